Context: an optimization exercise on an open-source flow, tuned for small area, a short achievable clock period and few clock cycles. The choices shown serve that exercise and are no tape-out recipe. At most, simulation tests tie the RTL to the original design; equivalence was not proved. Runs are listed by start time; runs that overlapped did not see each other's results, and the first one shown may already differ from the original design. The series may have gaps, and a smaller design here may also do less where the tests do not look. For run 2, only the layout was checked, not whether the RTL still works. Power and IR drop assume default switching activity.

### run.sh
#!/bin/bash
# synth_recipe.tcl (not shown) runs the flow's synth.tcl, then flattens the netlist and writes it again
# the make line also repeats each setting of config.mk as NAME=value (left out here)
make -C /OpenROAD-flow-scripts/flow DESIGN_CONFIG=/design/flow/config.mk WORK_HOME=/design/flow/orfs CLKGATE_MAP_FILE= SYNTH_SCRIPT=/design/flow/synth_recipe.tcl finish
### config.mk
export PLATFORM = sky130hd
export DESIGN_NAME = rvga_top
export DESIGN_NICKNAME = rvga_top
export VERILOG_FILES = /design/flow/design.v
export SDC_FILE = /design/flow/constraint.sdc
export NUM_CORES = 4
export LEC_CHECK = 0
export CAP_MARGIN = 20
export CORE_MARGIN = 2
export CORE_UTILIZATION = 40
export SLEW_MARGIN = 20
### constraint.sdc
create_clock -name core_clock -period 9.0 [get_ports {clk_i}]
set_input_delay 1.8000 -clock core_clock [delete_from_list [all_inputs] [get_ports {clk_i}]]
set_output_delay 1.8000 -clock core_clock [all_outputs]
set_load 0.01 [all_outputs]
### design.v
typedef logic [127:0] rvga_cacheline;
typedef logic [31:0] rvga_word;
typedef logic [15:0] rvga_short;
typedef logic [7:0] rvga_byte;
typedef logic [4:0] rvga_reg;
typedef logic unsigned [6:0] rvga_funct7;
typedef logic unsigned [2:0] rvga_funct3;
typedef logic unsigned [3:0] rvga_wmask;
typedef logic unsigned [6:0] rvga_opcode;
typedef enum logic[6:0] {
    e_rvga_opcode_err     = 7'b0000000
    , e_rvga_opcode_lui   = 7'b0110111
    , e_rvga_opcode_auipc = 7'b0010111
    , e_rvga_opcode_jal   = 7'b1101111
    , e_rvga_opcode_jalr  = 7'b1100111
    , e_rvga_opcode_br    = 7'b1100011
    , e_rvga_opcode_ld    = 7'b0000011
    , e_rvga_opcode_st    = 7'b0100011
    , e_rvga_opcode_imm   = 7'b0010011
    , e_rvga_opcode_reg   = 7'b0110011
    , e_rvga_opcode_fence = 7'b0001111
    , e_rvga_opcode_misc  = 7'b1110011
} rvga_opcode_e;
typedef logic[2:0] rvga_inst_type;
typedef enum logic[2:0] {
    e_rvga_inst_type_e = 3'b000
    , e_rvga_inst_type_r = 3'b001
    , e_rvga_inst_type_i = 3'b010
    , e_rvga_inst_type_s = 3'b011
    , e_rvga_inst_type_b = 3'b100
    , e_rvga_inst_type_u = 3'b101
    , e_rvga_inst_type_j = 3'b110
} rvga_inst_type_e;
typedef logic[2:0] rvga_artop;
typedef enum logic[2:0] {
    e_rvga_artop_addsub  = 3'b000
    , e_rvga_artop_sll   = 3'b001 
    , e_rvga_artop_slt   = 3'b010
    , e_rvga_artop_sltu  = 3'b011
    , e_rvga_artop_xor   = 3'b100
    , e_rvga_artop_srx   = 3'b101
    , e_rvga_artop_or    = 3'b110
    , e_rvga_artop_and   = 3'b111
} rvga_artop_e;
typedef logic[2:0] rvga_brop;
typedef enum logic[2:0] {
    e_rvga_brop_beq    = 3'b000
    , e_rvga_brop_bne  = 3'b001
    , e_rvga_brop_blt  = 3'b100
    , e_rvga_brop_bge  = 3'b101
    , e_rvga_brop_bltu = 3'b110
    , e_rvga_brop_bgeu = 3'b111
} rvga_brop_e;
typedef logic[2:0] rvga_ldop;
typedef enum logic[2:0] {
    e_rvga_ldop_lb    = 3'b000
    , e_rvga_ldop_lh  = 3'b001
    , e_rvga_ldop_lw  = 3'b010
    , e_rvga_ldop_lbu = 3'b100
    , e_rvga_ldop_lhu = 3'b101
} rvga_ldop_e;
typedef logic[2:0] rvga_strop;
typedef enum logic[2:0] {
    e_rvga_strop_sb   = 3'b000
    , e_rvga_strop_sh = 3'b001
    , e_rvga_strop_sw = 3'b010
} rvga_strop_e;
typedef struct packed {
  rvga_word pc;
  rvga_opcode opcode;
  rvga_inst_type inst_type;
  rvga_reg rs1;
  rvga_reg rs2;
  rvga_reg rd;
  rvga_funct3 funct3;
  rvga_funct7 funct7;
  logic v;
  logic br_v;
  logic rd_w_v;
  logic imm_v;
  logic dmem_r_v;
  logic dmem_w_v;
  logic addpc_v;
  logic jmp_v;
  logic shift_v;
} rvga_cword;
typedef struct packed {
  rvga_word imm_data;
  rvga_word rs1_data;
  rvga_word rs2_data;
  rvga_word alu_result;
  rvga_word ld_result;
} rvga_dword;
module dff #(parameter width_p = 1
             , parameter reset_val_p = 0)
  ( input logic clk_i
    , input logic rst_i
    , input logic[width_p-1:0] i
    , input logic w_v_i
    , output logic[width_p-1:0] o
    );
logic[width_p-1:0] data_r, data_n;
always_comb begin
  data_n = i;
  o = data_r;
end
always_ff @(posedge clk_i) begin
  if (rst_i) begin
    data_r <= reset_val_p;
  end else if(w_v_i) begin
    data_r <= data_n;
  end else begin
    data_r <= data_r;
  end
end
endmodule
module mux #(parameter els_p = 2
             , parameter width_p = 1
	     )
  ( input logic [$clog2(els_p)-1:0] sel_i
    , input logic [els_p-1:0][width_p-1:0] i
   , output logic [width_p-1:0] o
   );
  assign o = i[sel_i];
endmodule
module adder #(parameter width_p = 1)
  ( input logic[width_p-1:0] a_i
    , input logic[width_p-1:0] b_i
    , output logic[width_p-1:0] o
    );
always_comb begin
  o = a_i + b_i;
end 
endmodule
module regfile #(parameter width_p = 32
                 , parameter els_p = 32
                 , parameter zero_init_p = 0
		         )
  ( input logic clk_i
    , input logic rst_i
    , input logic rd_w_v_i
    , input logic[$clog2(els_p)-1:0] rd_i
    , input logic[width_p-1:0] rd_data_i
    , input logic[$clog2(els_p)-1:0] rs1_i
    , output logic[width_p-1:0] rs1_data_o
    , input logic[$clog2(els_p)-1:0] rs2_i
    , output logic[width_p-1:0] rs2_data_o
    );
logic[width_p-1:0] phys_r[els_p-1:0];
always_comb begin
  rs1_data_o = (rd_w_v_i && (rs1_i == rd_i) && (rd_i != 0)) ? rd_data_i : phys_r[rs1_i];
  rs2_data_o = (rd_w_v_i && (rs2_i == rd_i) && (rd_i != 0)) ? rd_data_i : phys_r[rs2_i];
end
always_ff @(posedge clk_i) begin
  if (rst_i) begin
    for (integer i = 0; i < els_p; i++) begin
      if(zero_init_p) begin
        phys_r[i] <= '0;
      end else begin
        phys_r[i] <= i;
      end
    end
  end else if (rd_w_v_i) begin
    phys_r[rd_i] <= (rd_i == 0) ? 0 : rd_data_i;
  end
end
endmodule
module inst_decoder
  ( input rvga_word pc_i
    , input logic ir_v_i
    , input rvga_word ir_i
    , output rvga_cword decoded_o
    );
rvga_inst_type inst_type;
always_comb begin
  decoded_o.pc = pc_i;
  decoded_o.opcode = ir_i[6:0];
  decoded_o.rs1 = ir_i[19:15];
  decoded_o.rs2 = ir_i[24:20];
  decoded_o.rd = ir_i[11:7];
  decoded_o.funct3 = ir_i[14:12];
  decoded_o.funct7 = ir_i[31:25];
  decoded_o.v = ir_v_i;
  decoded_o.br_v = '0;
  decoded_o.rd_w_v = '0;
  decoded_o.imm_v = '0;
  decoded_o.dmem_r_v = '0;
  decoded_o.dmem_w_v = '0;
  decoded_o.addpc_v = '0;
  decoded_o.jmp_v = '0;
  decoded_o.shift_v = '0;
  case (decoded_o.opcode) 
    e_rvga_opcode_auipc: begin
      decoded_o.inst_type = e_rvga_inst_type_u;
      decoded_o.imm_v = '1;
      decoded_o.addpc_v = '1;
      decoded_o.rd_w_v = '1;
    end
    e_rvga_opcode_lui: begin
      decoded_o.inst_type = e_rvga_inst_type_u;
      decoded_o.funct3 = e_rvga_artop_addsub;
      decoded_o.funct7 = '0;
      decoded_o.rs1 = '0;
      decoded_o.imm_v = '1;
      decoded_o.rd_w_v = '1;
    end
    e_rvga_opcode_jal: begin
      decoded_o.inst_type = e_rvga_inst_type_j;
      decoded_o.addpc_v = '1;
      decoded_o.imm_v = '1;
      decoded_o.jmp_v = '1;
      decoded_o.rd_w_v = '1;
    end   
    e_rvga_opcode_jalr: begin 
      decoded_o.inst_type = e_rvga_inst_type_i;
      decoded_o.funct3 = e_rvga_artop_addsub;
      decoded_o.funct7 = '0;
      decoded_o.imm_v = '1;
      decoded_o.jmp_v = '1;
      decoded_o.rd_w_v = '1;
    end 
    e_rvga_opcode_imm: begin
      decoded_o.inst_type = e_rvga_inst_type_i;
      decoded_o.imm_v = '1;
      decoded_o.rd_w_v = '1;
      if((decoded_o.funct3 == e_rvga_artop_sll) || (decoded_o.funct3 == e_rvga_artop_srx)) begin
        decoded_o.shift_v = '1;
      end else begin
        decoded_o.funct7 = '0;
      end
    end
    e_rvga_opcode_reg: begin
      decoded_o.inst_type = e_rvga_inst_type_r;
      decoded_o.rd_w_v = '1;
      if((decoded_o.funct3 == e_rvga_artop_sll) || (decoded_o.funct3 == e_rvga_artop_srx)) begin
        decoded_o.shift_v = '1;
      end
    end
    e_rvga_opcode_br: begin
      decoded_o.inst_type = e_rvga_inst_type_b;
      decoded_o.br_v = '1;
      decoded_o.addpc_v = '1;
      decoded_o.imm_v = '1;
    end
    e_rvga_opcode_ld: begin
      decoded_o.inst_type = e_rvga_inst_type_i;
      decoded_o.imm_v = '1;
      decoded_o.dmem_r_v = '1;
      decoded_o.rd_w_v = '1;
    end
    e_rvga_opcode_st: begin
      decoded_o.inst_type = e_rvga_inst_type_s;
      decoded_o.imm_v = '1;
      decoded_o.dmem_w_v = '1;
    end
    default: begin
      decoded_o.inst_type = e_rvga_inst_type_e;
    end
  endcase
end
endmodule
module imm_construct
  ( input rvga_inst_type inst_type_i
    , input logic[31:7] imm_raw_i
    , input logic shift_v_i
    , output rvga_word imm_o
    );
logic[6:0] inst_unused;
always_comb begin
  case(inst_type_i)
    e_rvga_inst_type_i: if(shift_v_i) begin
                            imm_o = {27'b0, imm_raw_i[24:20]};
                        end else begin
                            imm_o = {{20{imm_raw_i[31]}}, imm_raw_i[31:20]};
                        end
    e_rvga_inst_type_s: imm_o = {{20{imm_raw_i[31]}}, imm_raw_i[31:25], imm_raw_i[11:7]};
    e_rvga_inst_type_b: imm_o = {{20{imm_raw_i[31]}}, imm_raw_i[7], imm_raw_i[30:25], imm_raw_i[11:8], 1'b0};
    e_rvga_inst_type_u: imm_o = {imm_raw_i[31:12], {12{1'b0}}};
    e_rvga_inst_type_j: imm_o = {{12{imm_raw_i[31]}}, imm_raw_i[19:12], imm_raw_i[20], imm_raw_i[30:21], 1'b0};
    default: imm_o = 0;
  endcase
end
endmodule
module decode_stage
  (input logic clk_i
   , input logic rst_i
   , input logic stall_v_i
   , input logic bubble_v_i
   , input rvga_word pc_i
   , input logic inst_v_i
   , input rvga_word inst_i
   , output rvga_cword cword_o
   , output logic[31:7] imm_raw_o
   , output logic br_v_o
   );
rvga_cword decoded;
rvga_word ir_n, ir_r;
logic ir_v_r;
rvga_word rvga_nop;
dff #(.width_p(32)
      ,.reset_val_p(32'h13)
      )
  ir(.clk_i(clk_i)
       ,.rst_i(rst_i)
       ,.i(ir_n)
       ,.w_v_i(~stall_v_i)
       ,.o(ir_r)
       );
  dff #(.width_p((1)))
 inst_v(.clk_i(clk_i)
        ,.rst_i(rst_i)
        ,.i(inst_v_i)
        ,.w_v_i(~stall_v_i)
        ,.o(ir_v_r)
        );
 mux #(.els_p(2)
       ,.width_p(32)
       )
 irmux(.sel_i(bubble_v_i)
       ,.i({rvga_nop, inst_i})
       ,.o(ir_n)
       );
 inst_decoder #()
       decoder (.pc_i(pc_i)
                ,.ir_v_i(ir_v_r)
                ,.ir_i(ir_r)
                ,.decoded_o(decoded)
                );
always_comb begin
  rvga_nop = 32'b0000_0000_0000_0000_0000_0000_0001_0011;
  cword_o = decoded;
  imm_raw_o = ir_r[31:7];
  br_v_o = decoded.br_v | decoded.jmp_v;
end
endmodule
module idrf_latch
  (input logic clk_i
   , input logic rst_i
   , input logic stall_v_i
   , input rvga_cword cword_i
   , output rvga_cword cword_o
   );
rvga_cword cword_n, cword_r;
   dff #(.width_p(76))
  cword (.clk_i(clk_i)
        ,.rst_i(rst_i)
        ,.w_v_i(~stall_v_i)
        ,.i(cword_i)
        ,.o(cword_r)
        );
always_comb begin
  cword_n = cword_i;
  cword_o = cword_r;
end
endmodule
module rfetch_stage
  (input logic clk_i
   , input logic rst_i
   , input logic stall_v_i
   , input rvga_cword cword_i
   , input rvga_reg rd_i
   , input rvga_word rd_data_i 
   , input logic rd_w_v_i
   , input logic[31:7] imm_raw_i
   , output rvga_word imm_data_o
   , output rvga_word rs1_data_o
   , output rvga_word rs2_data_o
   , output logic br_v_o
   );
logic[31:7] imm_raw_n, imm_raw_r;
  regfile #(.width_p(32)
            ,.els_p(32)
            ,.zero_init_p('1)
            )
   regfile (.clk_i(clk_i)
            ,.rst_i(rst_i)
            ,.rd_w_v_i(rd_w_v_i)
            ,.rd_i(rd_i)
            ,.rd_data_i(rd_data_i)
            ,.rs1_i(cword_i.rs1)
            ,.rs1_data_o(rs1_data_o)
            ,.rs2_i(cword_i.rs2)
            ,.rs2_data_o(rs2_data_o)
            );
     dff #(.width_p(25))
  imm_raw (.clk_i(clk_i)
           ,.rst_i(rst_i)
           ,.w_v_i(~stall_v_i)
           ,.i(imm_raw_n)
           ,.o(imm_raw_r)
           );
imm_construct #()
  imm_construct(.inst_type_i(cword_i.inst_type)
                ,.imm_raw_i(imm_raw_r[31:7])
                ,.shift_v_i(cword_i.shift_v)
                ,.imm_o(imm_data_o)
                );
always_comb begin
  imm_raw_n = imm_raw_i;
  br_v_o = cword_i.br_v | cword_i.jmp_v;
end
endmodule
module rfex_latch
  (input logic clk_i
   , input logic rst_i
   , input logic stall_v_i
   , input rvga_cword cword_i
   , output rvga_cword cword_o
   );
rvga_cword cword_n, cword_r;
   dff #(.width_p(76))
  cword (.clk_i(clk_i)
        ,.rst_i(rst_i)
        ,.w_v_i(~stall_v_i)
        ,.i(cword_i)
        ,.o(cword_r)
        );
always_comb begin
  cword_n = cword_i;
  cword_o = cword_r;
end
endmodule
module rvga_alu 
  ( input rvga_word a_i
    , input rvga_word b_i
    , input rvga_funct3 op_i
    , input logic alt_i
    , input logic addr_calc_v_i
    , output rvga_word o
    );
always_comb begin
  if (addr_calc_v_i) begin
    o = (a_i + b_i);
  end else begin
    case (op_i) 
      e_rvga_artop_addsub: o = alt_i ? (a_i - b_i) : (a_i + b_i);
      e_rvga_artop_sll: o = a_i << b_i;  
      e_rvga_artop_slt: o = {{31{'0}}, ($signed(a_i) < $signed(b_i))};
      e_rvga_artop_sltu: o = {{31{'0}}, ($unsigned(a_i) < $unsigned(b_i))};
      e_rvga_artop_xor: o = a_i ^ b_i;
      e_rvga_artop_srx: o = alt_i ? $signed($signed(a_i) >>> $signed(b_i)) : (a_i >> b_i);
      e_rvga_artop_or: o = a_i | b_i;   
      e_rvga_artop_and: o = a_i & b_i;
    endcase
  end
end
endmodule
module rvga_bru 
  ( input rvga_word a_i
    , input rvga_word b_i
    , input rvga_funct3 op_i
    , output logic o
    );
always_comb begin
  case (op_i) 
    e_rvga_brop_beq : o = (a_i == b_i);
    e_rvga_brop_bne : o = (a_i != b_i);
    e_rvga_brop_blt : o = ($signed(a_i) <  $signed(b_i));
    e_rvga_brop_bge : o = ($signed(a_i) >= $signed(b_i));
    e_rvga_brop_bltu: o = ($unsigned(a_i) < $unsigned(b_i));
    e_rvga_brop_bgeu: o = ($unsigned(a_i) >= $unsigned(b_i));
    default         : o = '0;
  endcase
end
endmodule
module execute_stage
  (input logic clk_i
   , input logic rst_i
   , input logic stall_v_i
   , input rvga_cword cword_i
   , input rvga_word imm_data_i
   , input rvga_word rs1_data_i
   , input rvga_word rs2_data_i
   , input logic forward_memory_execute_rs1_v_i
   , input logic forward_memory_execute_rs2_v_i
   , input logic forward_writeback_execute_rs1_v_i
   , input logic forward_writeback_execute_rs2_v_i 
   , input rvga_word memory_rd_data_i
   , input rvga_word writeback_rd_data_i
   , output rvga_word alu_result_o
   , output logic bru_result_o
   , output rvga_word st_data_o
   , output logic br_v_o
   );
rvga_word rs1_mux_o, rs2_mux_o;
rvga_word alua_mux_o, alub_mux_o;
rvga_word imm_data_r, rs1_data_r, rs2_data_r;
    mux #(.els_p(4)
          ,.width_p(32)
          )
 rs1_mux (.sel_i({forward_memory_execute_rs1_v_i, forward_writeback_execute_rs1_v_i})
          ,.i({memory_rd_data_i, memory_rd_data_i, writeback_rd_data_i, rs1_data_r})
          ,.o(rs1_mux_o)
          );
    mux #(.els_p(4)
          ,.width_p(32)
          )
 rs2_mux (.sel_i({forward_memory_execute_rs2_v_i, forward_writeback_execute_rs2_v_i})
          ,.i({memory_rd_data_i, memory_rd_data_i, writeback_rd_data_i, rs2_data_r})
          ,.o(rs2_mux_o)
          );
mux #(.els_p(2)
      ,.width_p(32)
      )
amux (.sel_i(cword_i.addpc_v)
      ,.i({cword_i.pc, rs1_mux_o})
      ,.o({alua_mux_o})
      );
mux #(.els_p(4)
      ,.width_p(32)            
      )
bmux (.sel_i({cword_i.imm_v, cword_i.shift_v})
      ,.i({imm_data_r, imm_data_r, {27'b0, rs2_mux_o[4:0]}, rs2_mux_o})
      ,.o({alub_mux_o})
      );
rvga_alu #()
      alu (.a_i(alua_mux_o)
           ,.b_i(alub_mux_o)
           ,.op_i(cword_i.funct3)
           ,.alt_i(cword_i.funct7[5])
           ,.addr_calc_v_i(cword_i.addpc_v || cword_i.dmem_r_v || cword_i.dmem_w_v)
           ,.o(alu_result_o)
           );
 rvga_bru #()
       bru (.a_i(rs1_mux_o)
            ,.b_i(rs2_mux_o)
            ,.op_i(cword_i.funct3)
            ,.o(bru_result_o)
            );
     dff #(.width_p(32)) 
 rs1_data (.clk_i(clk_i)
           ,.rst_i(rst_i)
           ,.w_v_i(~stall_v_i)
           ,.i(rs1_data_i)
           ,.o(rs1_data_r)
           );
     dff #(.width_p(32)) 
 rs2_data (.clk_i(clk_i)
           ,.rst_i(rst_i)
           ,.w_v_i(~stall_v_i)
           ,.i(rs2_data_i)
           ,.o(rs2_data_r)
           );
     dff #(.width_p(32)) 
 imm_data (.clk_i(clk_i)
           ,.rst_i(rst_i)
           ,.w_v_i(~stall_v_i)
           ,.i(imm_data_i)
           ,.o(imm_data_r)
           );
always_comb begin
  br_v_o = cword_i.br_v | cword_i.jmp_v;
  st_data_o = rs2_mux_o;
end
endmodule
module exmem_latch
  (input logic clk_i
   , input logic rst_i
   , input logic stall_v_i
   , input rvga_cword cword_i
   , output rvga_cword cword_o
   );
rvga_cword cword_n, cword_r;
   dff #(.width_p(76))
  cword (.clk_i(clk_i)
        ,.rst_i(rst_i)
        ,.w_v_i(~stall_v_i)
        ,.i(cword_i)
        ,.o(cword_r)
        );
always_comb begin
  cword_n = cword_i;
  cword_o = cword_r;
end
endmodule
module memory_slicer
  ( input rvga_word ld_data_i
    , input rvga_word st_data_i
    , input rvga_funct3 op_i
    , output rvga_wmask wmask_o
    , output rvga_word  ld_result_o
    , output rvga_word  st_result_o
   );
always_comb begin
  case(op_i)
    e_rvga_ldop_lb : ld_result_o = {{24{ld_data_i[7]}}, ld_data_i[7:0]};
    e_rvga_ldop_lh : ld_result_o = {{16{ld_data_i[15]}},ld_data_i[15:0]};
    e_rvga_ldop_lw : ld_result_o = ld_data_i[31:0];
    e_rvga_ldop_lbu: ld_result_o = {{24{'0}}, ld_data_i[7:0]};
    e_rvga_ldop_lhu: ld_result_o = {{16{'0}}, ld_data_i[15:0]};
    default: ld_result_o = '0;
  endcase
  case(op_i)
    e_rvga_strop_sb : begin 
                        st_result_o = {{24{st_data_i[7]}}, st_data_i[7:0]};
                        wmask_o = 4'b0001;
                      end
    e_rvga_strop_sh : begin 
                        st_result_o = {{16{st_data_i[15]}}, st_data_i[15:0]};
                        wmask_o = 4'b0011;
                      end
    e_rvga_strop_sw : begin 
                        st_result_o = st_data_i[31:0];
                        wmask_o = 4'b1111;
                      end
    default:          begin 
                        st_result_o = '0;
                        wmask_o = '0;
                      end
  endcase
end
endmodule
module memory_stage
  (input logic clk_i
   , input logic rst_i
   , input logic stall_v_i
   , input rvga_cword cword_i
   , input rvga_word alu_result_i
   , input logic bru_result_i
   , input rvga_word st_data_i
   , output logic dmem_r_v_o
   , output logic dmem_w_v_o
   , output rvga_word dmem_addr_o
   , input rvga_word dmem_data_i
   , output rvga_word dmem_data_o   
   , output rvga_wmask dmem_wmask_o
   , output logic btaken_o
   , output rvga_word alu_or_ld_result_o   
   , output logic br_v_o  
   );
 rvga_word st_data_n, st_data_r;
 logic bru_result_n, bru_result_r;
 rvga_word alu_result_r;
 rvga_word ld_result;
    mux #(.els_p(2)
          ,.width_p(32)
          )
result_mux(.sel_i(cword_i.dmem_r_v)
          ,.i({ld_result, alu_result_r})
          ,.o(alu_or_ld_result_o)
          );    
  memory_slicer #()
           slicer(.ld_data_i(dmem_data_i)
                  ,.st_data_i(st_data_r)
                  ,.op_i(cword_i.funct3)
                  ,.wmask_o(dmem_wmask_o)
                  ,.ld_result_o(ld_result)
                  ,.st_result_o(dmem_data_o)
                  );
        dff #(.width_p(32))
  alu_result(.clk_i(clk_i)
              ,.rst_i(rst_i)
              ,.w_v_i(~stall_v_i)
              ,.i(alu_result_i)
              ,.o(alu_result_r)
              );
      dff #(.width_p(32))
    st_data(.clk_i(clk_i)
            ,.rst_i(rst_i)
            ,.w_v_i(~stall_v_i)
            ,.i(st_data_n)
            ,.o(st_data_r)
            );
      dff #(.width_p(1))
 bru_result(.clk_i(clk_i)
            ,.rst_i(rst_i)
            ,.w_v_i(~stall_v_i)
            ,.i(bru_result_n)
            ,.o(bru_result_r)
            );      
always_comb begin
  st_data_n = st_data_i;
  bru_result_n = bru_result_i;
  dmem_r_v_o = cword_i.dmem_r_v;
  dmem_w_v_o = cword_i.dmem_w_v;
  dmem_addr_o = alu_result_r;
  btaken_o = cword_i.jmp_v || (cword_i.br_v && bru_result_r);
  br_v_o = cword_i.jmp_v || cword_i.br_v;
end
endmodule
module memwb_latch
  (input logic clk_i
   , input logic rst_i
   , input logic stall_v_i
   , input rvga_cword cword_i
   , output rvga_cword cword_o
   , input rvga_word alu_or_ld_result_i
   , output rvga_word alu_or_ld_result_o
   , input logic btaken_i
   , output logic btaken_o
   );
rvga_cword cword_n, cword_r;
rvga_word alu_or_ld_result_n, alu_or_ld_result_r;
logic btaken_n, btaken_r;
   dff #(.width_p(76))
  cword (.clk_i(clk_i)
        ,.rst_i(rst_i)
        ,.w_v_i(~stall_v_i)
        ,.i(cword_i)
        ,.o(cword_r)
        );
             dff #(.width_p(32))
 alu_or_ld_result (.clk_i(clk_i)
                   ,.rst_i(rst_i)
                   ,.w_v_i(~stall_v_i)
                   ,.i(alu_or_ld_result_n)
                   ,.o(alu_or_ld_result_r)
                   );
   dff #(.width_p(1))
 btaken (.clk_i(clk_i)
         ,.rst_i(rst_i)
         ,.w_v_i(~stall_v_i)
         ,.i(btaken_n)
         ,.o(btaken_r)
         );
always_comb begin
  cword_n = cword_i;
  cword_o = cword_r;
  alu_or_ld_result_n = alu_or_ld_result_i;
  alu_or_ld_result_o = alu_or_ld_result_r;
  btaken_n = btaken_i;
  btaken_o = btaken_r;
end
endmodule
module writeback_stage  
  (input logic clk_i
   , input logic rst_i
   , input logic stall_v_i
   , input rvga_cword cword_i
   , input rvga_word alu_or_ld_result_i
   , input logic btaken_i
   , output logic br_v_o
   , output logic btaken_o
   , output rvga_word btgt_o
   , output rvga_reg rd_o
   , output rvga_word rd_data_o 
   , output logic rd_w_v_o
   );
logic rdmux_sel;
rvga_word pc_plus4, rvga_zero;
rvga_word rdmux_o;
  mux #(.els_p(2)
        ,.width_p(32)
        )
 rdmux (.sel_i(cword_i.jmp_v)
        ,.i({pc_plus4, alu_or_ld_result_i})
        ,.o(rdmux_o)
        );    
  adder #(.width_p(32))
  pc_inc (.a_i(cword_i.pc)
          ,.b_i(32'd4)
          ,.o(pc_plus4)
          );   
always_comb begin
  rd_o = cword_i.rd;
  rd_w_v_o = cword_i.rd_w_v;
  rd_data_o = rdmux_o;
  br_v_o = cword_i.jmp_v || cword_i.br_v;
  btaken_o = btaken_i;
  btgt_o = alu_or_ld_result_i;
end
endmodule
module ifetch_stage
  (input logic clk_i
   , input logic rst_i
   , output rvga_word imem_addr_o
   , input rvga_word imem_data_i
   , input logic stall_v_i
   , input logic bubble_v_i
   , output rvga_word pc_o
   , output logic inst_v_o
   , output rvga_word inst_o
   , input logic btaken_i
   , input rvga_word btgt_i
   );
rvga_word prev_pc_r, pc_r, pcmux_o;
rvga_word pc_plus4; 
dff #(.width_p(32)
      )
 pc(.clk_i(clk_i)
      ,.rst_i(rst_i)
      ,.i(pcmux_o)
      ,.w_v_i(~(stall_v_i || (bubble_v_i && ~btaken_i)))
      ,.o(pc_r)
      );
   dff #(.width_p(32)
         )
 prev_pc(.clk_i(clk_i)
         ,.rst_i(rst_i)
         ,.i(pc_r)
         ,.w_v_i(~(stall_v_i || (bubble_v_i && ~btaken_i)))
         ,.o(prev_pc_r)
         );
 mux #(.els_p(2)
       ,.width_p(32)
       )
 pcmux(.sel_i(btaken_i)
       ,.i({btgt_i, pc_plus4})
       ,.o(pcmux_o)
       );
adder #(.width_p(32)
        ) 
 pc_inc (.a_i(pc_r)
         ,.b_i(32'd4)
         ,.o(pc_plus4)
         );
always_comb begin
  imem_addr_o = pc_r;
  pc_o = prev_pc_r;
  inst_o = imem_data_i;
  inst_v_o = ~bubble_v_i;
end
endmodule
module hazard
  ( input logic imem_read_v_i
    , input logic imem_resp_v_i
    , input logic dmem_read_v_i
    , input logic dmem_resp_v_i
    , input logic decode_br_v_i
    , input logic rfetch_br_v_i
    , input logic execute_br_v_i
    , input logic memory_br_v_i
    , input logic writeback_br_v_i
    , output logic hazard_stall_v_o
    , output logic bubble_v_o
    );
always_comb begin
  hazard_stall_v_o = (imem_read_v_i && ~imem_resp_v_i) || (dmem_read_v_i && ~dmem_resp_v_i);
  bubble_v_o = decode_br_v_i || rfetch_br_v_i || execute_br_v_i || memory_br_v_i || writeback_br_v_i;
end
endmodule
module forwarding
  ( input logic memory_rd_w_v_i
    , input rvga_reg memory_rd_i
    , input logic writeback_rd_w_v_i
    , input rvga_reg writeback_rd_i
    , input rvga_reg execute_rs1_i
    , input rvga_reg execute_rs2_i
    , input logic execute_rs1_v_i
    , input logic execute_rs2_v_i
    , output logic forward_memory_execute_rs1_v_o
    , output logic forward_memory_execute_rs2_v_o
    , output logic forward_writeback_execute_rs1_v_o
    , output logic forward_writeback_execute_rs2_v_o
  );
always_comb begin
  forward_memory_execute_rs1_v_o = execute_rs1_v_i && (memory_rd_w_v_i && (memory_rd_i == execute_rs1_i) && (memory_rd_i != 0));
  forward_memory_execute_rs2_v_o = execute_rs2_v_i && (memory_rd_w_v_i && (memory_rd_i == execute_rs2_i) && (memory_rd_i != 0));
  forward_writeback_execute_rs1_v_o = execute_rs1_v_i && (writeback_rd_w_v_i && (writeback_rd_i == execute_rs1_i) && (writeback_rd_i != 0));
  forward_writeback_execute_rs2_v_o = execute_rs2_v_i && (writeback_rd_w_v_i && (writeback_rd_i == execute_rs2_i) && (writeback_rd_i != 0));
end
endmodule
module rvga_top #()
(
    input logic clk_i
    , input logic rst_i
    , output rvga_word imem_addr_o
    , input rvga_word imem_data_i
    , input logic imem_resp_v_i
	, output logic dmem_r_v_o
    , output logic dmem_w_v_o
    , output rvga_word dmem_addr_o
    , input rvga_word dmem_data_i
    , output rvga_word dmem_data_o
    , output rvga_wmask dmem_wmask_o
    , input logic dmem_resp_v_i
);
rvga_word pc;
rvga_word inst;
logic inst_v;
rvga_inst_type decode_inst_type;
logic[31:7] decode_imm_raw;
rvga_word rfetch_imm_data;
rvga_word rfetch_rs1_data;
rvga_word rfetch_rs2_data;
rvga_word execute_st_data;
logic hazard_stall_v;
logic bubble_v;
logic forward_writeback_execute_rs1_v, forward_writeback_execute_rs2_v, forward_memory_execute_rs1_v, forward_memory_execute_rs2_v;
rvga_cword decode_cword, idrf_cword, rfex_cword, exmem_cword, memwb_cword, debug_cword;
logic decode_br_v, rfetch_br_v, execute_br_v, memory_br_v, writeback_br_v;
rvga_word writeback_rd_data;
logic writeback_btaken;
rvga_word writeback_btgt;
rvga_reg writeback_rd;
rvga_word memory_alu_or_ld_result, memwb_alu_or_ld_result; 
logic writeback_rd_w_v;
rvga_word execute_alu_result;
logic execute_bru_result;
logic bru_result;
logic memory_btaken, memwb_btaken;
  ifetch_stage ifetch(.clk_i(clk_i)
                      ,.rst_i(rst_i)
                      ,.imem_addr_o(imem_addr_o)
                      ,.imem_data_i(imem_data_i)
                      ,.stall_v_i(hazard_stall_v)
                      ,.bubble_v_i(bubble_v)
                      ,.pc_o(pc)
                      ,.inst_v_o(inst_v)
                      ,.inst_o(inst)
                      ,.btaken_i(writeback_btaken)
                      ,.btgt_i(writeback_btgt)
                      );
  decode_stage decode(.clk_i(clk_i)
                      ,.rst_i(rst_i)
                      ,.stall_v_i(hazard_stall_v)
                      ,.bubble_v_i(bubble_v)
                      ,.pc_i(pc)
                      ,.inst_v_i(inst_v)
                      ,.inst_i(inst)
                      ,.cword_o(decode_cword)
                      ,.imm_raw_o(decode_imm_raw)
                      ,.br_v_o(decode_br_v)
                      );
  idrf_latch idrf(.clk_i(clk_i)
                  ,.rst_i(rst_i)
                  ,.stall_v_i(hazard_stall_v)
                  ,.cword_i(decode_cword)
                  ,.cword_o(idrf_cword)
                  );
  rfetch_stage rfetch(.clk_i(clk_i)
                      ,.rst_i(rst_i)
                      ,.stall_v_i(hazard_stall_v)
                      ,.cword_i(idrf_cword)
                      ,.rd_i(writeback_rd)
                      ,.rd_data_i(writeback_rd_data) 
                      ,.rd_w_v_i(writeback_rd_w_v)
                      ,.imm_raw_i(decode_imm_raw)
                      ,.imm_data_o(rfetch_imm_data)
                      ,.rs1_data_o(rfetch_rs1_data)
                      ,.rs2_data_o(rfetch_rs2_data)
                      ,.br_v_o(rfetch_br_v)
                      );
  rfex_latch rfex(.clk_i(clk_i)
                  ,.rst_i(rst_i)
                  ,.stall_v_i(hazard_stall_v)
                  ,.cword_i(idrf_cword)
                  ,.cword_o(rfex_cword)
                  );
  execute_stage execute(.clk_i(clk_i)
                        ,.rst_i(rst_i)
                        ,.stall_v_i(hazard_stall_v)
                        ,.cword_i(rfex_cword)
                        ,.imm_data_i(rfetch_imm_data)
                        ,.rs1_data_i(rfetch_rs1_data)
                        ,.rs2_data_i(rfetch_rs2_data)
                        ,.forward_memory_execute_rs1_v_i(forward_memory_execute_rs1_v)
                        ,.forward_memory_execute_rs2_v_i(forward_memory_execute_rs2_v)
                        ,.forward_writeback_execute_rs1_v_i(forward_writeback_execute_rs1_v)
                        ,.forward_writeback_execute_rs2_v_i(forward_writeback_execute_rs2_v)                          
                        ,.memory_rd_data_i(memory_alu_or_ld_result)           
                        ,.writeback_rd_data_i(writeback_rd_data)   
                        ,.alu_result_o(execute_alu_result)
                        ,.bru_result_o(execute_bru_result)  
                        ,.st_data_o(execute_st_data)
                        ,.br_v_o(execute_br_v)
                        );
  exmem_latch exmem(.clk_i(clk_i)
                    ,.rst_i(rst_i)
                    ,.stall_v_i(hazard_stall_v)
                    ,.cword_i(rfex_cword)
                    ,.cword_o(exmem_cword)
                    );
  memory_stage memory(.clk_i(clk_i)
                      ,.rst_i(rst_i)
                      ,.stall_v_i(hazard_stall_v)
                      ,.cword_i(exmem_cword)
                      ,.alu_result_i(execute_alu_result)
                      ,.bru_result_i(execute_bru_result)
                      ,.st_data_i(execute_st_data)
                      ,.dmem_r_v_o(dmem_r_v_o)
                      ,.dmem_w_v_o(dmem_w_v_o)
                      ,.dmem_addr_o(dmem_addr_o)
                      ,.dmem_data_i(dmem_data_i)
                      ,.dmem_data_o(dmem_data_o)
                      ,.dmem_wmask_o(dmem_wmask_o)
                      ,.btaken_o(memory_btaken)
                      ,.alu_or_ld_result_o(memory_alu_or_ld_result)
                      ,.br_v_o(memory_br_v)
                      );
  memwb_latch memwb(.clk_i(clk_i)
                    ,.rst_i(rst_i)
                    ,.stall_v_i(hazard_stall_v)
                    ,.cword_i(exmem_cword)
                    ,.cword_o(memwb_cword)
                    ,.alu_or_ld_result_i(memory_alu_or_ld_result)
                    ,.alu_or_ld_result_o(memwb_alu_or_ld_result)
                    ,.btaken_i(memory_btaken)
                    ,.btaken_o(memwb_btaken)
                    );
  writeback_stage writeback(.clk_i(clk_i)
                            ,.rst_i(rst_i)
                            ,.stall_v_i(hazard_stall_v)
                            ,.cword_i(memwb_cword)
                            ,.alu_or_ld_result_i(memwb_alu_or_ld_result)
                            ,.rd_o(writeback_rd)
                            ,.rd_data_o(writeback_rd_data)
                            ,.rd_w_v_o(writeback_rd_w_v)
                            ,.btaken_i(memwb_btaken)
                            ,.br_v_o(writeback_br_v)
                            ,.btaken_o(writeback_btaken)
                            ,.btgt_o(writeback_btgt)
                            );
  hazard hazard(.imem_read_v_i('1)
                ,.imem_resp_v_i(imem_resp_v_i)
                ,.dmem_read_v_i(dmem_r_v_o)
                ,.dmem_resp_v_i(dmem_resp_v_i)
                ,.decode_br_v_i(decode_br_v)
                ,.rfetch_br_v_i(rfetch_br_v)
                ,.execute_br_v_i(execute_br_v)
                ,.memory_br_v_i(memory_br_v)
                ,.writeback_br_v_i(writeback_br_v)
                ,.hazard_stall_v_o(hazard_stall_v)
                ,.bubble_v_o(bubble_v)
                ); 
  forwarding #()
    forward(.memory_rd_w_v_i(exmem_cword.rd_w_v)
            ,.memory_rd_i(exmem_cword.rd)
            ,.writeback_rd_w_v_i(memwb_cword.rd_w_v)
            ,.writeback_rd_i(memwb_cword.rd)
            ,.execute_rs1_i(rfex_cword.rs1)
            ,.execute_rs2_i(rfex_cword.rs2)
            ,.execute_rs1_v_i(~rfex_cword.addpc_v || rfex_cword.br_v)
            ,.execute_rs2_v_i(~rfex_cword.imm_v || rfex_cword.br_v || rfex_cword.dmem_w_v)
            ,.forward_memory_execute_rs1_v_o(forward_memory_execute_rs1_v)
            ,.forward_memory_execute_rs2_v_o(forward_memory_execute_rs2_v)
            ,.forward_writeback_execute_rs1_v_o(forward_writeback_execute_rs1_v)
            ,.forward_writeback_execute_rs2_v_o(forward_writeback_execute_rs2_v)
            );
endmodule
==> results.py, run 1 <==
metrics = {
    "status": {
        "status": "no timing/DRC/antenna violations",
    },
    "global_route": {
        "grt_max_degree": 201,
        "grt_pass1_wl_um": 503300,
        "grt_use_total_pct": 31.87,
        "grt.overflow.total": 0,
        "antenna_found_initial": 15,
        "first_global_vias": 67620,
    },
    "drt": {
        "dr_wl_met3_um": 37800,
        "vias": 70200,
        "first_pass_iters": 8,
        "route.detailed.drc": 0,
        "top_layer_used": "met5",
        "ant_nets": 0,
        "vias_per_cell": 6.450,
        "drtIter0Drc": 10280,
        "wl_per_cell_um": 32.81,
        "wl_met2_um": 162400,
        "route.layer.met1.wl_um": 133000,
        "routed_wl_um": 357100,
    },
    "synthesis": {
        "netlist_area_um2": 86360,
        "ys_seq_area_share_pct": 47.69,
        "synthAdderAreaFrac_pct": 1.930,
        "muxShareOfSynthArea_pct": 19.97,
        "synth_compound_area_share_pct": 11.49,
        "synth_flop_cell": "edfxtp_1",
        "synth_top_family_by_area": "multiplexers",
        "synthArstFlopShare_pct": 0,
        "synth_top_area_share_pct": 35.61,
        "synth_seq_cells": 1545,
        "yosys.area_share.xor_xnor_pct": 0.6592,
        "yosys.area.top_type": "edfxtp_1",
        "syn_area_per_cell_um2": 10.76,
        "ys_warn_count": 24,
        "yosys-top-cells-area": "edfxtp_1 (36%), mux4_2 (17%), dfxtp_1 (12%)",
        "yosys.area_share.simple_pct": 14.33,
        "ys_types": 108,
        "synth-edff-count": 1024,
        "synthesis.instances": 8024,
    },
    "hold_path": {
        "whs_endpoint": "memwb.cword.data_r[50]",
        "holdPathStages": 2,
        "hp-start": "exmem.cword.data_r[50]",
        "hp-class": "reg -> reg",
    },
    "cts": {
        "ctsResizeCount": 0,
        "clk_pin_slew_ns": 0.06,
        "cts_tree": "done",
        "cts_buffers": 170,
        "clk_path_buf_depth": 3,
        "cts_htree_levels": 4,
        "postCtsSetupBuffers": 0,
        "clk_latency_ns": 0.85,
        "cts_root_buffer": "clkbuf_16",
        "clock_sinks": 1545,
        "hold_buffers": 0,
    },
    "critical_path": {
        "cp.depth": 19,
        "reg2reg_slack_ns": 1.52,
        "r2r_start": "memwb.cword.data_r[19]",
        "startpoint_type": "register",
        "ff2ff_path_depth": 19,
        "slowest_delay_ns": 1.12,
        "worst_r2r_endpoint": "memory.alu_result.data_r[9]",
        "crit_buf_inv": 1,
        "path_cells": "xnor2_1 -> nand2_1 -> o31ai_1 -> a31oi_1 -> mux2i_1 -> inv_1 -> ha_1 -> a21oi_1 -> o21bai_1 -> a211oi_1 -> o21ai_0 -> a21oi_1 -> a31oi_1 -> xnor2_1 -> a311oi_1 -> o311a_1 -> o31ai_1 -> a221oi_1 -> nor3_1",
        "arrival_ns": 8.15,
        "crit_family": "compound AO/OA/AOI/OAI gates",
        "end_kind": "register",
        "slowest_stage": "o31ai_1",
        "setup.worst_path.class": "reg -> reg",
        "critPathRequiredTime_ns": 9.67,
        "cp_max_fo": 18,
    },
    "sta": {
        "fmax_mhz": 133.8,
        "setup_slack_ns": 1.523,
        "hold_viol_final": 0,
        "setup_viol": 0,
        "finalCritPeriodShare_pct": 83.07,
        "skew_ns": 0.06636,
        "rsz0062_at_grt": "false",
        "whs_ns": 0.4380,
        "worst_pin_slew_ns": 1.358,
        "slew-limit-headroom_pct": 8.847,
        "finalMaxSlewViolations": 0,
        "min_period_ns": 7.477,
        "fin_tns_setup_ns": 0,
    },
    "power_and_ir_drop": {
        "ir_worst_vdd_uv": 187.2,
        "leakage_nw": 31.71,
        "p_per_area_nw_per_um2": 181.6,
    },
    "placement": {
        "pre_cts_ws_ns": 1.252,
        "place_hpwl_um": 241200,
        "routabilityCongestion": 1.063,
        "port_buffers": 169,
    },
    "run": {
        "maxCapViolations": 0,
    },
    "finish": {
        "drive_gt1_share_pct": 16.64,
        "fillCellCount": 19820,
        "synthToLayoutAreaGrowth_pct": 12.08,
        "finalNetCount": 8101,
    },
    "floorplan": {
        "rows": 170,
        "die_w_um": 468.6,
        "die_area_um2": 219600,
        "ioPinCount": 170,
        "start_util_pct": 40.24,
        "core_area_um2": 214600,
        "dieHeight_um": 468.6,
    },
}
-- metrics by stage --
stage	area, µm²	utilization (%)	power (W)	instances
floorplan	86470	-	0.009474	8055
global placement	91010	42.41	0.01050	10560
detailed placement	91100	42.45	0.01051	10570
CTS	96710	45.06	0.01756	10880
global route	96780	45.09	0.01803	10880
finish	96790	45.10	0.01758	10880
-- per-layer routing --
metal	global-route usage (%)	up-vias
li1	-	29450
met1	40.79	35300
met2	49.50	4418
met3	7.521	1009
met4	18.32	20
met5	0	-
-- area by class of cell --
class	instances	area, µm²	area share (%)
antenna	5	12.51	0.01293
clock buffer	231	4659	4.814
clock inverter	80	949.7	0.9812
inverter	138	519.2	0.5365
multi-input combinational	5641	42230	43.63
sequential	1545	41220	42.59
tap	2838	3551	3.669
timing repair buffer	405	3645	3.766
-- worst max-delay path by stage --
stage,start,endpoint,slack [ns]
finish,memwb.cword.data_r[19],memory.alu_result.data_r[9],1.52
global route,memwb.cword.data_r[19],memory.alu_result.data_r[0],1.33
CTS,memwb.cword.data_r[19],memory.alu_result.data_r[0],1.86
detailed placement,dmem_data_i[3],memory.alu_result.data_r[0],1.25
global placement,dmem_data_i[3],memory.alu_result.data_r[27],1.26
floorplan,dmem_data_i[3],memory.alu_result.data_r[0],2.82
-- Yosys cell counts, types with 72 or more instances --
master and instances:
a21oi_1 584, a22oi_1 76, a31oi_1 76, buf_1 87
clkbuf_1 579, dfxtp_1 521, edfxtp_1 1024, ha_1 130
inv_1 129, mux2i_1 223, mux4_2 640, nand2_1 1025
nand2b_1 72, nor2_1 1418, nor3_1 90, o211ai_1 96
o21ai_0 203
-- cell families after synthesis --
logic type	after synthesis
mux	914
fa+ha+maj	132
buf+inv	869
compound gates	1541
simple gates	2957
flops	1545
other cells	1
xor+xnor	65
-- flip-flops by register name, summed over array words and instances (netlist names), named ones only --
name                           flops
rfetch.regfile.phys_r           1024
idrf.cword.data_r                 62
rfex.cword.data_r                 59
exmem.cword.data_r                45
memwb.cword.data_r                40
decode.ir.data_r                  32
execute.imm_data.data_r           32
execute.rs1_data.data_r           32
execute.rs2_data.data_r           32
ifetch.prev_pc.data_r             32
memory.alu_result.data_r          32
memory.st_data.data_r             32
memwb.alu_or_ld_result.data_r     32
ifetch.pc.data_r                  30
rfetch.imm_raw.data_r             15
memory.bru_result.data_r           1
memwb.btaken.data_r                1
-- worst reg2reg max path, stage by stage, from the launching register on --
cell      delay (ns)
dfxtp_1         0.45
xnor2_1         0.46
nand2_1         0.46
o31ai_1         1.13
a31oi_1         0.27
mux2i_1         0.49
inv_1           0.14
ha_1            0.46
a21oi_1         0.12
o21bai_1        0.48
a211oi_1        0.17
o21ai_0         0.29
a21oi_1         0.12
a31oi_1         0.22
xnor2_1         0.10
a311oi_1        1.08
o311a_1         0.39
o31ai_1         0.12
a221oi_1        0.27
nor3_1          0.10
-- power by group --
part	internal, W	switching [W]	total [W]
logic	0.000852	0.00162	0.00247
clock network	0.00406	0.00306	0.00712
registers	0.00778	0.000211	0.00799
total	0.0127	0.00489	0.0176
-- cells in the final DEF (no fill, tap or decap), types with 29 or more instances in the layout --
cell type and count:
mux2_2 48, o21ai_0 203, a21o_1 63, nand2b_1 41
a22oi_1 76, clkinv_1 29, ha_1 130, xnor2_1 48
dfxtp_1 507, a31oi_1 74, mux2i_1 223, o31ai_1 51
edfxtp_1 1024, o211ai_1 96, mux4_2 640, nand2_2 41
inv_1 129, nand3_1 64, clkbuf_1 49, nor3_1 89
clkdlybuf4s50_1 168, nand2_1 986, conb_1 32, buf_4 221
a211oi_1 63, clkbuf_16 175, nor2b_1 33, nor2_1 1413
and2_1 32, a21oi_1 582, nor4_1 41, nand4_1 46
Testbench counts, summed over its fixed seeds: cycles 262,573.
==> inputs of run 2 (changes only) <==
==> design.v (replaced) <==
typedef logic [127:0] rvga_cacheline;
typedef logic [31:0] rvga_word;
typedef logic [15:0] rvga_short;
typedef logic [7:0] rvga_byte;
typedef logic [4:0] rvga_reg;
typedef logic unsigned [6:0] rvga_funct7;
typedef logic unsigned [2:0] rvga_funct3;
typedef logic unsigned [3:0] rvga_wmask;
typedef logic unsigned [6:0] rvga_opcode;
typedef enum logic[6:0] {
    e_rvga_opcode_err     = 7'b0000000
    , e_rvga_opcode_lui   = 7'b0110111
    , e_rvga_opcode_auipc = 7'b0010111
    , e_rvga_opcode_jal   = 7'b1101111
    , e_rvga_opcode_jalr  = 7'b1100111
    , e_rvga_opcode_br    = 7'b1100011
    , e_rvga_opcode_ld    = 7'b0000011
    , e_rvga_opcode_st    = 7'b0100011
    , e_rvga_opcode_imm   = 7'b0010011
    , e_rvga_opcode_reg   = 7'b0110011
    , e_rvga_opcode_fence = 7'b0001111
    , e_rvga_opcode_misc  = 7'b1110011
} rvga_opcode_e;
typedef logic[2:0] rvga_inst_type;
typedef enum logic[2:0] {
    e_rvga_inst_type_e = 3'b000
    , e_rvga_inst_type_r = 3'b001
    , e_rvga_inst_type_i = 3'b010
    , e_rvga_inst_type_s = 3'b011
    , e_rvga_inst_type_b = 3'b100
    , e_rvga_inst_type_u = 3'b101
    , e_rvga_inst_type_j = 3'b110
} rvga_inst_type_e;
typedef logic[2:0] rvga_artop;
typedef enum logic[2:0] {
    e_rvga_artop_addsub  = 3'b000
    , e_rvga_artop_sll   = 3'b001 
    , e_rvga_artop_slt   = 3'b010
    , e_rvga_artop_sltu  = 3'b011
    , e_rvga_artop_xor   = 3'b100
    , e_rvga_artop_srx   = 3'b101
    , e_rvga_artop_or    = 3'b110
    , e_rvga_artop_and   = 3'b111
} rvga_artop_e;
typedef logic[2:0] rvga_brop;
typedef enum logic[2:0] {
    e_rvga_brop_beq    = 3'b000
    , e_rvga_brop_bne  = 3'b001
    , e_rvga_brop_blt  = 3'b100
    , e_rvga_brop_bge  = 3'b101
    , e_rvga_brop_bltu = 3'b110
    , e_rvga_brop_bgeu = 3'b111
} rvga_brop_e;
typedef logic[2:0] rvga_ldop;
typedef enum logic[2:0] {
    e_rvga_ldop_lb    = 3'b000
    , e_rvga_ldop_lh  = 3'b001
    , e_rvga_ldop_lw  = 3'b010
    , e_rvga_ldop_lbu = 3'b100
    , e_rvga_ldop_lhu = 3'b101
} rvga_ldop_e;
typedef logic[2:0] rvga_strop;
typedef enum logic[2:0] {
    e_rvga_strop_sb   = 3'b000
    , e_rvga_strop_sh = 3'b001
    , e_rvga_strop_sw = 3'b010
} rvga_strop_e;
typedef struct packed {
  rvga_word pc;
  rvga_opcode opcode;
  rvga_inst_type inst_type;
  rvga_reg rs1;
  rvga_reg rs2;
  rvga_reg rd;
  rvga_funct3 funct3;
  rvga_funct7 funct7;
  logic v;
  logic br_v;
  logic rd_w_v;
  logic imm_v;
  logic dmem_r_v;
  logic dmem_w_v;
  logic addpc_v;
  logic jmp_v;
  logic shift_v;
} rvga_cword;
typedef struct packed {
  rvga_word imm_data;
  rvga_word rs1_data;
  rvga_word rs2_data;
  rvga_word alu_result;
  rvga_word ld_result;
} rvga_dword;
module rvga_top #()
(
    input logic clk_i
    , input logic rst_i
    , output rvga_word imem_addr_o
    , input rvga_word imem_data_i
    , input logic imem_resp_v_i
    , output logic dmem_r_v_o
    , output logic dmem_w_v_o
    , output rvga_word dmem_addr_o
    , input rvga_word dmem_data_i
    , output rvga_word dmem_data_o
    , output rvga_wmask dmem_wmask_o
    , input logic dmem_resp_v_i
);
logic [31:2] pc_r;       
logic        e_v;        
rvga_word    e_a;        
rvga_word    e_b;        
rvga_word    e_imm;      
rvga_reg     e_rd;
logic [2:0]  e_f3;
logic        e_we;       
logic        e_ld, e_st, e_br, e_jal, e_jalr;
logic        e_uns;      
logic        e_sub;
logic        e_sra;
logic        r_add, r_lt, r_xor, r_or, r_and, r_sr, r_sl, r_pc4, r_tgt, r_lui, r_ld;
logic [31:0][31:0] rfv;   
logic [31:1]       rf_wen;
rvga_word          rf_wdata;
rvga_word          res;
logic              stall;
assign rfv[0] = '0;
for (genvar i = 1; i < 32; i++) begin : g_rf
  logic [31:0] q;
  always_ff @(posedge clk_i) begin
    if (rf_wen[i]) q <= rf_wdata;
  end
  assign rfv[i] = q;
end
always_comb begin
  for (int i = 1; i < 32; i++) begin
    rf_wen[i] = rst_i || (e_we && !stall && (e_rd == 5'(i)));
  end
  rf_wdata = rst_i ? '0 : res;
end
function automatic rvga_word rf_read(input logic [4:0] s, input logic [31:0][31:0] v);
  logic [15:0][31:0] l1;
  logic [7:0][31:0]  l2;
  logic [3:0][31:0]  l3;
  logic [1:0][31:0]  l4;
  for (int j = 0; j < 16; j++) l1[j] = s[0] ? v[2*j+1] : v[2*j];
  for (int j = 0; j < 8; j++)  l2[j] = s[1] ? l1[2*j+1] : l1[2*j];
  for (int j = 0; j < 4; j++)  l3[j] = s[2] ? l2[2*j+1] : l2[2*j];
  for (int j = 0; j < 2; j++)  l4[j] = s[3] ? l3[2*j+1] : l3[2*j];
  rf_read = s[4] ? l4[1] : l4[0];
endfunction
rvga_word ins;
logic [4:0] op;
logic f_lui, f_auipc, f_jal, f_jalr, f_br, f_ld, f_st, f_opi, f_op;
logic [4:0] f_rs1, f_rs2, f_rd;
logic [2:0] f3;
rvga_word imm_i, imm_s, imm_b, imm_u, imm_j, f_imm, f_bimm;
rvga_word rs1_rf, rs2_rf, rs1_v, rs2_v, f_b;
logic fwd1, fwd2, f_b_imm;
logic f_alu;
always_comb begin
  ins = imem_data_i;
  op = ins[6:2];
  f_lui   = (op == 5'b01101);
  f_auipc = (op == 5'b00101);
  f_jal   = (op == 5'b11011);
  f_jalr  = (op == 5'b11001);
  f_br    = (op == 5'b11000);
  f_ld    = (op == 5'b00000);
  f_st    = (op == 5'b01000);
  f_opi   = (op == 5'b00100);
  f_op    = (op == 5'b01100);
  f_alu   = f_opi || f_op;
  f_rs1 = ins[19:15];
  f_rs2 = ins[24:20];
  f_rd  = ins[11:7];
  f3    = ins[14:12];
  imm_i = {{20{ins[31]}}, ins[31:20]};
  imm_s = {{20{ins[31]}}, ins[31:25], ins[11:7]};
  imm_b = {{19{ins[31]}}, ins[31], ins[7], ins[30:25], ins[11:8], 1'b0};
  imm_u = {ins[31:12], 12'b0};
  imm_j = {{11{ins[31]}}, ins[31], ins[19:12], ins[20], ins[30:21], 1'b0};
  if (f_st)                f_imm = imm_s;
  else if (f_br)           f_imm = imm_b;
  else if (f_jal)          f_imm = imm_j;
  else if (f_lui || f_auipc) f_imm = imm_u;
  else                     f_imm = imm_i;
  f_bimm = f_lui ? imm_u : imm_i;
  f_b_imm = f_opi || f_lui;
  rs1_rf = rf_read(f_rs1, rfv);
  rs2_rf = rf_read(f_rs2, rfv);
  fwd1 = e_we && (e_rd == f_rs1);
  fwd2 = e_we && (e_rd == f_rs2);
  rs1_v = fwd1 ? res : rs1_rf;
  rs2_v = fwd2 ? res : rs2_rf;
  f_b = (!f_b_imm && !fwd2) ? rs2_rf : (f_b_imm ? f_bimm : res);
end
logic [32:0] sum33;
rvga_word    bx, sum, addr, sr, sl, ld;
logic [31:2] tgt, seq, npc;
logic        eq, ltu, lts, lt, cond, redirect;
logic        fill, sgn;
function automatic rvga_word rev32(input rvga_word x);
  for (int k = 0; k < 32; k++) rev32[k] = x[31-k];
endfunction
always_comb begin
  bx    = e_b ^ {32{e_sub}};
  sum33 = {1'b0, e_a} + {1'b0, bx} + {32'b0, e_sub};
  sum   = sum33[31:0];
  ltu   = !sum33[32];
  lts   = (e_a[31] ^ e_b[31]) ? e_a[31] : ltu;
  lt    = e_uns ? ltu : lts;
  eq    = (e_a == e_b);
  fill = e_sra && e_a[31];
  sr   = 32'($signed({fill, r_sl ? rev32(e_a) : e_a}) >>> e_b[4:0]);
  sl   = rev32(sr);
  sgn = !e_f3[2] && (e_f3[0] ? dmem_data_i[15] : dmem_data_i[7]);
  ld[7:0]   = dmem_data_i[7:0];
  ld[15:8]  = (e_f3[1:0] == 2'b00) ? {8{sgn}} : dmem_data_i[15:8];
  ld[31:16] = e_f3[1] ? dmem_data_i[31:16] : {16{sgn}};
  addr = e_a + e_imm;
  tgt  = pc_r + e_imm[31:2];
  seq  = pc_r + {29'b0, e_v};
  res = ({32{r_add}} & sum)
      | ({32{r_lt}}  & {31'b0, lt})
      | ({32{r_xor}} & (e_a ^ e_b))
      | ({32{r_or}}  & (e_a | e_b))
      | ({32{r_and}} & (e_a & e_b))
      | ({32{r_sr}}  & sr)
      | ({32{r_sl}}  & sl)
      | ({32{r_pc4}} & {seq, 2'b00})
      | ({32{r_tgt}} & {tgt, 2'b00})
      | ({32{r_lui}} & e_b)
      | ({32{r_ld}}  & ld);
  cond = (e_f3[2] ? lt : eq) ^ e_f3[0];
  redirect = e_jal || (e_br && cond);
  if (e_jalr)        npc = addr[31:2];
  else if (redirect) npc = tgt;
  else               npc = seq;
  stall = e_ld && !dmem_resp_v_i;
  imem_addr_o  = {npc, 2'b00};
  dmem_r_v_o   = e_ld;
  dmem_w_v_o   = e_st;
  dmem_addr_o  = addr;
  dmem_data_o  = e_b;
  dmem_wmask_o = {e_f3[1], e_f3[1], e_f3[1] | e_f3[0], 1'b1};
end
logic go;   
assign go = imem_resp_v_i;
always_ff @(posedge clk_i) begin
  if (rst_i) begin
    pc_r <= '0;
  end else if (!stall) begin
    pc_r <= npc;
  end
end
always_ff @(posedge clk_i) begin
  if (rst_i) begin
    e_v <= 1'b0; e_we <= 1'b0; e_ld <= 1'b0; e_st <= 1'b0; e_br <= 1'b0;
    e_jal <= 1'b0; e_jalr <= 1'b0;
  end else if (!stall) begin
    e_v    <= go;
    e_we   <= go && (f_rd != 5'd0) && (f_alu || f_lui || f_auipc || f_jal || f_jalr || f_ld);
    e_ld   <= go && f_ld;
    e_st   <= go && f_st;
    e_br   <= go && f_br;
    e_jal  <= go && f_jal;
    e_jalr <= go && f_jalr;
  end
end
always_ff @(posedge clk_i) begin
  if (!stall) begin
    e_a   <= rs1_v;
    e_b   <= f_b;
    e_imm <= f_imm;
    e_rd  <= f_rd;
    e_f3  <= f3;
    e_uns <= f_br ? f3[1] : f3[0];
    e_sub <= f_br || (f_alu && (f3[2:1] == 2'b01)) || (f_op && (f3 == 3'b000) && ins[30]);
    e_sra <= ins[30];
    r_add  <= f_alu && (f3 == 3'b000);
    r_lt   <= f_alu && (f3[2:1] == 2'b01);
    r_xor  <= f_alu && (f3 == 3'b100);
    r_or   <= f_alu && (f3 == 3'b110);
    r_and  <= f_alu && (f3 == 3'b111);
    r_sr   <= f_alu && (f3 == 3'b101);
    r_sl   <= f_alu && (f3 == 3'b001);
    r_pc4  <= f_jal || f_jalr;
    r_tgt  <= f_auipc;
    r_lui  <= f_lui;
    r_ld   <= f_ld;
  end
end
endmodule
--- a/config.mk
+++ b/config.mk
@@ -7,5 +7,7 @@
 export LEC_CHECK = 0
+export ABC_CLOCK_PERIOD_IN_PS = 4000
 export CAP_MARGIN = 20
 export CORE_MARGIN = 2
-export CORE_UTILIZATION = 40
+export CORE_UTILIZATION = 50
+export SETUP_SLACK_MARGIN = 5
 export SLEW_MARGIN = 20
==> run 2 against run 1 <==
Compared with the run above: critical path depth down 1; core utilization up 16 points; global-route usage up 3.1 points; cell area down 20%; via count down 36%; register-to-register slack better by 2.9 ns; clock skew up 0.022 ns; non-clock buffer count up 173; hold slack better by 0.015 ns; largest power group unchanged.
==> results.py, run 2 <==
metrics = {
    "status": {
        "status": "no timing/DRC/antenna violations",
    },
    "synthesis": {
        "ys_seq_area_share_pct": 52.78,
        "synth_seq_cells": 1147,
        "synthArstFlopShare_pct": 0,
        "ys_warn_count": 1,
        "synth_top_area_share_pct": 51.64,
        "netlist_area_um2": 64550,
        "syn_area_per_cell_um2": 14.95,
        "netlist_top_cells_count": "edfxtp_1 (1110), mux4_2 (610), a21oi_1 (285)",
        "synth-edff-count": 1110,
        "synthesis.instances": 4318,
        "yosys-top-cells-area": "edfxtp_1 (52%), mux4_2 (21%), ha_1 (3.1%)",
        "ys_types": 103,
        "yosys.area.top_type": "edfxtp_1",
        "synth.most_common_cell": "edfxtp_1",
        "synth_flop_cell": "edfxtp_1",
    },
    "drt": {
        "ant_nets": 0,
        "first_pass_iters": 6,
        "routed_wl_um": 234400,
        "vias_per_cell": 6.904,
        "drtIter0Drc": 5896,
        "wl_per_cell_um": 36.11,
        "vias": 44810,
        "route.detailed.drc": 0,
    },
    "finish": {
        "final_common_cell": "edfxtp_1",
        "layout_common_cells": "edfxtp_1 (1110), mux4_2 (613), nand2_1 (265)",
        "synthToLayoutAreaGrowth_pct": 20.65,
        "drive_gt1_share_pct": 35.76,
        "largest_reg_flops": 992,
        "fillCellCount": 9627,
        "utilization_pct": 60.92,
        "finalNetCount": 4960,
        "regMostFlops": "g_rf.q",
        "fin_cells": 6490,
    },
    "placement": {
        "port_buffers": 164,
        "place_inst": 5939,
        "place_hpwl_um": 138700,
        "routabilityCongestion": 1.021,
    },
    "critical_path": {
        "setup.worst_path.class": "reg -> out",
        "crit_start": "e_sub",
        "path_cells": "buf_6 -> xor2_1 -> ha_4 -> nand2_1 -> o2111ai_2 -> a41oi_2 -> a211o_4 -> a211oi_4 -> o22ai_4 -> a221oi_4 -> buf_12 -> buf_12 -> nor2_4 -> buf_12 -> buf_12 -> mux2i_4 -> nand2_2 -> buf_2",
        "r2r_start": "e_sub",
        "critPathRequiredTime_ns": 7.20,
        "slowest_stage": "edfxtp_1",
        "end_kind": "primary output",
        "startpoint_type": "register",
        "cp_max_fo": 7,
        "slowest_delay_ns": 0.55,
        "crit_top_cell": "buf_12",
        "arrival_ns": 4.96,
    },
    "global_route": {
        "use_met1_pct": 48.19,
        "grt.overflow.total": 0,
        "grt_use_met3_pct": 6.724,
        "first_global_vias": 43270,
        "grt.busiest_layer": "met2",
        "antenna_found_initial": 10,
        "grt_use_total_pct": 34.96,
        "met2_usage_pct": 54.43,
        "grt_pass1_wl_um": 324200,
        "grt_max_degree": 123,
    },
    "sta": {
        "skew_ns": 0.08802,
        "min_period_ns": 6.757,
        "finalCritPeriodShare_pct": 75.08,
        "setup_viol": 0,
        "rsz0062_at_grt": "true",
        "hold_viol_final": 0,
        "fmax_mhz": 148.0,
        "worst_pin_slew_ns": 1.349,
        "finalMaxSlewViolations": 0,
        "fin_tns_setup_ns": 0,
        "slew-limit-headroom_pct": 10.10,
    },
    "cts": {
        "cts_htree_levels": 3,
        "clk_pin_slew_ns": 0.06,
        "cts_tree": "done",
        "clk_path_buf_depth": 3,
        "clk_latency_ns": 0.79,
        "cts_root_buffer": "clkbuf_16",
        "cts_buffers": 120,
        "clock_sinks": 1147,
    },
    "floorplan": {
        "die_area_um2": 132000,
        "dieHeight_um": 363.3,
        "rows": 131,
        "start_util_pct": 50.49,
        "core_area_um2": 127800,
        "die_w_um": 363.3,
        "ioPinCount": 170,
    },
    "hold_path": {
        "hp-start": "e_st",
        "hp-class": "reg -> reg",
    },
    "run": {
        "maxCapViolations": 0,
    },
    "power_and_ir_drop": {
        "ir_worst_vdd_uv": 207.9,
        "leakage_nw": 28.54,
        "p_per_area_nw_per_um2": 202.4,
    },
}
[run 2: cell count changes after synthesis, sizes merged, moves of 52 or more]
cell,before,now
nor2,1420,215
nand2,1027,276
dfxtp,521,37
clkbuf,579,220
a21oi,587,287
mux2i,226,135
edfxtp,1024,1110
o211ai,97,25
xor2,17,80
a31oi,77,16
o21ai,216,156
buf,152,93
nand2b,72,20
[run 2: final timing paths]
check                    to  slack (ns)  cells after the start
max          imem_addr_o[5]        2.24                     18
min                    e_st        0.45                      2
min reg2reg            e_st        0.45                      2
max reg2reg         e_b[29]        4.38                     20
[run 2: layout make-up]
type,instances,area (µm²),area share (%)
inverters,120,466.7,0.5992
diodes,4,10.01,0.01285
clock inverters,73,737.0,0.9463
well taps,1662,2079,2.670
repair buffers,578,6076,7.801
multi-input cells,2764,31350,40.26
clock buffers,142,3085,3.962
flip-flops and latches,1147,34080,43.75
[run 2: logic make-up after synthesis]
kind of cell / Yosys count / share of synthesized area, %
and+or+nand+nor: 771 / 5.495
DFF: 1147 / 52.78
AOI/OAI and AO/OA: 847 / 8.695
xor gates and xnor gates: 143 / 1.940
muxes: 813 / 24.91
buffers and inverters: 434 / 3.006
other: 2 / 0.01163
adders and majority gates: 161 / 3.156
[run 2: worst max-delay path, delay by kind of cell, from the launching register on]
family / cells / cell delay (ns)
flops: 1 / 0.55
mux: 1 / 0.18
simple gates: 3 / 0.28
buf+inv: 6 / 0.93
xor+xnor: 1 / 0.17
compound gates: 6 / 1.73
fa+ha+maj: 1 / 0.33
[run 2: power by group]
group	switching (W)	internal, W
Clock	0.00216	0.00275
Sequential	0.000282	0.00627
Combinational	0.00238	0.00191
Total	0.00482	0.0109
[run 2: timing repair]
action	CTS	global route
endpoints found under the hold margin	0	0
gates cloned	30	21
pin swaps	146	109
setup endpoints to repair	1449	1215
hold buffers	0	0
buffers inserted	191	89
resized for setup	585	274
[run 2: metal layers]
metal	routed length (µm)	vias to the layer above
li1	-	18460
met1	89880	23150
met2	108700	2668
met3	23570	519
met4	12120	10
met5	68	-
[run 2: per-stage QoR]
step	hold slack (ns)	cell area (µm²)	setup WS [ns]	total power, W
CTS	0.4593	75710	2.284	0.01542
global placement	0.4426	68300	1.787	0.01008
finish	0.4527	77880	2.243	0.01576
global route	0.4824	77870	2.189	0.01623
floorplan	0.4356	65350	3.621	0.008773
detailed placement	0.4512	68310	1.770	0.01011
==> inputs of run 3 (changes only) <==
==> design.v (replaced) <==
typedef logic [127:0] rvga_cacheline;
typedef logic [31:0] rvga_word;
typedef logic [15:0] rvga_short;
typedef logic [7:0] rvga_byte;
typedef logic [4:0] rvga_reg;
typedef logic unsigned [6:0] rvga_funct7;
typedef logic unsigned [2:0] rvga_funct3;
typedef logic unsigned [3:0] rvga_wmask;
typedef logic unsigned [6:0] rvga_opcode;
typedef enum logic[6:0] {
    e_rvga_opcode_err     = 7'b0000000
    , e_rvga_opcode_lui   = 7'b0110111
    , e_rvga_opcode_auipc = 7'b0010111
    , e_rvga_opcode_jal   = 7'b1101111
    , e_rvga_opcode_jalr  = 7'b1100111
    , e_rvga_opcode_br    = 7'b1100011
    , e_rvga_opcode_ld    = 7'b0000011
    , e_rvga_opcode_st    = 7'b0100011
    , e_rvga_opcode_imm   = 7'b0010011
    , e_rvga_opcode_reg   = 7'b0110011
    , e_rvga_opcode_fence = 7'b0001111
    , e_rvga_opcode_misc  = 7'b1110011
} rvga_opcode_e;
typedef logic[2:0] rvga_inst_type;
typedef enum logic[2:0] {
    e_rvga_inst_type_e = 3'b000
    , e_rvga_inst_type_r = 3'b001
    , e_rvga_inst_type_i = 3'b010
    , e_rvga_inst_type_s = 3'b011
    , e_rvga_inst_type_b = 3'b100
    , e_rvga_inst_type_u = 3'b101
    , e_rvga_inst_type_j = 3'b110
} rvga_inst_type_e;
typedef logic[2:0] rvga_artop;
typedef enum logic[2:0] {
    e_rvga_artop_addsub  = 3'b000
    , e_rvga_artop_sll   = 3'b001 
    , e_rvga_artop_slt   = 3'b010
    , e_rvga_artop_sltu  = 3'b011
    , e_rvga_artop_xor   = 3'b100
    , e_rvga_artop_srx   = 3'b101
    , e_rvga_artop_or    = 3'b110
    , e_rvga_artop_and   = 3'b111
} rvga_artop_e;
typedef logic[2:0] rvga_brop;
typedef enum logic[2:0] {
    e_rvga_brop_beq    = 3'b000
    , e_rvga_brop_bne  = 3'b001
    , e_rvga_brop_blt  = 3'b100
    , e_rvga_brop_bge  = 3'b101
    , e_rvga_brop_bltu = 3'b110
    , e_rvga_brop_bgeu = 3'b111
} rvga_brop_e;
typedef logic[2:0] rvga_ldop;
typedef enum logic[2:0] {
    e_rvga_ldop_lb    = 3'b000
    , e_rvga_ldop_lh  = 3'b001
    , e_rvga_ldop_lw  = 3'b010
    , e_rvga_ldop_lbu = 3'b100
    , e_rvga_ldop_lhu = 3'b101
} rvga_ldop_e;
typedef logic[2:0] rvga_strop;
typedef enum logic[2:0] {
    e_rvga_strop_sb   = 3'b000
    , e_rvga_strop_sh = 3'b001
    , e_rvga_strop_sw = 3'b010
} rvga_strop_e;
typedef struct packed {
  rvga_word pc;
  rvga_opcode opcode;
  rvga_inst_type inst_type;
  rvga_reg rs1;
  rvga_reg rs2;
  rvga_reg rd;
  rvga_funct3 funct3;
  rvga_funct7 funct7;
  logic v;
  logic br_v;
  logic rd_w_v;
  logic imm_v;
  logic dmem_r_v;
  logic dmem_w_v;
  logic addpc_v;
  logic jmp_v;
  logic shift_v;
} rvga_cword;
typedef struct packed {
  rvga_word imm_data;
  rvga_word rs1_data;
  rvga_word rs2_data;
  rvga_word alu_result;
  rvga_word ld_result;
} rvga_dword;
module rvga_top #()
(
    input logic clk_i
    , input logic rst_i
    , output rvga_word imem_addr_o
    , input rvga_word imem_data_i
    , input logic imem_resp_v_i
    , output logic dmem_r_v_o
    , output logic dmem_w_v_o
    , output rvga_word dmem_addr_o
    , input rvga_word dmem_data_i
    , output rvga_word dmem_data_o
    , output rvga_wmask dmem_wmask_o
    , input logic dmem_resp_v_i
);
logic        e_v;        
rvga_word    e_a;        
rvga_word    e_b;        
rvga_word    e_imm;      
logic [31:2] e_seq;      
logic [31:2] e_tgt;      
rvga_reg     e_rd;
logic [2:0]  e_f3;
logic        e_we;       
logic        e_ld, e_st, e_br, e_jalr, e_pt;   
logic        e_uns;      
logic        e_sub;
logic        e_inv;      
logic        e_sra;
logic        r_add, r_lt, r_xor, r_or, r_and, r_sr, r_sl, r_pc4, r_b;
rvga_word    m_addr;
rvga_word    m_res;      
rvga_reg     m_rd;
logic [2:0]  m_f3;
logic        m_we, m_ld, m_st;
logic [31:0][31:0] rfv;   
logic [31:1]       rf_wen;
rvga_word          rf_wdata;
rvga_word          m_wdata;
logic              mstall;
assign rfv[0] = '0;
for (genvar i = 1; i < 32; i++) begin : g_rf
  logic [31:0] q;
  always_ff @(posedge clk_i) begin
    if (rf_wen[i]) q <= rf_wdata;
  end
  assign rfv[i] = q;
end
always_comb begin
  for (int i = 1; i < 32; i++) begin
    rf_wen[i] = rst_i || (m_we && (m_rd == 5'(i)));
  end
  rf_wdata = rst_i ? '0 : m_wdata;
end
function automatic rvga_word rf_read(input logic [4:0] s, input logic [31:0][31:0] v);
  rf_read = '0;
  for (int j = 1; j < 32; j++) rf_read = rf_read | ({32{s == 5'(j)}} & v[j]);
endfunction
rvga_word ld;
logic     sgn;
always_comb begin
  mstall = m_ld && !dmem_resp_v_i;
  sgn = !m_f3[2] && (m_f3[0] ? dmem_data_i[15] : dmem_data_i[7]);
  ld[7:0]   = dmem_data_i[7:0];
  ld[15:8]  = (m_f3[1:0] == 2'b00) ? {8{sgn}} : dmem_data_i[15:8];
  ld[31:16] = m_f3[1] ? dmem_data_i[31:16] : {16{sgn}};
  m_wdata = m_ld ? ld : m_res;
  dmem_r_v_o   = m_ld;
  dmem_w_v_o   = m_st;
  dmem_addr_o  = m_addr;
  dmem_data_o  = m_res;
  dmem_wmask_o = {m_f3[1], m_f3[1], m_f3[1] | m_f3[0], 1'b1};
end
rvga_word    bx, sum, sr, sl, addr, res;
logic [31:2] npc, retry;
logic        eq, lt, mispred, redir;
logic        fill;
function automatic rvga_word rev32(input rvga_word x);
  for (int k = 0; k < 32; k++) rev32[k] = x[31-k];
endfunction
always_comb begin
  bx    = e_b ^ {32{e_sub}};
  sum   = e_a + bx + {31'b0, e_sub};
  lt    = {e_a[31] ^ !e_uns, e_a[30:0]} < {e_b[31] ^ !e_uns, e_b[30:0]};
  eq    = (e_a == e_b);
  fill = e_sra && e_a[31];
  sr   = 32'($signed({fill, r_sl ? rev32(e_a) : e_a}) >>> e_b[4:0]);
  sl   = rev32(sr);
  addr = e_a + e_imm;
  res = ({32{r_add}} & sum)
      | ({32{r_lt}}  & {31'b0, lt})
      | ({32{r_xor}} & (e_a ^ e_b))
      | ({32{r_or}}  & (e_a | e_b))
      | ({32{r_and}} & (e_a & e_b))
      | ({32{r_sr}}  & sr)
      | ({32{r_sl}}  & sl)
      | ({32{r_pc4}} & {e_seq, 2'b00})
      | ({32{r_b}}   & e_b);
  npc = e_pt ? e_tgt : e_seq;
  mispred = e_br && ((e_f3[2] ? lt : eq) ^ e_inv);
  redir   = mispred || e_jalr;
  imem_addr_o = {npc, 2'b00};
end
rvga_word ins;
logic [4:0] op;
logic f_lui, f_auipc, f_jal, f_jalr, f_br, f_ld, f_st, f_opi, f_op;
logic [4:0] f_rs1, f_rs2, f_rd;
logic [2:0] f3;
rvga_word imm_i, imm_s, imm_b, imm_u, imm_j, f_aimm, f_bimm, f_auipc_v;
logic [31:2] tgt_b, tgt_j;
logic [12:2] tb_lo;
logic [20:2] tj_lo;
logic [31:13] npc_hi_b_inc, npc_hi_b_dec;
logic [31:21] npc_hi_j_inc, npc_hi_j_dec;
logic cb, cj;
rvga_word rs1_rf, rs2_rf, rs1_v, rs2_v, f_b;
logic fwde1, fwde2, fwdm1, fwdm2, f_b_imm, f_use1, f_use2, loaduse, go;
logic f_alu;
always_comb begin
  ins = imem_data_i;
  op = ins[6:2];
  f_lui   = (op == 5'b01101);
  f_auipc = (op == 5'b00101);
  f_jal   = (op == 5'b11011);
  f_jalr  = (op == 5'b11001);
  f_br    = (op == 5'b11000);
  f_ld    = (op == 5'b00000);
  f_st    = (op == 5'b01000);
  f_opi   = (op == 5'b00100);
  f_op    = (op == 5'b01100);
  f_alu   = f_opi || f_op;
  f_rs1 = ins[19:15];
  f_rs2 = ins[24:20];
  f_rd  = ins[11:7];
  f3    = ins[14:12];
  f_use1 = !(f_lui || f_auipc || f_jal);
  f_use2 = f_op || f_br || f_st;
  imm_i = {{20{ins[31]}}, ins[31:20]};
  imm_s = {{20{ins[31]}}, ins[31:25], ins[11:7]};
  imm_b = {{19{ins[31]}}, ins[31], ins[7], ins[30:25], ins[11:8], 1'b0};
  imm_u = {ins[31:12], 12'b0};
  imm_j = {{11{ins[31]}}, ins[31], ins[19:12], ins[20], ins[30:21], 1'b0};
  f_aimm = f_st ? imm_s : imm_i;                               
  {cb, tb_lo} = {1'b0, npc[12:2]} + {1'b0, imm_b[12:2]};
  npc_hi_b_inc = npc[31:13] + 19'd1;
  npc_hi_b_dec = npc[31:13] - 19'd1;
  tgt_b = {({19{cb == ins[31]}} & npc[31:13]) | ({19{cb && !ins[31]}} & npc_hi_b_inc)
           | ({19{!cb && ins[31]}} & npc_hi_b_dec), tb_lo};
  {cj, tj_lo} = {1'b0, npc[20:2]} + {1'b0, imm_j[20:2]};
  npc_hi_j_inc = npc[31:21] + 11'd1;
  npc_hi_j_dec = npc[31:21] - 11'd1;
  tgt_j = {({11{cj == ins[31]}} & npc[31:21]) | ({11{cj && !ins[31]}} & npc_hi_j_inc)
           | ({11{!cj && ins[31]}} & npc_hi_j_dec), tj_lo};
  f_auipc_v = {npc[31:12] + ins[31:12], npc[11:2], 2'b00};    
  if (f_auipc)    f_bimm = f_auipc_v;                         
  else if (f_lui) f_bimm = imm_u;
  else            f_bimm = imm_i;
  f_b_imm = f_opi || f_lui || f_auipc;
  rs1_rf = rf_read(f_rs1, rfv);
  rs2_rf = rf_read(f_rs2, rfv);
  fwde1 = e_we && (e_rd == f_rs1);
  fwde2 = e_we && (e_rd == f_rs2);
  fwdm1 = m_we && (m_rd == f_rs1);
  fwdm2 = m_we && (m_rd == f_rs2);
  rs1_v = fwde1 ? res : (fwdm1 ? m_wdata : rs1_rf);
  rs2_v = fwde2 ? res : (fwdm2 ? m_wdata : rs2_rf);
  f_b = f_b_imm ? f_bimm : rs2_v;
  loaduse = e_ld && ((fwde1 && f_use1) || (fwde2 && f_use2));
  go = imem_resp_v_i && !mstall && !redir && !loaduse;
  if (mstall)       retry = e_seq - {29'd0, e_v};
  else if (mispred) retry = e_pt ? e_seq : e_tgt;
  else if (e_jalr)  retry = addr[31:2];
  else              retry = npc;
end
always_ff @(posedge clk_i) begin
  if (rst_i) begin
    e_v <= 1'b0; e_we <= 1'b0; e_ld <= 1'b0; e_st <= 1'b0; e_br <= 1'b0; e_jalr <= 1'b0;
    e_pt <= 1'b0; e_seq <= '0;
  end else begin
    e_v    <= go;
    e_we   <= go && (f_rd != 5'd0) && (f_alu || f_lui || f_auipc || f_jal || f_jalr || f_ld);
    e_ld   <= go && f_ld;
    e_st   <= go && f_st;
    e_br   <= go && f_br;
    e_jalr <= go && f_jalr;
    e_pt   <= go && (f_jal || (f_br && (ins[31] || f3[0])));
    e_seq  <= go ? npc + 30'd1 : retry;
  end
end
always_ff @(posedge clk_i) begin
  e_a    <= rs1_v;
  e_b    <= f_b;
  e_imm  <= f_aimm;
  e_tgt  <= ins[3] ? tgt_j : tgt_b;
  e_rd   <= f_rd;
  e_f3   <= f3;
  e_uns  <= f_br ? f3[1] : f3[0];
  e_sub  <= f_op && (f3 == 3'b000) && ins[30];
  e_inv  <= f3[0] ^ (ins[31] || f3[0]);
  e_sra  <= ins[30];
  r_add  <= f_alu && (f3 == 3'b000);
  r_lt   <= f_alu && (f3[2:1] == 2'b01);
  r_xor  <= f_alu && (f3 == 3'b100);
  r_or   <= f_alu && (f3 == 3'b110);
  r_and  <= f_alu && (f3 == 3'b111);
  r_sr   <= f_alu && (f3 == 3'b101);
  r_sl   <= f_alu && (f3 == 3'b001);
  r_pc4  <= f_jal || f_jalr;
  r_b    <= f_lui || f_auipc || f_st;
end
always_ff @(posedge clk_i) begin
  if (rst_i) begin
    m_we <= 1'b0; m_ld <= 1'b0; m_st <= 1'b0;
  end else if (!mstall) begin
    m_we <= e_we;
    m_ld <= e_ld;
    m_st <= e_st;
  end
end
always_ff @(posedge clk_i) begin
  if (!mstall) begin
    m_addr <= addr;
    m_rd   <= e_rd;
    m_f3   <= e_f3;
  end
  m_res <= res;
end
endmodule
--- a/config.mk
+++ b/config.mk
@@ -10,3 +10,3 @@
 export CORE_MARGIN = 2
-export CORE_UTILIZATION = 50
+export CORE_UTILIZATION = 45
 export SETUP_SLACK_MARGIN = 5
==> run 3 against run 2 <==
Compared with the run above: clock power increased by 18%; first-iteration DRC count is 120% higher; flip-flop and latch count rose by 83; hold slack lost 0.047 ns; core utilization decreased by 5.6 points; combinational power shrank 29%; fmax increased by 61%; via count grew 36%; cell count up 24%; count of clock-buffer cells in the layout is 19 higher; setup slack gained 2.6 ns; largest power group unchanged; highest routed layer unchanged.
==> results.py, run 3 <==
metrics = {
    "global_route": {
        "grt_use_total_pct": 45.05,
        "grt.overflow.total": 0,
        "grt_max_degree": 57,
        "first_global_vias": 56730,
        "antenna_found_initial": 19,
        "grt_pass1_wl_um": 456800,
    },
    "cts": {
        "cts_root_buffer": "clkbuf_16",
        "cts_htree_levels": 4,
        "clk_path_buf_depth": 3,
        "clk_pin_slew_ns": 0.07,
        "clock_sinks": 1230,
        "cts_buffers": 135,
        "cts_tree": "done",
        "clk_latency_ns": 0.83,
    },
    "sta": {
        "finalMaxSlewViolations": 0,
        "worst_pin_slew_ns": 1.347,
        "setup_viol": 0,
        "skew_ns": 0.05305,
        "fin_tns_setup_ns": 0,
        "min_period_ns": 4.201,
        "finalCritPeriodShare_pct": 46.68,
        "rsz0062_at_grt": "true",
        "whs_ns": 0.4054,
        "hold_viol_final": 0,
        "slew-limit-headroom_pct": 10.23,
        "fmax_mhz": 238.0,
    },
    "critical_path": {
        "slowest_stage": "a221oi_1",
        "r2r_start": "e_pt",
        "critPathRequiredTime_ns": 9.73,
        "crit_top_cell": "buf_4",
        "crit_start": "imem_data_i[15]",
        "ff2ff_path_depth": 17,
        "arrival_ns": 4.93,
        "worst_r2r_endpoint": "e_b[30]",
        "setup.worst_path.class": "in -> reg",
        "end_kind": "register",
        "reg2reg_slack_ns": 4.98,
        "crit_end": "e_a[16]",
        "path_cells": "clkdlybuf4s15_2 -> nand2_4 -> nor2_4 -> buf_4 -> buf_4 -> a22oi_1 -> nand3_1 -> nor3_1 -> a221oi_1 -> a21o_1",
        "slowest_delay_ns": 0.64,
        "startpoint_type": "input port",
        "cp_max_fo": 10,
    },
    "drt": {
        "vias": 61010,
        "ant_nets": 0,
        "drtIter0Drc": 12680,
        "wl_per_cell_um": 42.35,
        "route.detailed.drc": 0,
        "routed_wl_um": 340900,
        "vias_per_cell": 7.578,
        "first_pass_iters": 12,
    },
    "synthesis": {
        "synth_seq_cells": 1230,
        "synth_flop_cell": "edfxtp_1",
        "synthArstFlopShare_pct": 0,
        "synthesis.instances": 5625,
        "yosys.area.top_type": "edfxtp_1",
        "synth-edff-count": 1032,
        "netlist_area_um2": 64380,
        "ys_seq_area_share_pct": 54.29,
        "synth.most_common_cell": "edfxtp_1",
        "synth_top_area_share_pct": 48.13,
        "yosys-top-cells-area": "edfxtp_1 (48%), a22oi_1 (7.1%), dfxtp_1 (6.2%)",
        "syn_area_per_cell_um2": 11.45,
        "ys_types": 97,
        "netlist_top_cells_count": "edfxtp_1 (1032), a22oi_1 (607), nand2_1 (367)",
        "ys_warn_count": 1,
    },
    "finish": {
        "largest_reg_flops": 992,
        "drive_gt1_share_pct": 20.33,
        "finalNetCount": 6311,
        "final_common_cell": "edfxtp_1",
        "utilization_pct": 55.30,
        "multi_input_area_um2": 29620,
        "synthToLayoutAreaGrowth_pct": 21.77,
        "layout.area.seq_um2": 35030,
        "fillCellCount": 11790,
        "layout_common_cells": "edfxtp_1 (1032), a22oi_1 (602), buf_4 (413)",
        "regMostFlops": "g_rf.q",
    },
    "placement": {
        "routabilityCongestion": 1.048,
        "port_buffers": 164,
        "place_hpwl_um": 200500,
    },
    "hold_path": {
        "hp-class": "reg -> reg",
    },
    "power_and_ir_drop": {
        "p_per_area_nw_per_um2": 201.8,
        "leakage_nw": 29.15,
        "ir_worst_vdd_uv": 170.1,
    },
    "floorplan": {
        "dieHeight_um": 382.3,
        "core_area_um2": 141800,
        "die_area_um2": 146100,
        "start_util_pct": 45.42,
        "ioPinCount": 170,
        "rows": 138,
        "die_w_um": 382.3,
    },
    "status": {
        "status": "no timing/DRC/antenna violations",
    },
    "run": {
        "maxCapViolations": 0,
    },
}
==> run 3: cell families after synthesis <==
group | synth area share, %
other | 0.01166
muxes | 3.399
AOI/OAI and AO/OA | 21.89
and+or+nand+nor | 9.933
adders and majority gates | 4.081
buffers and inverters | 3.426
xor gates and xnor gates | 2.966
DFF | 54.29
==> run 3: cell type report <==
cell class              instances  share of cell area, %
well taps                    1890                  3.016
multi-input cells            3839                  37.78
inverters                     168                 0.9512
flip-flops and latches       1230                  44.68
repair buffers                662                  7.729
clock inverters                88                  1.286
diodes                         13                0.04150
clock buffers                 161                  4.513
==> run 3: how the worst min path moves through the flow <==
stage | cells after the start | to | slack [ns] | from
floorplan | 0 | m_f3[0] | 0.39 | e_f3[0]
global placement | 0 | m_f3[1] | 0.39 | e_f3[1]
detailed placement | 0 | m_f3[0] | 0.39 | e_f3[0]
CTS | 0 | m_f3[0] | 0.41 | e_f3[0]
global route | 0 | m_f3[0] | 0.41 | e_f3[0]
finish | 0 | m_f3[0] | 0.41 | e_f3[0]
==> run 3: metrics by stage <==
stage / cells / cell area, µm² / power [W] / setup slack (ns)
2_1_floorplan: 5626 / 64620 / 0.008465 / 4.625
3_3_place_gp: 7513 / 69460 / 0.009723 / 2.574
3_5_place_dp: 7514 / 69470 / 0.009744 / 2.574
4_1_cts: 7983 / 77380 / 0.01555 / 4.876
5_1_grt: 8044 / 78380 / 0.01612 / 4.820
6_report: 8051 / 78400 / 0.01582 / 4.799
==> run 3: per-layer routing <==
metal / vias to the layer above / part of all wire, % / GRT usage (%)
met5: - / 0.072 / 0.6283
met4: 20 / 12 / 38.39
met3: 2218 / 17 / 19.76
met2: 6587 / 40 / 63.71
met1: 28910 / 32 / 52.09
li1: 23280 / - / -
==> run 3: power breakdown <==
| part | internal (W) | total (W) | switching, W |
|---|---|---|---|
| logic | 0.00107 | 0.00303 | 0.00196 |
| registers | 0.00662 | 0.00702 | 0.000396 |
| clock network | 0.00324 | 0.00578 | 0.00254 |
==> run 3: repair_timing <==
action,4_1_cts,5_1_grt
pin swaps,75,46
hold buffers,0,0
setup buffers,211,50
setup endpoints to repair,155,169
gates cloned,9,2
gates resized for setup,501,167
==> run 3: worst max-delay path, delay by kind of cell <==
kind                   cells  cell delay [ns]
and+or+nand+nor            4             0.92
AOI/OAI and AO/OA          3             0.93
buffers and inverters      3             1.22
Testbench counts for the RTL of run 3, summed over its fixed seeds: cycles 149,448.
==> inputs of run 4 (changes only) <==
==> flow/run.sh (new file) <==
#!/bin/bash
set -euo pipefail
bash standard.sh BUFFER_PORTS_ARGS="-buffer_cell sky130_fd_sc_hd__buf_4" finish > standard.log 2>&1
==> standard.sh (new file) <==
#!/bin/bash
# synth_recipe.tcl (not shown) runs the flow's synth.tcl, then flattens the netlist and writes it again
# the make line also repeats each setting of config.mk as NAME=value (left out here)
make -C /OpenROAD-flow-scripts/flow DESIGN_CONFIG=/design/flow/config.mk WORK_HOME=/design/flow/orfs CLKGATE_MAP_FILE= SYNTH_SCRIPT=/design/flow/synth_recipe.tcl "${@:-finish}"
--- a/config.mk
+++ b/config.mk
@@ -11,2 +11,3 @@
 export CORE_UTILIZATION = 45
+export CTS_CLUSTER_SIZE = 25
 export SETUP_SLACK_MARGIN = 5
removed: run.sh
==> run 4 against run 3 <==
Compared with the run above: power down 1.4%; global-route usage down 0.70 points; cell count down 1.1%; cell area down 1.8%; core utilization down 1.0 points; non-clock buffer count down 79; synthesized cell count unchanged; hold slack worse by 0.0052 ns; combinational power down 1%; clock skew up 0.020 ns; critical endpoint is now e_a[30].
==> results.py, run 4 <==
metrics = {
    "floorplan": {
        "dieHeight_um": 382.3,
        "start_util_pct": 45.42,
        "rows": 138,
        "die_area_um2": 146100,
        "core_area_um2": 141800,
        "die_w_um": 382.3,
        "ioPinCount": 170,
    },
    "global_route": {
        "grt_pass1_wl_um": 447900,
        "grt_use_total_pct": 44.35,
        "grt_max_degree": 63,
        "antenna_found_initial": 17,
        "first_global_vias": 54980,
        "grt.overflow.total": 0,
    },
    "synthesis": {
        "netlist_top_cells_count": "edfxtp_1 (1032), a22oi_1 (607), nand2_1 (367)",
        "synth.most_common_cell": "edfxtp_1",
        "ys_types": 97,
        "synth_top_area_share_pct": 48.13,
        "ys_warn_count": 1,
        "yosys.area.top_type": "edfxtp_1",
        "yosys-top-cells-area": "edfxtp_1 (48%), a22oi_1 (7.1%), dfxtp_1 (6.2%)",
        "synth_seq_cells": 1230,
        "ys_seq_area_share_pct": 54.29,
        "syn_area_per_cell_um2": 11.45,
        "synthesis.instances": 5625,
        "netlist_area_um2": 64380,
        "synthArstFlopShare_pct": 0,
        "synth_flop_cell": "edfxtp_1",
        "synth-edff-count": 1032,
    },
    "sta": {
        "skew_ns": 0.07345,
        "setup_viol": 0,
        "worst_pin_slew_ns": 1.381,
        "fmax_mhz": 239.5,
        "rsz0062_at_grt": "true",
        "finalMaxSlewViolations": 0,
        "hold_viol_final": 0,
        "min_period_ns": 4.176,
        "slew-limit-headroom_pct": 7.909,
        "fin_tns_setup_ns": 0,
        "finalCritPeriodShare_pct": 46.40,
    },
    "placement": {
        "place_hpwl_um": 201200,
        "placed_area_um2": 69000,
        "port_buffers": 164,
        "routabilityCongestion": 1.035,
    },
    "critical_path": {
        "cp_max_fo": 14,
        "reg2reg_slack_ns": 4.91,
        "ff2ff_path_depth": 23,
        "end_kind": "register",
        "crit_end": "e_a[30]",
        "r2r_start": "e_pt",
        "arrival_ns": 4.95,
        "startpoint_type": "input port",
        "critPathRequiredTime_ns": 9.78,
        "setup.worst_path.class": "in -> reg",
        "crit_start": "imem_data_i[16]",
        "worst_r2r_endpoint": "e_tgt[23]",
    },
    "power_and_ir_drop": {
        "p_per_area_nw_per_um2": 202.6,
        "clock_power_share_pct": 35.8,
        "pwr-share-comb_pct": 19.2,
        "leakage_nw": 28.76,
        "ir_worst_vdd_uv": 169.3,
        "swShare_pct": 31.31,
        "power.share.sequential_pct": 45.1,
        "p_int_w": 0.01071,
        "p_switching_w": 0.004883,
    },
    "finish": {
        "drive_gt1_share_pct": 20.63,
        "largest_reg_flops": 992,
        "final_common_cell": "edfxtp_1",
        "finalNetCount": 6231,
        "finalInstanceArea_um2": 76970,
        "layout_common_cells": "edfxtp_1 (1032), a22oi_1 (606), buf_4 (498)",
        "regMostFlops": "g_rf.q",
        "synthToLayoutAreaGrowth_pct": 19.56,
    },
    "cts": {
        "clock_sinks": 1230,
        "cts_htree_levels": 4,
        "cts_buffers": 134,
        "clk_pin_slew_ns": 0.07,
        "clk_latency_ns": 0.85,
        "clk_path_buf_depth": 3,
        "cts_root_buffer": "clkbuf_16",
        "hold_buffers": 0,
        "cts_tree": "done",
    },
    "drt": {
        "vias": 60290,
        "vias_per_cell": 7.571,
        "ant_nets": 0,
        "drtIter0Drc": 11430,
        "first_pass_iters": 14,
        "route.detailed.drc": 0,
        "routed_wl_um": 338300,
        "wl_per_cell_um": 42.48,
    },
    "hold_path": {
        "hp-class": "reg -> reg",
        "holdPathStages": 0,
    },
    "status": {
        "status": "no timing/DRC/antenna violations",
    },
    "run": {
        "maxCapViolations": 0,
    },
}
[run 4: how the worst min path moves through the flow]
| stage | from | endpoint | slack, ns |
|---|---|---|---|
| 3_3_place_gp | e_f3[1] | m_f3[1] | 0.39 |
| 5_1_grt | e_f3[0] | m_f3[0] | 0.42 |
| 2_1_floorplan | e_f3[0] | m_f3[0] | 0.39 |
| 4_1_cts | e_f3[0] | m_f3[0] | 0.40 |
| 3_5_place_dp | e_f3[1] | m_f3[1] | 0.39 |
| 6_report | e_f3[0] | m_f3[0] | 0.40 |
[run 4: metrics by stage]
stage               hold WS [ns]  instances  worst slack (ns)  power, W  utilization (%)
detailed placement        0.3887       7510             3.272  0.009717            48.67
finish                    0.4001       7964             4.824   0.01560            54.30
floorplan                 0.3855       5626             4.625  0.008465                -
global placement          0.3891       7509             3.321  0.009705            48.66
CTS                       0.3999       7855             4.832   0.01528            53.08
global route              0.4155       7948             4.833   0.01590            54.27
[run 4: area by class of cell]
class / count / area, µm²
diodes: 16 / 40.04
repair buffers: 583 / 5144
flip-flops and latches: 1230 / 35050
multi-input cells: 3839 / 29300
clock buffers: 165 / 3501
clock inverters: 73 / 859.6
fillers: 12040 / 64780
well taps: 1890 / 2365
inverters: 168 / 714.4
[run 4: what timing repair did]
item                       CTS  global route
setup endpoints to repair  158           112
gates cloned                 7            10
resized for setup          226           184
buffers inserted           100            82
pin swaps                   35            40
[run 4: critical path: stages]
cell	delay [ns]
buf_4	0.23
or3b_2	0.60
nor2_4	0.44
buf_4	0.44
buf_4	0.46
a221oi_1	0.17
nand4_1	0.12
nor3_1	0.09
a221oi_2	0.42
a21o_1	0.13
[run 4: cell families (layout without fill, tap and decap cells)]
logic type | count (synthesis) | after routing | synth area share [%]
AOI/OAI and AO/OA | 1902 | 1902 | 21.89
xor gates and xnor gates | 218 | 218 | 2.966
adders and majority gates | 207 | 207 | 4.081
buffers and inverters | 560 | 989 | 3.426
DFF | 1230 | 1230 | 54.29
muxes | 164 | 164 | 3.399
other | 2 | 19 | 0.01166
and+or+nand+nor | 1342 | 1345 | 9.933
[run 4: layer usage]
metal	wire (µm)	global-route usage [%]	up-vias
met1	108700	51.62	28910
met4	36190	35.13	32
met5	467	1.157	-
met3	55660	19.59	1968
met2	137300	63.40	6262
li1	-	-	23120
[run 4: power groups by stage]
stage          sequential, W  combinational [W]  clock, W
4_1_cts              0.00700            0.00272   0.00555
2_1_floorplan        0.00695            0.00151         0
3_5_place_dp         0.00711            0.00260         0
5_1_grt              0.00705            0.00308   0.00578
6_report             0.00703            0.00299   0.00558
3_3_place_gp         0.00711            0.00259         0
==> inputs of run 5 (changes only) <==
--- a/design.v
+++ b/design.v
@@ -118,2 +118,3 @@
 logic        e_ld, e_st, e_br, e_jalr, e_pt;   
+logic        e_npt;      
 logic        e_uns;      
@@ -194,3 +195,3 @@
   redir   = mispred || e_jalr;
-  imem_addr_o = {npc, 2'b00};
+  imem_addr_o = {e_npt ? e_seq : e_tgt, 2'b00};
 end
@@ -270,3 +271,3 @@
     e_v <= 1'b0; e_we <= 1'b0; e_ld <= 1'b0; e_st <= 1'b0; e_br <= 1'b0; e_jalr <= 1'b0;
-    e_pt <= 1'b0; e_seq <= '0;
+    e_pt <= 1'b0; e_npt <= 1'b1; e_seq <= '0;
   end else begin
@@ -279,2 +280,3 @@
     e_pt   <= go && (f_jal || (f_br && (ins[31] || f3[0])));
+    e_npt  <= !(go && (f_jal || (f_br && (ins[31] || f3[0]))));
     e_seq  <= go ? npc + 30'd1 : retry;
==> run 5 against run 4 <==
Compared with the run above: first-iteration DRC count is 1.3% higher; area after synthesis rose by 0.56%; fmax down 1.8%; global-route usage down 0.61 points; clock power grew 4.7%; hold slack improved by 0.0020 ns; routed wire length shrank 1.5%; flip-flop and latch count rose by 1; critical path depth rose by 1; largest power group unchanged; highest routed layer unchanged.
==> results.py, run 5 <==
metrics = {
    "critical_path": {
        "cp_max_fo": 15,
        "end_kind": "register",
        "crit_start": "imem_data_i[21]",
        "r2r_start": "m_f3[1]",
        "setup.worst_path.class": "in -> reg",
        "arrival_ns": 4.96,
        "critPathRequiredTime_ns": 9.71,
        "startpoint_type": "input port",
    },
    "synthesis": {
        "ys_warn_count": 1,
        "synthesis.instances": 5741,
        "synth_seq_cells": 1231,
        "synth_top_area_share_pct": 47.87,
        "syn_area_per_cell_um2": 11.28,
        "ys_types": 92,
        "ys_seq_area_share_pct": 54.02,
        "netlist_top_cells_count": "edfxtp_1 (1032), a22oi_1 (664), nand2_1 (448)",
        "yosys.area.top_type": "edfxtp_1",
        "synthArstFlopShare_pct": 0,
        "synth_flop_cell": "edfxtp_1",
        "yosys-top-cells-area": "edfxtp_1 (48%), a22oi_1 (7.7%), dfxtp_1 (6.2%)",
        "synth-edff-count": 1032,
        "synth.most_common_cell": "edfxtp_1",
        "netlist_area_um2": 64740,
    },
    "drt": {
        "vias_per_cell": 7.435,
        "wl_per_cell_um": 41.61,
        "routed_wl_um": 333400,
        "vias": 59570,
        "route.detailed.drc": 0,
        "ant_nets": 0,
        "drtIter0Drc": 11580,
        "first_pass_iters": 12,
    },
    "sta": {
        "fmax_mhz": 235.2,
        "whs_ns": 0.4022,
        "finalCritPeriodShare_pct": 47.23,
        "skew_ns": 0.03995,
        "slew-limit-headroom_pct": 10.54,
        "fin_tns_setup_ns": 0,
        "hold_viol_final": 0,
        "setup_viol": 0,
        "worst_pin_slew_ns": 1.333,
        "finalMaxSlewViolations": 0,
        "setup_slack_ns": 4.749,
        "rsz0062_at_grt": "true",
        "min_period_ns": 4.251,
    },
    "finish": {
        "fin_cells": 8012,
        "drive_gt1_share_pct": 19.46,
        "largest_reg_flops": 992,
        "layout.area.seq_um2": 35060,
        "finalNetCount": 6266,
        "multi_input_area_um2": 29540,
        "fillCellCount": 12300,
        "regMostFlops": "g_rf.q",
        "synthToLayoutAreaGrowth_pct": 18.86,
        "final_common_cell": "edfxtp_1",
        "layout_common_cells": "edfxtp_1 (1032), a22oi_1 (664), nand2_1 (434), buf_4 (434), nor2_1 (290)",
    },
    "placement": {
        "place_inst": 7633,
        "pre_cts_ws_ns": 3.320,
        "routabilityCongestion": 1.022,
        "port_buffers": 164,
        "place_hpwl_um": 198800,
    },
    "status": {
        "status": "no timing/DRC/antenna violations",
    },
    "hold_path": {
        "hp-start": "e_f3[1]",
        "hp-class": "reg -> reg",
    },
    "cts": {
        "hold_buffers": 0,
        "clk_pin_slew_ns": 0.07,
        "cts_htree_levels": 4,
        "clock_sinks": 1231,
        "cts_root_buffer": "clkbuf_16",
        "clk_latency_ns": 0.82,
        "cts_buffers": 132,
        "clk_path_buf_depth": 3,
        "cts_tree": "done",
    },
    "global_route": {
        "grt_max_degree": 56,
        "antenna_found_initial": 14,
        "grt.overflow.total": 0,
        "grt_use_total_pct": 43.73,
        "grt_pass1_wl_um": 444000,
        "first_global_vias": 54890,
    },
    "floorplan": {
        "dieHeight_um": 383.3,
        "start_util_pct": 45.23,
        "ioPinCount": 170,
        "die_w_um": 383.3,
        "rows": 139,
        "die_area_um2": 146900,
        "core_area_um2": 143100,
    },
    "power_and_ir_drop": {
        "p_per_area_nw_per_um2": 207.0,
        "leakage_nw": 28.87,
        "ir_worst_vdd_uv": 177.6,
    },
    "run": {
        "maxCapViolations": 0,
    },
}
run 5: power by group:
group	switching [W]	internal (W)	leakage, nW
clock network	0.00247	0.00337	2.24
registers	0.000378	0.00663	12.3
logic	0.00202	0.00106	14.3
total	0.00487	0.0111	28.9
run 5: logic make-up (layout without fill, tap and decap cells):
kind of cell / count (synthesis) / in the layout / share of synthesized area [%]
flip-flops: 1231 / 1231 / 54.02
adder cells (fa/ha/maj): 207 / 207 / 4.058
multiplexers: 174 / 174 / 3.484
buffers and inverters: 581 / 938 / 3.488
XOR/XNOR: 226 / 226 / 3.057
AND/OR/NAND/NOR: 1404 / 1406 / 10.24
AO/OA/AOI/OAI: 1916 / 1916 / 21.64
other: 2 / 11 / 0.01160
run 5: final timing paths:
check        endpoint  slack [ns]  depth (start not counted)
max            e_b[7]        4.75                         11
min           m_f3[1]        0.40                          0
max reg2reg   e_b[12]        4.93                          9
min reg2reg   m_f3[1]        0.40                          0
run 5: cell type report:
type | instances | area share, %
Sequential cell | 1231 | 45.56
Clock inverter | 87 | 1.406
Inverter | 175 | 0.9024
Multi-Input combinational cell | 3932 | 38.39
Antenna cell | 8 | 0.02601
Timing Repair Buffer | 519 | 6.011
Tap cell | 1903 | 3.094
Clock buffer | 157 | 4.608
run 5: what timing repair did:
action	in CTS	in global routing
gates cloned	5	9
endpoints found under the hold margin	0	0
setup buffers	43	69
pin swaps	33	31
resized for setup	198	156
endpoints found under the setup margin	309	95
run 5: worst max-delay path: stages:
cell and delay [ns]:
buf_4 0.22, or3b_2 0.63, nor2_4 0.31, buf_4 0.32, buf_4 0.33, a22oi_1 0.14
nand4_1 0.18, o22ai_2 0.16, nand2_1 0.13, o311ai_0 0.39, a21oi_1 0.31
run 5: through the flow:
stage	power [W]	cell area (µm²)	utilization (%)
2_1_floorplan	0.008525	65140	-
3_3_place_gp	0.009767	69570	48.60
3_5_place_dp	0.009787	69580	48.61
4_1_cts	0.01561	75520	52.76
5_1_grt	0.01627	76940	53.75
6_report	0.01593	76950	53.76
run 5: layer usage:
layer / track usage [%] / vias up / part of all wire [%]
li1: - / 23310 / -
met1: 52.14 / 28570 / 33
met2: 62.17 / 5882 / 40
met3: 18.12 / 1776 / 16
met4: 34.46 / 22 / 10
met5: 0.4224 / - / 0.065
Testbench counts for the RTL of run 5, summed over its fixed seeds: cycles 149,448.
==> inputs of run 6 (changes only) <==
==> flow/run.sh (replaced) <==
#!/bin/bash
set -euo pipefail
bash standard.sh \
  BUFFER_PORTS_ARGS="-buffer_cell sky130_fd_sc_hd__buf_4" \
  MATCH_CELL_FOOTPRINT=0 \
  CTS_ARGS="-sink_clustering_enable -repair_clock_nets -dont_use_dummy_load" \
  finish > standard.log 2>&1
--- a/config.mk
+++ b/config.mk
@@ -10,4 +10,3 @@
 export CORE_MARGIN = 2
-export CORE_UTILIZATION = 45
-export CTS_CLUSTER_SIZE = 25
+export CORE_UTILIZATION = 50
 export SETUP_SLACK_MARGIN = 5
==> run 6 against run 5 <==
Compared with the run above: combinational power shrank 1%; power shrank 7.0%; routed wire length shrank 0.82%; core utilization grew 4.3 points; still clean on timing, DRC and antenna; critical path depth shrank 2; largest cell class unchanged.
==> results.py, run 6 <==
metrics = {
    "synthesis": {
        "synth-edff-count": 1032,
        "yosys-top-cells-area": "edfxtp_1 (48%), a22oi_1 (7.7%), dfxtp_1 (6.2%)",
        "ys_seq_area_share_pct": 54.02,
        "synth.most_common_cell": "edfxtp_1",
        "synthesis.instances": 5741,
        "netlist_top_cells_count": "edfxtp_1 (1032), a22oi_1 (664), nand2_1 (448)",
        "synth_top_area_share_pct": 47.87,
        "netlist_area_um2": 64740,
        "synth_seq_cells": 1231,
        "syn_area_per_cell_um2": 11.28,
        "yosys.area.top_type": "edfxtp_1",
        "synth_flop_cell": "edfxtp_1",
        "synthArstFlopShare_pct": 0,
        "ys_types": 92,
        "ys_warn_count": 1,
    },
    "global_route": {
        "antenna_found_initial": 22,
        "grt.overflow.total": 0,
        "first_global_vias": 54330,
        "grt_use_total_pct": 48.44,
        "grt_pass1_wl_um": 439900,
        "grt_max_degree": 56,
    },
    "finish": {
        "largest_reg_flops": 992,
        "final_common_cell": "edfxtp_1",
        "layout_common_cells": "edfxtp_1 (1032), a22oi_1 (664), nand2_1 (433)",
        "regMostFlops": "g_rf.q",
        "finalNetCount": 6235,
        "drive_gt1_share_pct": 17.72,
        "synthToLayoutAreaGrowth_pct": 15.72,
    },
    "critical_path": {
        "end_kind": "register",
        "ff2ff_path_depth": 15,
        "setup.worst_path.class": "in -> reg",
        "slowest_delay_ns": 0.68,
        "path_cells": "buf_4 -> or2_2 -> nor2_4 -> buf_4 -> a22oi_1 -> nand3_1 -> nor4_2 -> a221oi_2 -> a21o_1",
        "startpoint_type": "input port",
        "critPathRequiredTime_ns": 9.73,
        "crit_top_cell": "buf_4",
        "arrival_ns": 4.89,
        "slowest_stage": "buf_4",
        "cp_max_fo": 26,
    },
    "status": {
        "status": "no timing/DRC/antenna violations",
    },
    "drt": {
        "vias": 59220,
        "vias_per_cell": 7.681,
        "first_pass_iters": 13,
        "drtIter0Drc": 12410,
        "wl_per_cell_um": 42.89,
        "route.detailed.drc": 0,
        "ant_nets": 0,
        "routed_wl_um": 330700,
    },
    "sta": {
        "min_period_ns": 4.164,
        "hold_viol_final": 0,
        "slew-limit-headroom_pct": 11.49,
        "fin_tns_setup_ns": 0,
        "fmax_mhz": 240.2,
        "finalMaxSlewViolations": 0,
        "setup_viol": 0,
        "rsz0062_at_grt": "true",
        "finalCritPeriodShare_pct": 46.26,
        "whs_ns": 0.4077,
        "skew_ns": 0.08199,
        "worst_pin_slew_ns": 1.314,
    },
    "floorplan": {
        "dieHeight_um": 363.8,
        "ioPinCount": 170,
        "rows": 132,
        "die_w_um": 363.8,
        "die_area_um2": 132400,
        "start_util_pct": 50.19,
        "core_area_um2": 129000,
    },
    "placement": {
        "port_buffers": 164,
        "place_hpwl_um": 197400,
        "routabilityCongestion": 1.034,
    },
    "cts": {
        "clk_pin_slew_ns": 0.06,
        "clk_latency_ns": 0.81,
        "cts_htree_levels": 4,
        "cts_root_buffer": "clkbuf_16",
        "clk_path_buf_depth": 3,
        "clock_sinks": 1231,
        "hold_buffers": 0,
        "cts_tree": "done",
        "cts_buffers": 135,
    },
    "power_and_ir_drop": {
        "leakage_nw": 28.02,
        "ir_worst_vdd_uv": 177.3,
        "p_per_area_nw_per_um2": 197.7,
    },
    "hold_path": {
        "holdPathStages": 0,
        "hp-class": "reg -> reg",
    },
    "run": {
        "maxCapViolations": 0,
    },
}
[run 6: cell counts after synthesis]
Identical to the previous run, type by type.
[run 6: path summary, 6_finish.rpt]
check                                      from         to  slack, ns
worst max register to register          e_a[31]  e_seq[21]       4.88
worst min register to register          e_f3[1]    m_f3[1]       0.41
worst min-delay path                    e_f3[1]    m_f3[1]       0.41
worst max-delay path            imem_data_i[19]    e_a[16]       4.84
[run 6: routing by layer]
layer	wire [µm]	up-vias	track usage, %
li1	-	23120	-
met2	133800	6128	69.02
met5	427	-	0.2179
met3	55690	1867	21.67
met1	107600	28080	57.60
met4	33200	29	35.88
[run 6: timing repair]
item	in CTS	in global routing
resized for setup	142	156
gates cloned	7	5
pin swaps	34	31
setup endpoints to repair	130	103
setup buffers	42	36
[run 6: final cells by class]
cell class | instances | area (µm²)
diodes | 10 | 25.02
clock buffers | 135 | 3378
fillers | 10700 | 54070
inverters | 175 | 671.9
multi-input cells | 3935 | 29540
flip-flops and latches | 1231 | 35030
well taps | 1742 | 2180
repair buffers | 481 | 4100
repair inverters | 1 | 5.005
[run 6: worst max-delay path: cells and delay by family]
family	cells	cell delay, ns
AND/OR/NAND/NOR	4	1.20
AO/OA/AOI/OAI	3	0.97
buffers and inverters	2	0.86
[run 6: cells by family (layout without fill, tap and decap cells)]
group / after synthesis / count (layout) / share of synthesized area [%]
other: 2 / 13 / 0.01160
adder cells (fa/ha/maj): 207 / 207 / 4.058
multiplexers: 174 / 174 / 3.484
buffers and inverters: 581 / 792 / 3.488
AND/OR/NAND/NOR: 1404 / 1409 / 10.24
flip-flops: 1231 / 1231 / 54.02
XOR/XNOR: 226 / 226 / 3.057
AO/OA/AOI/OAI: 1916 / 1916 / 21.64
[run 6: through the flow]
stage	std cells	total power, W	util [%]	setup WS, ns	area, µm²
2_1_floorplan	5742	0.008523	-	4.597	65100
3_3_place_gp	7475	0.009783	53.80	3.316	69400
3_5_place_dp	7475	0.009798	53.80	3.300	69400
4_1_cts	7659	0.01452	57.21	4.785	73790
5_1_grt	7700	0.01514	58.06	4.869	74900
6_report	7710	0.01481	58.08	4.836	74920
[run 6: power breakdown]
part | switching (W) | total, W | internal, W
registers | 0.000370 | 0.00700 | 0.00663
clock network | 0.00216 | 0.00478 | 0.00262
logic | 0.00201 | 0.00303 | 0.00102
==> inputs of run 7 (changes only) <==
==> flow/run.sh (replaced) <==
#!/bin/bash
set -euo pipefail
bash standard.sh \
  BUFFER_PORTS_ARGS="-buffer_cell sky130_fd_sc_hd__buf_4" \
  MATCH_CELL_FOOTPRINT=0 \
  CTS_ARGS="-sink_clustering_enable -repair_clock_nets -dont_use_dummy_load -sink_clustering_size 26 -sink_clustering_max_diameter 100" \
  finish > standard.log 2>&1
==> run 7 against run 6 <==
Compared with the run above: clock skew increased by 0.058 ns; routed wire length down 0.61%; first-iteration DRC count down 2.3%; sequential power barely moved; cell count decreased by 0.86%; sequential share of layout area grew 1.0 points; fmax is 0.84% lower; critical endpoint is now e_b[14]; largest cell class unchanged.
==> results.py, run 7 <==
metrics = {
    "hold_path": {
        "hp-class": "reg -> reg",
        "hp-start": "e_f3[1]",
    },
    "critical_path": {
        "crit_start": "imem_data_i[21]",
        "critPathRequiredTime_ns": 9.60,
        "setup.worst_path.class": "in -> reg",
        "cp_max_fo": 22,
        "crit_top_cell": "buf_4",
        "end_kind": "register",
        "path_cells": "buf_4 -> nand3b_1 -> buf_4 -> nor2_4 -> buf_4 -> a22oi_1 -> nand2_1 -> nor3_1 -> nand3_1 -> o21ai_1 -> o221ai_2",
        "r2r_start": "e_a[1]",
        "slowest_delay_ns": 0.57,
        "startpoint_type": "input port",
        "arrival_ns": 4.80,
        "slowest_stage": "buf_4",
    },
    "cts": {
        "cts_buffers": 58,
        "clk_path_buf_depth": 3,
        "clk_pin_slew_ns": 0.10,
        "hold_buffers": 0,
        "clk_latency_ns": 0.79,
        "cts_htree_levels": 2,
        "cts_root_buffer": "clkbuf_16",
        "cts_tree": "done",
        "clock_sinks": 1231,
    },
    "placement": {
        "pre_cts_ws_ns": 3.300,
        "place_inst": 7475,
        "routabilityCongestion": 1.034,
        "placed_area_um2": 69400,
        "port_buffers": 164,
        "place_hpwl_um": 197400,
    },
    "drt": {
        "routed_wl_um": 328700,
        "ant_nets": 0,
        "vias_per_cell": 7.719,
        "first_pass_iters": 13,
        "vias": 59010,
        "route.detailed.drc": 0,
        "wl_per_cell_um": 43.00,
        "drtIter0Drc": 12130,
    },
    "power_and_ir_drop": {
        "ir_worst_vdd_uv": 182.3,
        "p_per_area_nw_per_um2": 177.6,
        "leakage_nw": 27.19,
    },
    "floorplan": {
        "ioPinCount": 170,
        "rows": 132,
        "die_w_um": 363.8,
        "die_area_um2": 132400,
        "core_area_um2": 129000,
        "start_util_pct": 50.19,
        "dieHeight_um": 363.8,
    },
    "sta": {
        "hold_viol_final": 0,
        "finalCritPeriodShare_pct": 46.65,
        "setup_viol": 0,
        "setup_slack_ns": 4.801,
        "slew-limit-headroom_pct": 7.814,
        "fin_tns_setup_ns": 0,
        "min_period_ns": 4.199,
        "skew_ns": 0.1401,
        "finalMaxSlewViolations": 0,
        "fmax_mhz": 238.2,
        "worst_pin_slew_ns": 1.368,
        "rsz0062_at_grt": "true",
    },
    "synthesis": {
        "synthesis.instances": 5741,
        "ys_warn_count": 1,
        "synth-edff-count": 1032,
        "synthArstFlopShare_pct": 0,
        "synth.most_common_cell": "edfxtp_1",
        "synth_top_area_share_pct": 47.87,
        "yosys-top-cells-area": "edfxtp_1 (48%), a22oi_1 (7.7%), dfxtp_1 (6.2%)",
        "ys_seq_area_share_pct": 54.02,
        "yosys.area.top_type": "edfxtp_1",
        "syn_area_per_cell_um2": 11.28,
        "ys_types": 92,
        "synth_flop_cell": "edfxtp_1",
        "synth_seq_cells": 1231,
        "netlist_top_cells_count": "edfxtp_1 (1032), a22oi_1 (664), nand2_1 (448)",
        "netlist_area_um2": 64740,
    },
    "global_route": {
        "grt_max_degree": 56,
        "grt.overflow.total": 0,
        "first_global_vias": 53800,
        "antenna_found_initial": 20,
        "grt_use_total_pct": 48.24,
        "grt_pass1_wl_um": 439300,
    },
    "finish": {
        "finalNetCount": 6171,
        "synthToLayoutAreaGrowth_pct": 13.28,
        "fillCellCount": 10800,
        "regMostFlops": "g_rf.q",
        "finalInstanceArea_um2": 73340,
        "final_common_cell": "edfxtp_1",
        "largest_reg_flops": 992,
        "layout.area.seq_um2": 35030,
        "multi_input_area_um2": 29620,
        "layout_common_cells": "edfxtp_1 (1032), a22oi_1 (663), nand2_1 (432)",
        "fin_cells": 7644,
        "drive_gt1_share_pct": 17.14,
    },
    "run": {
        "maxCapViolations": 0,
    },
    "status": {
        "status": "no timing/DRC/antenna violations",
    },
}
-- run 7: cell families after synthesis --
group                    share of synthesized area, %
AO/OA/AOI/OAI                                   21.64
AND/OR/NAND/NOR                                 10.24
flip-flops                                      54.02
buffers and inverters                           3.488
XOR/XNOR                                        3.057
adder cells (fa/ha/maj)                         4.058
multiplexers                                    3.484
other                                         0.01160
-- run 7: path summary, 6_finish.rpt --
check | cells after the start | endpoint | slack [ns]
worst max-delay path | 11 | e_b[14] | 4.80
worst min-delay path | 0 | m_f3[1] | 0.40
worst max register to register | 13 | e_seq[21] | 4.96
worst min register to register | 0 | m_f3[1] | 0.40
-- run 7: final cells by class --
type | instances | area share, %
inverters | 175 | 0.9298
flip-flops and latches | 1231 | 47.77
diodes | 8 | 0.02730
well taps | 1742 | 2.972
multi-input cells | 3934 | 40.39
clock buffers | 58 | 1.979
repair buffers | 494 | 5.923
repair inverters | 2 | 0.01535
-- run 7: report_power, final --
part,internal (W),switching [W]
logic,0.00104,0.00202
clock network,0.00114,0.00183
registers,0.00662,0.000368
total,0.00880,0.00422
-- run 7: what timing repair did --
item,4_1_cts,5_1_grt
cloned,9,3
pin swaps,46,36
endpoints found under the setup margin,132,125
resized for setup,207,142
setup buffers,65,26
-- run 7: stage by stage --
step	total power [W]	hold WS, ns	utilization (%)
after floorplan	0.008523	0.3855	-
after global placement	0.009783	0.3894	53.80
after detailed placement	0.009798	0.3919	53.80
after CTS	0.01276	0.4153	56.16
after global routing	0.01332	0.4227	56.85
final	0.01302	0.4041	56.86
-- run 7: worst max-delay path, delay by kind of cell --
| kind | cells | cell delay (ns) |
|---|---|---|
| buffers and inverters | 3 | 1.07 |
| and+or+nand+nor | 5 | 1.00 |
| AOI/OAI and AO/OA | 3 | 0.86 |
-- run 7: layer usage --
metal,wire [µm],GRT usage (%),up-vias
li1,-,-,22970
met1,107700,58.42,28160
met2,133000,69.58,6081
met3,54690,19.55,1768
met4,32840,34.46,28
met5,442,0.7988,-

## what the ideal ports hide
Ports are ideal in the flow. The routed layouts listed here were re-timed in OpenROAD. Step 1 (the two cells are an assumption about what drives the block):
set clk [get_ports {clk_i}]
set_driving_cell -lib_cell sky130_fd_sc_hd__clkbuf_16 $clk
set_driving_cell -lib_cell sky130_fd_sc_hd__buf_2 [delete_from_list [all_inputs] $clk]
Step 2 adds t to the input delays and takes it off the output delays; t is the mean of the earliest and latest rising clock arrival at the registers after step 1. Input paths then give back, and output paths get back, about the clock's delay inside the block. Three values: ideal, step 1, step 2; two values: the first two.
run | shift t [ns] | slack for setup (ns) | hold slack, ns | latest minus earliest clock arrival (ns)
run 1 | 0.914 | 1.523 / 1.523 / 0.761 | 0.438 / 0.438 / 0.438 | 0.067 / 0.066
run 2 | 0.818 | 2.243 / 2.172 / 2.990 | 0.453 / 0.453 / 0.453 | 0.088 / 0.088
run 3 | 0.883 | 4.799 / 4.846 / 3.963 | 0.405 / 0.405 / 0.405 | 0.055 / 0.055
run 4 | 0.895 | 4.824 / 4.791 / 3.982 | 0.400 / 0.400 / 0.400 | 0.073 / 0.073
run 5 | 0.878 | 4.749 / 4.793 / 3.915 | 0.402 / 0.402 / 0.402 | 0.044 / 0.044
run 6 | 0.839 | 4.836 / 4.797 / 3.958 | 0.408 / 0.408 / 0.408 | 0.093 / 0.093
run 7 | 0.798 | 4.801 / 4.732 / 3.933 | 0.404 / 0.404 / 0.404 | 0.142 / 0.143
After both steps setup and hold are still met in every run listed. The setup slack of run 6, which loses most, moves by -0.039 ns with the drivers and by -0.878 ns with both steps.
